This is an optimization exercise on Yosys and OpenROAD, whose aim is a short achievable clock period and few clock cycles, not a production implementation.
In this exercise RTL edits were held to simulation tests only and were not proved equivalent to the original.
Order is by start time. A run may have started before the one above it ended, and the first run may already hold edits.
Some runs may be left out. An edit can pass the tests and still lose a function that they never use.
In runs 5 to 7 the design's own scripts or RTL, not TritonCTS, make the clock network.
The flow treats the clock pin as an ideal source. Dropping or thinning the clock tree relies on that and would not hold on a real chip.
No activity file was given, so power comes from the tool's default toggle rates.

===== flow/run.sh =====
#!/bin/bash
# synth_recipe.tcl (not shown) runs the flow's synth.tcl, then flattens the netlist and writes it again
# the make line also repeats each setting of config.mk as NAME=value (left out here)
make -C /OpenROAD-flow-scripts/flow DESIGN_CONFIG=/design/flow/config.mk WORK_HOME=/design/flow/orfs CLKGATE_MAP_FILE= SYNTH_SCRIPT=/design/flow/synth_recipe.tcl finish

===== flow/config.mk =====
export PLATFORM = sky130hd
export DESIGN_NAME = CPU
export DESIGN_NICKNAME = CPU
export VERILOG_FILES = /design/flow/design.v
export SDC_FILE = /design/flow/constraint.sdc
export NUM_CORES = 4
export LEC_CHECK = 0
export CAP_MARGIN = 20
export CORE_MARGIN = 2
export CORE_UTILIZATION = 40
export SETUP_SLACK_MARGIN = 0.8
export SLEW_MARGIN = 20

===== flow/constraint.sdc =====
create_clock -name core_clock -period 14.0 [get_ports {clk}]
set_input_delay 2.8000 -clock core_clock [delete_from_list [all_inputs] [get_ports {clk}]]
set_output_delay 2.8000 -clock core_clock [all_outputs]
set_load 0.01 [all_outputs]

===== flow/design.v =====
`timescale 1ns / 1ps
module PC(
	input [31:0] next_inst_in,
	input clk,
	input reset,
	output reg [31:0] next_inst_out
);
always @ (posedge clk or posedge reset) 
	begin
		if(reset == 1)
			next_inst_out <= 0;
		else
			next_inst_out <= next_inst_in;
	end
endmodule
`timescale 1ns / 1ps
module RF(
	 input reg_write,
	 input clk,
    input [4:0] read_register1,
    input [4:0] read_register2,
    input [4:0] write_register,
    input [31:0] write_data,
    output reg[31:0] read_data1,
    output reg[31:0] read_data2
    );
reg [31:0] register_space [0:31];
always @ (posedge clk)
begin
	if(reg_write == 1)
	begin
		register_space[write_register] <= write_data;
	end
end
always @ (*)
begin
	read_data1 = register_space[read_register1];
	read_data2 = register_space[read_register2];
end
endmodule
`timescale 1ns / 1ps
module adder(
	input [31:0] A,B,
  output reg [31:0] result
);
	always @ (*) begin
		result <= A+B;
	end
endmodule
`timescale 1ns / 1ps
module alu (in1,in2,shamt,alucontrol,aluresult,zero);
input      [31:0]   in1,in2;
input      [3:0] alucontrol;
input      [4:0] shamt;
output reg [31:0] aluresult;
output zero;
assign zero = (aluresult == 0);
always@(in1,in2,alucontrol,shamt)
case(alucontrol)
4'b0000: aluresult <= in1&in2;
4'b0001: aluresult <= in1|in2;
4'b0010: aluresult <= in1+in2;
4'b0110: aluresult <= in1-in2;
4'b1110: aluresult <= in2<<shamt;
4'b0111: if (in1 < in2) 
              aluresult <= 1; 
         else aluresult <= 0;
default: aluresult <=0;
endcase
endmodule
`timescale 1ns / 1ps
module alu_control (alu_op,func,alu_alu_output);
input[1:0] alu_op;
input[5:0] func;
output reg[3:0] alu_alu_output;
always @(alu_op or func)
begin
if (alu_op==2'b00)
 alu_alu_output<=4'b0010;
else if (alu_op==2'b01)
alu_alu_output<=4'b0110;
else if (alu_op==2'b11)
 alu_alu_output<=4'b0001;
else if(alu_op==2'b10&& func==6'b100000)
 alu_alu_output<=4'b0010;
else if (alu_op==2'b10&& func==6'b100010)
 alu_alu_output<=4'b0110;
else if (alu_op==2'b10&& func==6'b100100)
 alu_alu_output<=4'b0000;
else if (alu_op==2'b10&& func==6'b100101)
 alu_alu_output<=4'b0001;
else if (alu_op==2'b10&& func==6'b101010)
 alu_alu_output<=4'b0111;
else if (alu_op==2'b10&& func==6'b000000)
 alu_alu_output<=4'b1110;
else  alu_alu_output<=4'bxxxx;
end 
endmodule
`timescale 1ns / 1ps
module and_gate(
    input A,
    input B,
    output out
    );
assign out = A&B;
endmodule
`timescale 1ns / 1ps
module control_unit(
    input [5:0] opcode,
    output reg reg_dst, alu_src, mem_to_reg, reg_write, mem_read, mem_write, branch, jump,
    output reg [1:0] alu_op
);
always @(opcode) begin
    case (opcode)
        6'b000000:{reg_dst, alu_src, mem_to_reg, reg_write, mem_read, mem_write, branch, jump, alu_op}<=10'b100100_0_0_10;  
        6'b100011:{reg_dst, alu_src, mem_to_reg, reg_write, mem_read, mem_write, branch, jump, alu_op}<=10'b011110_0_0_00;  
        6'b101011:{reg_dst, alu_src, mem_to_reg, reg_write, mem_read, mem_write, branch, jump, alu_op}<=10'bx1x001_0_0_00;  
        6'b000100:{reg_dst, alu_src, mem_to_reg, reg_write, mem_read, mem_write, branch, jump, alu_op}<=10'bx0x000_1_0_01;  
        6'b000010:{reg_dst, alu_src, mem_to_reg, reg_write, mem_read, mem_write, branch, jump, alu_op}<=10'b000000_0_1_00;  
		  6'b001000:{reg_dst, alu_src, mem_to_reg, reg_write, mem_read, mem_write, branch, jump, alu_op}<=10'b010100_0_0_00;  
        default:{reg_dst, alu_src, mem_to_reg, reg_write, mem_read, mem_write, branch, jump, alu_op}<=9'bxxx_xxx_x_xx;
    endcase
end
endmodule
`timescale 1ns / 1ps
module data_memory(
    input clk,
    input mem_write,
    input [5:0] address,
    input [31:0] write_data,
    output reg [31:0] read_data
    );
reg [31:0] address_space [0:63];
always @ (posedge clk)
begin
	if(mem_write == 1)
	begin
		address_space[address] <= write_data;
	end
end
always @ (*)
begin
	read_data = address_space[address];
end
endmodule
`timescale 1ns / 1ps
module mux2(
    input [31:0] a,
    input [31:0] b,
    input s,
    output reg [31:0] out
);
always @ (*)
begin
    if(s == 0)
        out <= a;
    else 
        out <= b;
end
endmodule
`timescale 1ns / 1ps
module mux5(
    input [4:0] a,
    input [4:0] b,
    input s,
    output reg [4:0] out
);
always @ (*)
begin
    if(s == 0)
        out <= a;
    else 
        out <= b;
end
endmodule
module shift_left26(
    input [25:0] a,
    output [27:0] out
);
assign out = {a, 2'b00}; 
endmodule
module shift_left32(
    input [31:0] a,
    output [31:0] out
);
assign out = {a[29:0], 2'b00}; 
endmodule
`timescale 1ns / 1ps
module sign_ext(
    input [15:0] in_imm,
    output reg[31:0] out_imm
    );
always @ (*)
begin
out_imm <= {{16{in_imm[15]}},in_imm[15:0]};
end
endmodule
`timescale 1ns / 1ps
module CPU(
clk,
reset,
imem_addr,
imem_data,
wb_en, wb_reg, wb_data,
st_en, st_addr, st_data
);
input clk,reset;
output wire [31:0] imem_addr;
input wire [31:0] imem_data;
output wire wb_en;
output wire [4:0] wb_reg;
output wire [31:0] wb_data;
output wire st_en;
output wire [5:0] st_addr;
output wire [31:0] st_data;
wire [31:0] PCout,PCin;
PC pc_instance(
	.clk(clk),
	.reset(reset),
	.next_inst_in(PCin),
	.next_inst_out(PCout)
);
wire [31:0] inst;
assign imem_addr = PCout;
assign inst = imem_data;
wire reg_dst, alu_src, mem_to_reg, reg_write, mem_read, mem_write, branch, jump;
wire [1:0] alu_op;
control_unit cont_unit_instance(
.opcode(inst[31:26]),
.reg_dst(reg_dst),
.alu_src(alu_src),
.mem_to_reg(mem_to_reg),
.reg_write(reg_write),
.mem_read(mem_read),
.mem_write(mem_write),
.branch(branch),
.jump(jump),
.alu_op(alu_op)
);
wire [4:0] write_reg;
mux5 mux5_instance(
.a(inst[20:16]),
.b(inst[15:11]),
.s(reg_dst),
.out(write_reg)
);
wire [31:0] read_data1,read_data2;
wire [31:0] write_data_reg;
RF rf_instance(
.reg_write(reg_write),
.clk(clk),
.read_register1(inst[25:21]),
.read_register2(inst[20:16]),
.write_register(write_reg),
.write_data(write_data_reg),
.read_data1(read_data1),
.read_data2(read_data2)
);
wire [31:0] sign_imm;
sign_ext sign_extn_instance(
.in_imm(inst[15:0]),
.out_imm(sign_imm)
);
wire [31:0] src_b;
mux2 mux2_instance1(
.a(read_data2),
.b(sign_imm),
.s(alu_src),
.out(src_b)
);
wire [31:0] shift_signed;
shift_left32 shift_instance1(
.a(sign_imm),
.out(shift_signed)
);
wire [3:0] alu_control_wire;
alu_control alu_control_instance(
.func(inst[5:0]),
.alu_op(alu_op),
.alu_alu_output(alu_control_wire)
);
wire [31:0] alu_result;
wire zero_flag;
alu alu_instance(
.in1(read_data1),
.in2(src_b),
.alucontrol(alu_control_wire),
.shamt(inst[10:6]),
.aluresult(alu_result),
.zero(zero_flag)
);
wire [31:0] data_mem_out;
data_memory data_mem_instance(
.clk(clk),
.mem_write(mem_write),
.address(alu_result[5:0]),
.write_data(read_data2),
.read_data(data_mem_out)
);
mux2 mux2_instance2(
.a(alu_result),
.b(data_mem_out),
.s(mem_to_reg),
.out(write_data_reg)
);
wire [31:0] pc_plus_4;
adder adder_instance1(
.A(PCout),
.B(32'd4),
.result(pc_plus_4)
);
wire [31:0] pc_branch;
adder adder_instance2(
.A(shift_signed),
.B(pc_plus_4),
.result(pc_branch)
);
wire [27:0] jump_address;
shift_left26 shift_left26_instance(
.a(inst[25:0]),
.out(jump_address)
);
wire pc_src;
and_gate and_gate_instance(
.A(branch),
.B(zero_flag),
.out(pc_src)
);
wire [31:0] mux_branch;
mux2 mux2_instance3(
.a(pc_plus_4),
.b(pc_branch),
.s(pc_src),
.out(mux_branch)
);
mux2 mux_instance4(
.a(mux_branch),
.b({pc_plus_4[31:28],jump_address}),
.s(jump),
.out(PCin)
);
assign wb_en = reg_write;
assign wb_reg = write_reg;
assign wb_data = write_data_reg;
assign st_en = mem_write;
assign st_addr = alu_result[5:0];
assign st_data = read_data2;
endmodule

==> summary.md, run 1 <==
| Metric | Value |
|---|---|
| Status | `complete, no violations` |
| Min Tclk post-route | `13270 ps` |
| Nets@finish | `10200` |
| Clk Latency, worst-skew pair | `just under 1000 ps` |
| Fin crit share | `a little over nine tenths` |
| I/O Buffers | `between 100 and 150` |
| Layout cells sized above 1 | `20.8%` |
| CTS Buffer Depth | `4` |
| Setup Viol. Count Final | `0` |
| Post-synthesis mux area share | `a little under an eighth` |
| Crit path launch type | `input pin` |
| Post-synthesis simple-gate area fraction | `a little under 7%` |
| Max-cap violation count | `0` |
| Top cell type's share of synthesized area | `between 60% and 70%` |
| Main synth FF type | `edfxtp_1` |
| DRC Markers | `0` |
| Gr usage total | `a little under a third` |
| Slowest CP cell | `nor4_4` |
| Detailed placement HPWL | `361000 µm` |
| H-tree depth | `5` |
| Slew Limit Fails | `0` |
| Commonest non-fill, non-tap cell in the layout | `edfxtp_1` |
| Fillers | `between 20000 and 30000` |
| Worst-path clk slew | `60 ps` |
| Biggest register | `data_mem_instance.address_space` |
| Crit-path leading delay family | `buffers and inverters` |
| Compound-Gate Fraction of Synth Area | `approximately a tenth` |
| Number of flip-flops in the largest register | `slightly above 2000` |
| Max Used Layer | `met5` |
| Routed met2 length | `around 250000 µm` |
| Vias in the first global route | `between 90000 and 100k` |
| CTS tree | `built` |
| Pin count of the biggest net entering global routing | `just under 100` |
| Vert. Die Dim | `591 µm` |
| Crit path arrival time | `about 10000 ps` |
| XOR/XNOR share of the synthesized area | `less than 1%` |
| Core Box Area | `343000 µm²` |
| Synth-to-Final Area Change | `18.1%` |
| WP buf/inv | `9` |
| Biggest area consumer among synthesized cells | `edfxtp_1` |
| EDFF count, synth | `about 3000` |
| Fin cells | `~15000` |
| Iter 0 DRT Violations | `approximately 16000` |
| Vias | `roughly 97000` |
| Largest family of logic cells by synthesized area | `multiplexers` |
| Post-route cell area | `about 160000 µm²` |
| Worst slew margin | `14.4%` |
| VDD IR-drop max | `about 0.14 mV` |
| Setup crit end kind | `output pin` |
| Total CTS buffers | `roughly 340` |
| Biggest regs | `data_mem_instance.address_space (2048), rf_instance.register_space (1024), pc_instance.next_inst_out (30)` |
| Top post-synthesis cells by area | `edfxtp_1 67%, mux4_2 7.6%, mux2i_1 3.7%` |
| Wirelength per Cell | `about 38 µm` |
| Pre-antenna DRT Iters | `7` |
| RSZ-0062 raised after global routing | `false` |
| Fin util | `between 40% and 50%` |
| Die Width | `about 590 µm` |
| Data required, critical path | `11200 ps` |
| First-pass GRT wire length | `between 700000 and 800000 µm` |
| Synth unique cells | `96` |
| Ys Warns | `10` |
| Placer Congestion | `a little under 1` |
| DIE AREA | `349000 µm²` |
| Sequential share of the synthesized area | `approximately two thirds` |
| Worst Hold Class | `register to register` |
| FMAX | `75.4 MHz` |
| M1 WL | `~210000 µm` |
| Syn_area_per_cell | `14.7 µm²` |
| Vias per cell | `approximately 6.5` |
| CTS sink cnt | `around 3100` |
| CP max FO | `26` |
| IO Pins | `around 140` |
| Peak per-stage delay on the critical path | `approximately 700 ps` |
| Met3 wire len | `between 70000 and 80000 µm` |
| Most frequent cells in the layout | `3072 x edfxtp_1, 1265 x nand2_1, 717 x buf_4` |
| Placed instance area | `between 150000 and 200000 µm²` |
| Hold Violations, Final | `0` |
| Mapped Cells | `9349` |
| Power Dens Cells | `~170 nW/µm²` |
| # rows | `roughly 220` |
| FFs w/ async S/R, synth | `less than 1%` |
| GRT overflow | `0` |
| Post-CTS Hold Fix Bufs | `0` |
| Final Skew | `roughly 110 ps` |
| Worst slew pin tran | `around 1300 ps` |
| Initial antenna violation count | `47` |
| Worst path most repeated cell | `buf_4` |
| Adder-Cell Fraction of Synth Area | `about 1.2%` |
| Flops & latches, synth | `3102` |
| Drt total wl | `570000 µm` |
| Clock Tree Root | `clkbuf_16` |
| Sum Neg Setup Slack | `0 ps` |
| Pleak | `between 0.05 and 0.06 µW` |
| Critical Setup Path Class | `input pin to output pin` |
| Detail Route Antenna Nets | `0` |
| Placed cells | `~14000` |
| Synthesized cell area | `138000 µm²` |
| Initial Util | `40.2%` |
## Yosys cell counts, drive strengths merged, types with 117 or more instances
master     n
nand2   1271
o22ai    127
edfxtp  3072
mux4     468
a22oi    219
clkbuf   401
a221oi   170
mux2i    509
inv      149
nor2     361
nand3    117
o21ai    249
ha       130
a21oi    652
buf      238
## worst min-delay path: stages (launching register included)
cell     delay [ps]
dfrtp_1         420
xor2_1          110
xnor2_1         120
## report_power, final
part           total (µW)  switching (µW)  internal (µW)
Clock                8540            3770           4760
Combinational        8680            6100           2580
Sequential          10800            14.7          10800
## final timing paths
check | from | endpoint | slack [ps] | depth (start not counted)
min reg2reg | pc_instance.next_inst_out[31] | pc_instance.next_inst_out[31] | 690 | 2
max reg2reg | rf_instance.register_space[11][0] | pc_instance.next_inst_out[21] | 4840 | 22
max | imem_data[17] | wb_data[15] | 730 | 29
max in group asynchronous | reset | pc_instance.next_inst_out[14] | 11440 | 3
min in group asynchronous | reset | pc_instance.next_inst_out[2] | 2220 | 3
min | pc_instance.next_inst_out[31] | pc_instance.next_inst_out[31] | 690 | 2
## metal layers
metal  GRT usage (%)  vias up
met5           0.162        -
met4            18.0       22
met3            8.99     1462
met2            47.6     7358
met1            41.8    50000
li1                -    38500
## layout make-up
class	count	area [µm²]	share of cell area [%]
well taps	4557	5700	3.50
flip-flops and latches	3102	93000	57.2
clock buffers	407	8800	5.41
multi-input cells	5456	43500	26.7
diodes	34	85.1	0.0523
inverters	153	604	0.371
repair buffers	990	9540	5.87
clock inverters	185	1510	0.926
## repair_timing
action	CTS	global route
buffers inserted	13	8
pin swaps	7	8
resized for setup	65	57
cloned	6	5
endpoints found under the setup margin	32	30
## cell families (layout without fill, tap and decap cells)
| group | after synthesis | after routing |
|---|---|---|
| buffers and inverters | 792 | 1735 |
| adder cells (fa/ha/maj) | 133 | 133 |
| flip-flops | 3102 | 3102 |
| XOR/XNOR | 60 | 60 |
| multiplexers | 1034 | 1034 |
| AO/OA/AOI/OAI | 2046 | 2046 |
| AND/OR/NAND/NOR | 2181 | 2181 |
| other | 1 | 36 |
## stage by stage
stage | hold slack (ps) | total power (µW) | setup slack (ps)
5_1_grt | 749 | 28500 | 771
2_1_floorplan | 631 | 14500 | 824
4_1_cts | 709 | 27700 | 752
6_report | 691 | 28000 | 733
3_3_place_gp | 677 | 19100 | -642
3_5_place_dp | 694 | 19200 | -467
Testbench counts, summed over its fixed seeds: cycles 32,515.
==> inputs of run 2 (changes only) <==
==> flow/design.v (replaced) <==
`timescale 1ns / 1ps
module CPU(
clk,
reset,
imem_addr,
imem_data,
wb_en, wb_reg, wb_data,
st_en, st_addr, st_data
);
input clk,reset;
output wire [31:0] imem_addr;
input wire [31:0] imem_data;
output reg wb_en;
output reg [4:0] wb_reg;
output reg [31:0] wb_data;
output reg st_en;
output reg [5:0] st_addr;
output reg [31:0] st_data;
localparam [5:0] OP_R = 6'b000000, OP_LW = 6'b100011, OP_SW = 6'b101011,
                 OP_BEQ = 6'b000100, OP_J = 6'b000010, OP_ADDI = 6'b001000;
reg [31:0] rf [0:31];
reg [31:0] dmem [0:63];
reg  [9:0] pc;
assign imem_addr = {20'd0, pc, 2'b00};
wire [31:0] inst = imem_data;
wire [9:0]  pcp1 = pc + 10'd1;
wire        f_j  = (inst[31:26] == OP_J);
wire        f_pt = (inst[31:26] == OP_BEQ) & ((inst[25:21] == inst[20:16]) | inst[15]);
wire [9:0]  f_bt = pcp1 + inst[9:0];
wire       redirect;
wire [9:0] redirect_pc;
always @(posedge clk or posedge reset)
	if (reset)
		pc <= 10'd0;
	else if (redirect)
		pc <= redirect_pc;
	else if (f_j)
		pc <= inst[9:0];
	else if (f_pt)
		pc <= f_bt;
	else
		pc <= pcp1;
reg        d_valid;
reg [31:0] d_inst;
reg [9:0]  d_pcp1;
reg        d_pt;
always @(posedge clk or posedge reset)
	if (reset)
		d_valid <= 1'b0;
	else
		d_valid <= ~redirect;
always @(posedge clk) begin
	d_inst <= inst;
	d_pcp1 <= pcp1;
	d_pt   <= f_pt;
end
wire [5:0]  d_op = d_inst[31:26];
wire [4:0]  d_rs = d_inst[25:21];
wire [4:0]  d_rt = d_inst[20:16];
wire [4:0]  d_rd = d_inst[15:11];
wire [5:0]  d_fn = d_inst[5:0];
wire [31:0] d_imm = {{16{d_inst[15]}}, d_inst[15:0]};
wire d_is_r    = (d_op == OP_R);
wire d_is_addi = (d_op == OP_ADDI);
wire d_is_lw   = (d_op == OP_LW);
wire d_is_sw   = (d_op == OP_SW);
wire d_is_beq  = (d_op == OP_BEQ);
wire d_writes  = d_is_r | d_is_addi | d_is_lw;
wire [4:0] d_wreg = d_is_r ? d_rd : d_rt;
wire d_useimm  = d_is_addi | d_is_lw | d_is_sw;
reg        e_valid;
reg        e_writes;
reg [4:0]  e_wreg;
wire [31:0] d_a = (wb_en && wb_reg == d_rs) ? wb_data : rf[d_rs];
wire [31:0] d_b = (wb_en && wb_reg == d_rt) ? wb_data : rf[d_rt];
wire d_fwd_a = e_valid & e_writes & (e_wreg == d_rs);
wire d_fwd_b = e_valid & e_writes & (e_wreg == d_rt);
reg        e_is_sw, e_is_beq, e_is_lw, e_pt;
reg        e_fwd_a, e_fwd_b, e_fwd_bi;
reg [31:0] e_a, e_b, e_bi, e_imm;
reg [5:0]  e_addr_nf;
reg [4:0]  e_sh;
reg        e_sub, e_sel_arith, e_sel_and, e_sel_or, e_sel_slt, e_sel_sll;
reg [9:0]  e_alt;
always @(posedge clk or posedge reset)
	if (reset)
		e_valid <= 1'b0;
	else
		e_valid <= d_valid & ~redirect;
always @(posedge clk) begin
	e_writes    <= d_writes;
	e_wreg      <= d_wreg;
	e_is_sw     <= d_is_sw;
	e_is_lw     <= d_is_lw;
	e_is_beq    <= d_is_beq;
	e_pt        <= d_pt;
	e_fwd_a     <= d_fwd_a;
	e_fwd_b     <= d_fwd_b;
	e_fwd_bi    <= d_fwd_b & ~d_useimm;
	e_a         <= d_a;
	e_b         <= d_b;
	e_bi        <= d_useimm ? d_imm : d_b;
	e_imm       <= d_imm;
	e_addr_nf   <= d_a[5:0] + d_imm[5:0];
	e_sh        <= d_inst[10:6];
	e_sub       <= d_is_r & (d_fn == 6'b100010);
	e_sel_arith <= ~d_is_r | (d_fn == 6'b100000) | (d_fn == 6'b100010);
	e_sel_and   <= d_is_r & (d_fn == 6'b100100);
	e_sel_or    <= d_is_r & (d_fn == 6'b100101);
	e_sel_slt   <= d_is_r & (d_fn == 6'b101010);
	e_sel_sll   <= d_is_r & (d_fn == 6'b000000);
	e_alt       <= d_pt ? d_pcp1 : d_pcp1 + d_inst[9:0];
end
wire [31:0] x_a  = e_fwd_a  ? wb_data : e_a;
wire [31:0] x_b  = e_fwd_b  ? wb_data : e_b;
wire [31:0] x_bi = e_fwd_bi ? wb_data : e_bi;
wire [31:0] x_sum = e_sub ? x_a - x_bi : x_a + x_bi;
wire        x_lt  = x_a < x_bi;
wire [31:0] x_sll = x_bi << e_sh;
wire        x_eq  = (x_a == x_bi);
wire [5:0]  x_addr = e_fwd_a ? wb_data[5:0] + e_imm[5:0] : e_addr_nf;
wire [31:0] x_ld   = (st_en && st_addr == x_addr) ? st_data : dmem[x_addr];
wire [31:0] x_res = e_is_lw ? x_ld :
	({32{e_sel_arith}} & x_sum) |
	({32{e_sel_and}} & (x_a & x_bi)) |
	({32{e_sel_or}} & (x_a | x_bi)) |
	({32{e_sel_slt}} & {31'd0, x_lt}) |
	({32{e_sel_sll}} & x_sll);
assign redirect    = e_valid & e_is_beq & (x_eq != e_pt);
assign redirect_pc = e_alt;
always @(posedge clk or posedge reset)
	if (reset) begin
		wb_en <= 1'b0;
		st_en <= 1'b0;
	end else begin
		wb_en <= e_valid & e_writes;
		st_en <= e_valid & e_is_sw;
	end
always @(posedge clk) begin
	wb_reg  <= e_wreg;
	wb_data <= x_res;
	st_addr <= x_addr;
	st_data <= x_b;
end
always @(posedge clk) begin
	if (wb_en)
		rf[wb_reg] <= wb_data;
	if (st_en)
		dmem[st_addr] <= st_data;
end
endmodule
==> run 2 against run 1 <==
Utilization fell by 2.1 points. Via count fell by 3.6%. Largest cell class unchanged. Combinational power fell by about 30%. Setup slack improved by 6600 ps. Global-route usage fell by 6.1 points. Synthesized area rose by 5.3%. Critical path depth fell by 13. Sequential power rose by 11%. First-iteration DRC count fell by 19%. Critical path type is now register to register.
==> summary.md, run 2 <==
| Metric | Value |
|---|---|
| Status | `complete, no violations` |
| Detail Route Antenna Nets | `0 (unchanged)` |
| Number of flip-flops in the largest register | `2048 (unchanged)` |
| Commonest non-fill, non-tap cell in the layout | `edfxtp_1` |
| Total CTS buffers | `353 (+5.4%)` |
| Setup crit end kind | `register` |
| CTS Buffer Depth | `4 (unchanged)` |
| Gr usage total | `25.7% (-6.1 points)` |
| Setup Buffers After CTS | `0 (-13)` |
| Layout cells sized above 1 | `16.4% (-4.4 points)` |
| Biggest register | `dmem` |
| Reg2reg path depth | `16 (-27%)` |
| I/O Buffers | `120 (-14%)` |
| Min Tclk post-route | `6690 ps (-6570 ps)` |
| Vias in the first global route | `91000 (-1.5%)` |
| FFs w/ async S/R, synth | `0.418% (-0.55 points)` |
| Hold path depth | `0 (-2)` |
| Drt total wl | `482000 µm (-15%)` |
| VDD IR-drop max | `0.132 mV (-3.2%)` |
| Power Dens Cells | `167 nW/µm² (-3.0%)` |
| Reg2Reg Setup Slack | `7310 ps (+2470 ps)` |
| Post-CTS Hold Fix Bufs | `0 (unchanged)` |
| Clock Tree Root | `clkbuf_16` |
| Worst r2r src | `wb_data[0]` |
| Iter 0 DRT Violations | `13000 (-19%)` |
| Placed cells | `14700 (+3.4%)` |
| Hold slack | `353 ps (-338 ps)` |
| Biggest area consumer among synthesized cells | `edfxtp_1` |
| Worst slew margin | `5.42% (-9.0 points)` |
| Fin crit share | `47.8% (-47 points)` |
| Main synth FF type | `edfxtp_1` |
| Crit path arrival time | `7540 ps (-2930 ps)` |
| Initial antenna violation count | `26 (-45%)` |
| Top cell type's share of synthesized area | `63.5% (-3.4 points)` |
| Placer Congestion | `0.917 (-7.0%)` |
| First-pass GRT wire length | `678000 µm (-12%)` |
| Flops & latches, synth | `3346 (+7.9%)` |
| Top post-synthesis cells by count | `3072 x edfxtp_1, 2265 x nand2_1, 751 x nand3_1` |
| Hold Startpoint | `d_inst[10]` |
| Data required, critical path | `14840 ps (+3640 ps)` |
| FMAX | `149 MHz (+98%)` |
| H-tree depth | `5 (unchanged)` |
| Critical Setup Path Class | `register to register` |
| Sequential share of the synthesized area | `67.4% (-0.12 points)` |
| # rows | `221 (+2.8%)` |
| Placed instance area | `153000 µm² (+1.1%)` |
| Pin count of the biggest net entering global routing | `154 (+57%)` |
| DRC Markers | `0 (unchanged)` |
| Synth-to-Final Area Change | `13.1%` |
| Initial Util | `40.1% (-0.070 points)` |
| IO Pins | `143 (unchanged)` |
| Hold Path End | `e_sh[4]` |
| Final Skew | `105 ps (-3.56 ps)` |
| Wirelength per Cell | `31.4 µm (-18%)` |
| CP max FO | `153 (+490%)` |
| Crit path launch type | `register` |
| Fillers | `31500 (+7.7%)` |
| CTS sink cnt | `3346 (+7.9%)` |
| Compound-Gate Fraction of Synth Area | `5.29% (-4.6 points)` |
| Mapped Cells | `10200 (+9.3%)` |
| Synthesized cell area | `145000 µm² (+5.3%)` |
| XOR/XNOR share of the synthesized area | `0.518% (+0.14 points)` |
| Worst slew pin tran | `1420 ps (+141 ps)` |
| Vias per cell | `6.11 (-6.7%)` |
| Fin cells | `15400 (+3.3%)` |
| Area of the multi-input gates | `44600 µm² (+2.7%)` |
| Total power | `27400 µW (-2.1%)` |
| Top-count cell post-synth | `edfxtp_1` |
| Post-CTS sizing | `0 (-100%)` |
| Biggest regs | `dmem (2048), rf (1024)` |
| Hold Violations, Final | `0 (unchanged)` |
| EDFF count, synth | `3072 (unchanged)` |
| DIE AREA | `368000 µm² (+5.3%)` |
| Die Width | `606 µm (+2.6%)` |
| Syn_area_per_cell | `14.2 µm² (-3.6%)` |
| Register area | `97900 µm² (+5.3%)` |
| Pre-antenna DRT Iters | `8 (+1)` |
| Ys Warns | `1 (-9)` |
| Setup Viol. Count Final | `0 (unchanged)` |
| GRT overflow | `0 (unchanged)` |
| Post-synthesis simple-gate area fraction | `11.1% (+4.2 points)` |
| Post-route cell area | `164000 µm² (+0.94%)` |
| Nets@finish | `10400 (+2.4%)` |
| Pleak | `0.0546 µW (-0.61%)` |
| Slew Limit Fails | `0 (unchanged)` |
| Worst R2R End | `wb_data[9]` |
| Largest family of logic cells by synthesized area | `multiplexers` |
| Core Box Area | `362000 µm² (+5.5%)` |
| Clk Latency, worst-skew pair | `950 ps (-30 ps)` |
| Most frequent cells in the layout | `3072 x edfxtp_1, 2265 x nand2_1, 751 x nand3_1` |
| Adder-Cell Fraction of Synth Area | `1.24% (+0.014 points)` |
| Max-cap violation count | `0 (unchanged)` |
| Vias | `93900 (-3.6%)` |
| Worst-path clk slew | `70 ps (about the same)` |
| Post-synthesis mux area share | `12.0% (+0.17 points)` |
| Sum Neg Setup Slack | `0 ps (unchanged)` |
| Vert. Die Dim | `606 µm (+2.6%)` |
| Worst Hold Class | `register to register` |
| RSZ-0062 raised after global routing | `false` |
| CTS tree | `built` |
| Top post-synthesis cells by area | `edfxtp_1 64%, mux4_2 10%, nand2_1 5.9%` |
| Synth unique cells | `78 (-19%)` |
| Detailed placement HPWL | `277000 µm (-23%)` |
[run 2: how the worst max path moves through the flow]
stage / from / endpoint / slack (ps)
detailed placement: wb_data[0] / wb_data[9] / 7670
global route: wb_data[1] / wb_data[2] / 7310
floorplan: imem_data[1] / pc[9] / 9210
CTS: wb_data[1] / wb_data[2] / 7600
finish: wb_data[0] / wb_data[9] / 7310
global placement: wb_data[0] / wb_data[9] / 7740
[run 2: report_power, final]
group	total [µW]	switching [µW]	leakage (µW)	internal, µW
clock	9340	3960	0.00555	5380
combinational	6110	4430	0.0191	1680
sequential	12000	298	0.0300	11700
total	27400	8690	0.0546	18800
[run 2: kinds of logic after synthesis]
group	after synthesis
simple gates	3746
fa+ha+maj	140
flops	3346
buf+inv	884
compound gates	1118
other cells	1
mux	899
xor+xnor	85
[run 2: routing by layer]
| metal | vias up | global-route usage, % | wire [µm] |
|---|---|---|---|
| met3 | 1037 | 5.92 | 50700 |
| met1 | 48500 | 34.8 | 188000 |
| met5 | - | 0 | 62 |
| met2 | 5250 | 40.1 | 221000 |
| li1 | 39100 | - | - |
| met4 | 10 | 10.6 | 22300 |
[run 2: metrics by stage]
stage	utilization (%)	setup WS, ps
final	45.4	7310
after global routing	45.4	7310
after CTS	45.3	7600
after detailed placement	42.2	7670
after global placement	42.2	7740
after floorplan	-	9210
[run 2: area by class of cell]
class / count / share of cell area (%)
antenna: 20 / 0.0305
clock buffer: 459 / 5.83
clock inverter: 185 / 1.09
inverter: 149 / 0.353
multi-input combinational: 6010 / 27.2
sequential: 3346 / 59.6
tap: 4794 / 3.65
timing repair buffer: 415 / 2.25
[run 2: worst max-delay path: stages, from the launching register on]
cell       delay [ps]
dfxtp_1           300
buf_4             160
ha_1              240
fa_1              540
mux2i_4            80
buf_4             280
inv_8             530
buf_12            550
buf_4             680
nand2_1           100
and3_1            200
a311oi_1          260
a31oi_1            90
a21oi_1           950
a2111oi_0         270
o21ai_0           610
o311a_1           290
Testbench counts for the RTL of run 2, summed over its fixed seeds: cycles 33,771.
==> inputs of run 3 (changes only) <==
==> flow/design.v (replaced) <==
`timescale 1ns / 1ps
module CPU(
clk,
reset,
imem_addr,
imem_data,
wb_en, wb_reg, wb_data,
st_en, st_addr, st_data
);
input clk,reset;
output wire [31:0] imem_addr;
input wire [31:0] imem_data;
output reg wb_en;
output reg [4:0] wb_reg;
output reg [31:0] wb_data;
output reg st_en;
output reg [5:0] st_addr;
output reg [31:0] st_data;
localparam [5:0] OP_R = 6'b000000, OP_LW = 6'b100011, OP_SW = 6'b101011,
                 OP_BEQ = 6'b000100, OP_J = 6'b000010, OP_ADDI = 6'b001000;
integer i;
reg [31:0] rf [0:31];
reg [31:0] dmem [0:63];
wire       redirect;
wire       stall;
reg  [9:0] pc;
reg  [9:0] pc_n;
reg  [9:0] e_alt;          
assign imem_addr = {20'd0, pc, 2'b00};
reg  [9:0] pcp1;
reg        inc_c;
always @(*) begin
	inc_c = 1'b1;
	for (i = 0; i < 10; i = i + 1) begin
		pcp1[i] = ~pc_n[i] ^ inc_c;
		inc_c   = inc_c & ~pc_n[i];
	end
end
wire [31:0] inst = imem_data;
wire        f_is_j = (inst[31:26] == OP_J);
wire        f_pt = (inst[31:26] == OP_BEQ) & ((inst[25:21] == inst[20:16]) | inst[15]);
wire [9:0]  f_bt = pcp1 + inst[9:0];
wire [9:0]  f_next = redirect ? e_alt : stall ? ~pc_n : f_is_j ? inst[9:0] : f_pt ? f_bt : pcp1;
always @(posedge clk or posedge reset)
	if (reset) begin
		pc   <= 10'd0;
		pc_n <= 10'h3ff;
	end else begin
		pc   <= f_next;
		pc_n <= ~f_next;
	end
reg        d_valid;
reg [31:0] d_inst;
reg [9:0]  d_pcp1;
reg        d_pt;
reg [31:0] d_rs_oh, d_rt_oh;
always @(posedge clk or posedge reset)
	if (reset)
		d_valid <= 1'b0;
	else if (redirect)
		d_valid <= 1'b0;
	else if (!stall)
		d_valid <= 1'b1;
always @(posedge clk)
	if (!stall) begin
		d_inst <= inst;
		d_pcp1 <= pcp1;
		d_pt   <= f_pt;
		for (i = 0; i < 32; i = i + 1) begin
			d_rs_oh[i] <= (inst[25:21] == i);
			d_rt_oh[i] <= (inst[20:16] == i);
		end
	end
wire [5:0]  d_op = d_inst[31:26];
wire [4:0]  d_rs = d_inst[25:21];
wire [4:0]  d_rt = d_inst[20:16];
wire [4:0]  d_rd = d_inst[15:11];
wire [5:0]  d_fn = d_inst[5:0];
wire [31:0] d_imm = {{16{d_inst[15]}}, d_inst[15:0]};
wire d_is_r    = (d_op == OP_R);
wire d_is_addi = (d_op == OP_ADDI);
wire d_is_lw   = (d_op == OP_LW);
wire d_is_sw   = (d_op == OP_SW);
wire d_is_beq  = (d_op == OP_BEQ);
wire d_writes  = d_is_r | d_is_addi | d_is_lw;
wire d_useimm  = d_is_addi | d_is_lw | d_is_sw;
wire d_uses_rt = d_is_r | d_is_sw | d_is_beq;
wire [4:0] d_wreg = d_is_r ? d_rd : d_rt;
reg        wbi_en;
reg [31:0] wbi_sel;       
reg [31:0] wbi_data_n;    
reg        sti_en;
reg [63:0] sti_sel;       
reg [31:0] sti_data_n;    
wire [31:0] wbi_data = ~wbi_data_n;
wire [31:0] sti_data = ~sti_data_n;
reg        e_valid;
reg        e_writes;
reg [4:0]  e_wreg;
reg        e_is_sw, e_is_beq, e_is_lw, e_pt;
reg        e_fm_a, e_fm_b, e_fm_bi;     
reg        e_fw_a, e_fw_b, e_fw_bi;     
reg [31:0] e_a, e_b, e_bi;
reg [5:0]  e_imm6;
reg [4:0]  e_sh;
reg        e_sub, e_sel_arith, e_sel_and, e_sel_or, e_sel_slt, e_sel_sll;
reg        m_valid;
reg        m_writes;
reg [4:0]  m_wreg;
reg        m_is_lw, m_is_sw;
reg [31:0] m_res;
reg [63:0] m_sel;
reg [5:0]  m_addr;
reg [31:0] m_sdata;
reg [31:0] d_rf_a, d_rf_b;
always @(*) begin
	d_rf_a = 32'd0;
	d_rf_b = 32'd0;
	for (i = 0; i < 32; i = i + 1) begin
		d_rf_a = d_rf_a | ({32{d_rs_oh[i]}} & rf[i]);
		d_rf_b = d_rf_b | ({32{d_rt_oh[i]}} & rf[i]);
	end
end
wire d_byp_a = wbi_en & |(wbi_sel & d_rs_oh);
wire d_byp_b = wbi_en & |(wbi_sel & d_rt_oh);
wire [31:0] d_a = d_byp_a ? wbi_data : d_rf_a;
wire [31:0] d_b = d_byp_b ? wbi_data : d_rf_b;
wire d_fm_a = e_valid & e_writes & (e_wreg == d_rs);
wire d_fm_b = e_valid & e_writes & (e_wreg == d_rt);
wire d_fw_a = m_valid & m_writes & (m_wreg == d_rs);
wire d_fw_b = m_valid & m_writes & (m_wreg == d_rt);
assign stall = d_valid & e_is_lw & (d_fm_a | (d_fm_b & d_uses_rt));
always @(posedge clk or posedge reset)
	if (reset)
		e_valid <= 1'b0;
	else
		e_valid <= d_valid & ~redirect & ~stall;
always @(posedge clk) begin
	e_writes    <= d_writes;
	e_wreg      <= d_wreg;
	e_is_sw     <= d_is_sw;
	e_is_lw     <= d_is_lw;
	e_is_beq    <= d_is_beq;
	e_pt        <= d_pt;
	e_fm_a      <= d_fm_a;
	e_fm_b      <= d_fm_b;
	e_fm_bi     <= d_fm_b & ~d_useimm;
	e_fw_a      <= d_fw_a & ~d_fm_a;
	e_fw_b      <= d_fw_b & ~d_fm_b;
	e_fw_bi     <= d_fw_b & ~d_fm_b & ~d_useimm;
	e_a         <= d_a;
	e_b         <= d_b;
	e_bi        <= d_useimm ? d_imm : d_b;
	e_imm6      <= d_inst[5:0];
	e_sh        <= d_inst[10:6];
	e_sub       <= d_is_r & (d_fn == 6'b100010);
	e_sel_arith <= ~d_is_r | (d_fn == 6'b100000) | (d_fn == 6'b100010);
	e_sel_and   <= d_is_r & (d_fn == 6'b100100);
	e_sel_or    <= d_is_r & (d_fn == 6'b100101);
	e_sel_slt   <= d_is_r & (d_fn == 6'b101010);
	e_sel_sll   <= d_is_r & (d_fn == 6'b000000);
	e_alt       <= d_pt ? d_pcp1 : d_pcp1 + d_inst[9:0];
end
wire [31:0] x_a  = e_fm_a  ? m_res : e_fw_a  ? wbi_data : e_a;
wire [31:0] x_b  = e_fm_b  ? m_res : e_fw_b  ? wbi_data : e_b;
wire [31:0] x_bi = e_fm_bi ? m_res : e_fw_bi ? wbi_data : e_bi;
wire [31:0] x_sum = e_sub ? x_a - x_bi : x_a + x_bi;
wire        x_lt  = x_a < x_bi;
wire [31:0] x_sll = x_bi << e_sh;
wire        x_eq  = (x_a == x_bi);
wire [31:0] x_res =
	({32{e_sel_arith}} & x_sum) |
	({32{e_sel_and}} & (x_a & x_bi)) |
	({32{e_sel_or}} & (x_a | x_bi)) |
	({32{e_sel_slt}} & {31'd0, x_lt}) |
	({32{e_sel_sll}} & x_sll);
wire [5:0] x_addr = x_a[5:0] + e_imm6;
assign redirect = e_valid & e_is_beq & (x_eq != e_pt);
always @(posedge clk or posedge reset)
	if (reset)
		m_valid <= 1'b0;
	else
		m_valid <= e_valid;
always @(posedge clk) begin
	m_writes <= e_writes;
	m_wreg   <= e_wreg;
	m_is_lw  <= e_is_lw;
	m_is_sw  <= e_is_sw;
	m_res    <= x_res;
	m_addr   <= x_addr;
	for (i = 0; i < 64; i = i + 1)
		m_sel[i] <= (x_addr == i);
	m_sdata  <= x_b;
end
reg  [31:0] y_mem;
always @(*) begin
	y_mem = 32'd0;
	for (i = 0; i < 64; i = i + 1)
		y_mem = y_mem | ({32{m_sel[i]}} & dmem[i]);
end
wire        y_ld_byp = sti_en & |(sti_sel & m_sel);
wire [31:0] y_res = !m_is_lw ? m_res : y_ld_byp ? sti_data : y_mem;
always @(posedge clk or posedge reset)
	if (reset) begin
		wb_en <= 1'b0;
		st_en <= 1'b0;
	end else begin
		wb_en <= m_valid & m_writes;
		st_en <= m_valid & m_is_sw;
	end
always @(posedge clk) begin
	wb_reg  <= m_wreg;
	wb_data <= y_res;
	st_addr <= m_addr;
	st_data <= m_sdata;
end
always @(posedge clk) begin
	wbi_en     <= m_valid & m_writes;
	for (i = 0; i < 32; i = i + 1)
		wbi_sel[i] <= (m_wreg == i);
	wbi_data_n <= ~y_res;
	sti_en     <= m_valid & m_is_sw;
	sti_sel    <= m_sel;
	sti_data_n <= ~m_sdata;
end
always @(posedge clk) begin
	for (i = 0; i < 32; i = i + 1)
		if (wbi_en && wbi_sel[i])
			rf[i] <= wbi_data;
	for (i = 0; i < 64; i = i + 1)
		if (sti_en && sti_sel[i])
			dmem[i] <= sti_data;
end
endmodule
==> flow/flow/run.sh (new file) <==
#!/bin/bash
set -euo pipefail
bash standard.sh synth > synth.log 2>&1
sed 's|"\${@:-finish}"|SETUP_SLACK_MARGIN=10 MATCH_CELL_FOOTPRINT=0 "BUFFER_PORTS_ARGS=-buffer_cell sky130_fd_sc_hd__buf_4" "${@:-finish}"|' standard.sh > tuned.sh
grep -q 'SETUP_SLACK_MARGIN=10 MATCH_CELL_FOOTPRINT=0' tuned.sh
bash tuned.sh > layout.log 2>&1
==> flow/standard.sh (new file) <==
#!/bin/bash
# synth_recipe.tcl (not shown) runs the flow's synth.tcl, then flattens the netlist and writes it again
# the make line also repeats each setting of config.mk as NAME=value (left out here)
make -C /OpenROAD-flow-scripts/flow DESIGN_CONFIG=/design/flow/config.mk WORK_HOME=/design/flow/orfs CLKGATE_MAP_FILE= SYNTH_SCRIPT=/design/flow/synth_recipe.tcl "${@:-finish}"
--- a/flow/config.mk
+++ b/flow/config.mk
@@ -7,6 +7,5 @@
 export LEC_CHECK = 0
 export CAP_MARGIN = 20
 export CORE_MARGIN = 2
-export CORE_UTILIZATION = 40
-export SETUP_SLACK_MARGIN = 0.8
+export CORE_UTILIZATION = 55
 export SLEW_MARGIN = 20
removed: flow/run.sh
==> run 3 against run 2 <==
Hold slack got worse by 25 ps. Synthesized cell count down 11%. Setup slack improved by 2300 ps. Cell count down 14%. Non-clock buffer count up 135. Sequential power grew 13%. Critical path depth down 15. Clock power increased by about 10%.
==> summary.md, run 3 <==
| Metric | Value |
|---|---|
| Die Width | `514 µm (-15%)` |
| Detail Route Antenna Nets | `0 (unchanged)` |
| Biggest register | `dmem` |
| Vias per cell | `7.87 (+29%)` |
| Setup crit end kind | `output pin` |
| Drt total wl | `651000 µm (+35%)` |
| FMAX | `228 MHz (+52%)` |
| Crit path arrival time | `1590 ps (-5950 ps)` |
| Total CTS buffers | `385 (+9.1%)` |
| Synth-to-Final Area Change | `14.6%` |
| Hold path depth | `0 (unchanged)` |
| Final Skew | `88.9 ps (-16.3 ps)` |
| Pleak | `0.0545 µW (-0.18%)` |
| CTS tree | `built` |
| Ys Warns | `3 (+2)` |
| Critical Setup Path Class | `register to output pin` |
| Iter 0 DRT Violations | `23900 (+85%)` |
| VDD IR-drop max | `0.140 mV (+6.1%)` |
| Min Tclk post-route | `4390 ps (-2300 ps)` |
| Max-cap violation count | `0 (unchanged)` |
| Core Box Area | `259000 µm² (-28%)` |
| Crit-path leading delay family | `flip-flops` |
| RSZ-0062 raised after global routing | `true` |
| Layout cells sized above 1 | `16.3% (-0.075 points)` |
| Reg2reg path depth | `8 (-8)` |
| Vias | `104000 (+11%)` |
| Worst-path clk slew | `60 ps (about the same)` |
| Number of flip-flops in the largest register | `2048 (unchanged)` |
| Initial Util | `55.1% (+15 points)` |
| Clk Latency, worst-skew pair | `1020 ps (+70 ps)` |
| Top post-synthesis cells by count | `3179 x edfxtp_1, 1059 x a22oi_1, 532 x a221oi_1` |
| Setup Viol. Count Final | `0 (unchanged)` |
| DRC Markers | `0 (unchanged)` |
| Detailed placement HPWL | `351000 µm (+26%)` |
| Wirelength per Cell | `49.1 µm (+57%)` |
| Placer Congestion | `0.974 (+6.2%)` |
| Reg2Reg Setup Slack | `9820 ps (+2510 ps)` |
| Worst r2r src | `d_rt_oh[11]` |
| Main synth FF type | `edfxtp_1` |
| WP buf/inv | `1 (-4)` |
| Data required, critical path | `11200 ps (-3640 ps)` |
| IO Pins | `143 (unchanged)` |
| Gr usage total | `48.3% (+23 points)` |
| Pre-antenna DRT Iters | `7 (-1)` |
| Total power | `28800 µW (+4.9%)` |
| Flops & latches, synth | `3722 (+11%)` |
| Worst Hold Class | `register to register` |
| Vias in the first global route | `96200 (+5.7%)` |
| Hold Startpoint | `m_addr[5]` |
| Sum Neg Setup Slack | `0 ps (unchanged)` |
| Slew Limit Fails | `0 (unchanged)` |
| Initial antenna violation count | `47 (+81%)` |
| CP Depth | `1 (-15)` |
| Top post-synthesis cells by area | `edfxtp_1 67%, dfxtp_1 7.3%, a22oi_1 5.6%` |
| Slowest CP cell | `dfxtp_4` |
| Most frequent cells in the layout | `3179 x edfxtp_1, 1059 x a22oi_1, 530 x a221oi_1` |
| Synth unique cells | `84 (+7.7%)` |
| Worst setup path start | `wb_data[22]` |
| Peak per-stage delay on the critical path | `450 ps (-500 ps)` |
| Pin count of the biggest net entering global routing | `88 (-43%)` |
| CTS Buffer Depth | `4 (unchanged)` |
| Worst slew margin | `8.62% (+3.2 points)` |
| Top-count cell post-synth | `edfxtp_1` |
| Top cell type's share of synthesized area | `66.8% (+3.3 points)` |
| Worst slew pin tran | `1360 ps (-58.2 ps)` |
| Commonest non-fill, non-tap cell in the layout | `edfxtp_1` |
| H-tree depth | `5 (unchanged)` |
| I/O Buffers | `120 (unchanged)` |
| Vert. Die Dim | `514 µm (-15%)` |
| Biggest regs | `dmem (2048), rf (1024)` |
| GRT overflow | `0 (unchanged)` |
| Syn_area_per_cell | `15.6 µm² (+9.9%)` |
| FFs w/ async S/R, synth | `0.672% (+0.25 points)` |
| Synthesized cell area | `143000 µm² (-1.6%)` |
| Nets@finish | `9689 (-7.3%)` |
| # rows | `187 (-15%)` |
| CTS sink cnt | `3722 (+11%)` |
| Mapped Cells | `9143 (-11%)` |
| Crit path launch type | `register` |
| Power Dens Cells | `176 nW/µm² (+5.3%)` |
| Clock Tree Root | `clkbuf_16` |
| EDFF count, synth | `3179 (+3.5%)` |
| First-pass GRT wire length | `852000 µm (+26%)` |
| Fin crit share | `31.4% (-16 points)` |
| Hold Violations, Final | `0 (unchanged)` |
| Worst R2R End | `e_bi[18]` |
| CP max FO | `1 (-99%)` |
| Status | `complete, no violations` |
| Sequential share of the synthesized area | `74.5% (+7.2 points)` |
| Worst Setup EP | `wb_data[22]` |
| Biggest area consumer among synthesized cells | `edfxtp_1` |
| CP Cell Sequence | `buf_6` |
| DIE AREA | `264000 µm² (-28%)` |
-- run 3: layout make-up --
cell class	count	area (µm²)
timing repair inverter	3	15.0
sequential	3722	107000
inverter	253	968
antenna	26	65.1
tap	3402	4260
multi-input combinational	4608	34400
clock buffer	512	10600
timing repair buffer	550	4810
clock inverter	174	1870
fill	18800	95300
-- run 3: worst reg2reg max path, delay by kind of cell (launching register included) --
kind	cells	cell delay (ps)
mux	1	330
buf+inv	2	760
simple gates	2	1640
compound gates	3	1010
flops	1	350
-- run 3: stage by stage --
step / cells / util [%] / area (µm²) / worst slack, ps / hold slack [ps]
after detailed placement: 12500 / 57.7 / 149000 / 8910 / 312
after global routing: 13200 / 63.2 / 164000 / 9620 / 333
after global placement: 12500 / 57.5 / 149000 / 8800 / 313
after CTS: 13200 / 62.9 / 163000 / 9610 / 326
after floorplan: 9164 / - / 143000 / 9280 / 310
final: 13300 / 63.2 / 164000 / 9610 / 328
-- run 3: routing by layer --
| metal | vias to the layer above | wire length, µm | global-route usage, % |
|---|---|---|---|
| li1 | 38100 | - | - |
| met1 | 51200 | 206000 | 59.7 |
| met2 | 11600 | 272000 | 69.9 |
| met3 | 3380 | 107000 | 17.5 |
| met4 | 32 | 65100 | 36.0 |
| met5 | - | 203 | 0 |
-- run 3: where the power goes --
| group | leakage [µW] | switching (µW) | internal, µW | total [µW] |
|---|---|---|---|---|
| sequential | 0.0336 | 529 | 13100 | 13600 |
| clock | 0.00609 | 4370 | 5940 | 10300 |
| combinational | 0.0149 | 3480 | 1350 | 4840 |
| total | 0.0545 | 8380 | 20400 | 28800 |
-- run 3: worst min-delay path by stage --
stage | to | slack, ps
floorplan | m_is_sw | 310
global placement | m_is_sw | 310
detailed placement | m_is_sw | 310
CTS | m_is_sw | 330
global route | st_addr[5] | 330
finish | st_addr[5] | 330
-- run 3: cell families (layout without fill, tap and decap cells) --
| kind of cell | after synthesis | after routing | synth area share, % |
|---|---|---|---|
| AO/OA/AOI/OAI | 2730 | 2731 | 14.7 |
| XOR/XNOR | 68 | 68 | 0.417 |
| adder cells (fa/ha/maj) | 132 | 132 | 1.18 |
| buffers and inverters | 835 | 1492 | 2.30 |
| flip-flops | 3722 | 3722 | 74.5 |
| multiplexers | 202 | 202 | 1.61 |
| other | 1 | 48 | 0.00263 |
| AND/OR/NAND/NOR | 1453 | 1453 | 5.26 |
-- run 3: repair_timing --
item	4_1_cts	5_1_grt
gates resized for setup	263	76
setup endpoints to repair	207	156
hold buffers	0	0
buffers inserted	13	20
pin swaps	11	21
cloned	4	4
Testbench counts for the RTL of run 3, summed over its fixed seeds: cycles 34,077.
==> inputs of run 4 (changes only) <==
--- a/flow/design.v
+++ b/flow/design.v
@@ -40,7 +40,11 @@
 wire        f_is_j = (inst[31:26] == OP_J);
 wire        f_pt = (inst[31:26] == OP_BEQ) & ((inst[25:21] == inst[20:16]) | inst[15]);
 wire [9:0]  f_bt = pcp1 + inst[9:0];
-wire [9:0]  f_next = redirect ? e_alt : stall ? ~pc_n : f_is_j ? inst[9:0] : f_pt ? f_bt : pcp1;
+wire        f_hold  = redirect | stall;
+wire [9:0]  f_base  = redirect ? e_alt : stall ? ~pc_n : pcp1;
+wire        f_taken = f_is_j | f_pt;
+wire [9:0]  f_tgt   = f_is_j ? inst[9:0] : f_bt;
+wire [9:0]  f_next  = (f_taken & ~f_hold) ? f_tgt : f_base;
 always @(posedge clk or posedge reset)
 	if (reset) begin
 		pc   <= 10'd0;
@@ -54,6 +58,7 @@
 reg [9:0]  d_pcp1;
 reg        d_pt;
 reg [31:0] d_rs_oh, d_rt_oh;
+reg        d_byp_a, d_byp_b;    
 always @(posedge clk or posedge reset)
 	if (reset)
 		d_valid <= 1'b0;
@@ -112,6 +117,11 @@
 reg [63:0] m_sel;
 reg [5:0]  m_addr;
 reg [31:0] m_sdata;
+reg        m_ld_byp;    
+always @(posedge clk) begin
+	d_byp_a <= m_valid & m_writes & (m_wreg == (stall ? d_inst[25:21] : inst[25:21]));
+	d_byp_b <= m_valid & m_writes & (m_wreg == (stall ? d_inst[20:16] : inst[20:16]));
+end
 reg [31:0] d_rf_a, d_rf_b;
 always @(*) begin
 	d_rf_a = 32'd0;
@@ -121,8 +131,6 @@
 		d_rf_b = d_rf_b | ({32{d_rt_oh[i]}} & rf[i]);
 	end
 end
-wire d_byp_a = wbi_en & |(wbi_sel & d_rs_oh);
-wire d_byp_b = wbi_en & |(wbi_sel & d_rt_oh);
 wire [31:0] d_a = d_byp_a ? wbi_data : d_rf_a;
 wire [31:0] d_b = d_byp_b ? wbi_data : d_rf_b;
 wire d_fm_a = e_valid & e_writes & (e_wreg == d_rs);
@@ -191,6 +199,7 @@
 	for (i = 0; i < 64; i = i + 1)
 		m_sel[i] <= (x_addr == i);
 	m_sdata  <= x_b;
+	m_ld_byp <= m_valid & m_is_sw & (m_addr == x_addr);
 end
 reg  [31:0] y_mem;
 always @(*) begin
@@ -198,8 +207,7 @@
 	for (i = 0; i < 64; i = i + 1)
 		y_mem = y_mem | ({32{m_sel[i]}} & dmem[i]);
 end
-wire        y_ld_byp = sti_en & |(sti_sel & m_sel);
-wire [31:0] y_res = !m_is_lw ? m_res : y_ld_byp ? sti_data : y_mem;
+wire [31:0] y_res = !m_is_lw ? m_res : m_ld_byp ? sti_data : y_mem;
 always @(posedge clk or posedge reset)
 	if (reset) begin
 		wb_en <= 1'b0;
--- a/flow/config.mk
+++ b/flow/config.mk
@@ -8,4 +8,6 @@
 export CAP_MARGIN = 20
 export CORE_MARGIN = 2
 export CORE_UTILIZATION = 55
+export CTS_CLUSTER_DIAMETER = 80
+export CTS_CLUSTER_SIZE = 25
 export SLEW_MARGIN = 20
==> run 4 against run 3 <==
Cell count decreased by 2.2%. Hold slack got worse by 5.5 ps. Largest power group unchanged. Critical path depth unchanged. Critical path type unchanged. Clock power decreased by about 40%. Sequential share of layout area increased by 2.8 points. Largest cell class unchanged.
==> summary.md, run 4 <==
| Metric | Value |
|---|---|
| Status | `complete, no violations` |
| Met1 Use GR | `59.6% (-0.11 points)` |
| Crit path launch type | `register` |
| Setup Viol. Count Final | `0 (unchanged)` |
| DRC Markers | `0 (unchanged)` |
| I/O Buffers | `120 (unchanged)` |
| Top cell type's share of synthesized area | `66.8% (about the same)` |
| Core Box Area | `259000 µm² (unchanged)` |
| CP max FO | `1 (unchanged)` |
| Biggest area consumer among synthesized cells | `edfxtp_1` |
| Min Tclk post-route | `4230 ps (-166 ps)` |
| Worst r2r src | `m_sel[27]` |
| Peak per-stage delay on the critical path | `400 ps (-50 ps)` |
| Busiest grt layer | `met2` |
| Adder-Cell Fraction of Synth Area | `1.18% (about the same)` |
| Worst setup path start | `pc[8]` |
| Setup crit end kind | `output pin` |
| Pre-antenna DRT Iters | `10 (+3)` |
| WP buf/inv | `1 (unchanged)` |
| Largest family of logic cells by synthesized area | `compound AO/OA/AOI/OAI gates` |
| Initial antenna violation count | `42 (-11%)` |
| Met3 Usage GRT | `16.0% (-1.5 points)` |
| Vias per cell | `7.93 (+0.78%)` |
| Detailed placement HPWL | `353000 µm (+0.74%)` |
| Data required, critical path | `11200 ps (about the same)` |
| Fillers | `19600 (+4.5%)` |
| Compound-Gate Fraction of Synth Area | `14.6% (-0.052 points)` |
| Post-synthesis mux area share | `1.28% (-0.32 points)` |
| Fin crit share | `30.2% (-1.2 points)` |
| GRT overflow | `0 (unchanged)` |
| H-tree depth | `4 (-1)` |
| VDD IR-drop max | `0.153 mV (+9.7%)` |
| Synth unique cells | `95 (+13%)` |
| Clock Tree Root | `clkbuf_16` |
| CTS sink cnt | `3725 (+0.081%)` |
| IO Pins | `143 (unchanged)` |
| Crit-path leading delay family | `flip-flops` |
| Fin cells | `13000 (-2.2%)` |
| Slew Limit Fails | `0 (unchanged)` |
| Hold path depth | `0 (unchanged)` |
| Vert. Die Dim | `514 µm (about the same)` |
| Mapped Cells | `9140 (-0.033%)` |
| # rows | `187 (unchanged)` |
| Iter 0 DRT Violations | `24300 (+1.4%)` |
| Worst Setup EP | `imem_addr[10]` |
| Nets@finish | `9536 (-1.6%)` |
| XOR/XNOR share of the synthesized area | `0.497% (+0.080 points)` |
| FMAX | `236 MHz (+3.9%)` |
| Ys Warns | `3 (unchanged)` |
| Total CTS buffers | `179 (-54%)` |
| Top post-synthesis cells by count | `3179 x edfxtp_1, 643 x a22oi_1, 618 x a221oi_1` |
| Number of flip-flops in the largest register | `2048 (unchanged)` |
| Initial Util | `55.2% (about the same)` |
| CP Cell Sequence | `buf_6` |
| Pleak | `0.0517 µW (-5.2%)` |
| Slowest CP cell | `dfrtp_1` |
| Die Width | `514 µm (about the same)` |
| Gr usage total | `47.7% (-0.59 points)` |
| CTS Buffer Depth | `3 (-1)` |
| Top post-synthesis cells by area | `edfxtp_1 67%, dfxtp_1 7.3%, a221oi_1 3.8%` |
| Wirelength per Cell | `49.7 µm (+1.1%)` |
| Worst Hold Class | `register to register` |
| Main synth FF type | `edfxtp_1` |
| Power Dens Cells | `156 nW/µm² (-11%)` |
| Reg2Reg Setup Slack | `9790 ps (-30 ps)` |
| Worst R2R End | `wb_data[4]` |
| DIE AREA | `264000 µm² (about the same)` |
| Hold Violations, Final | `0 (unchanged)` |
| Detail Route Antenna Nets | `0 (unchanged)` |
| Pin count of the biggest net entering global routing | `88 (unchanged)` |
| First-pass GRT wire length | `841000 µm (-1.4%)` |
| Worst-path clk slew | `100 ps (+40 ps)` |
| Flops & latches, synth | `3725 (+0.081%)` |
| Placer Congestion | `0.966 (-0.76%)` |
| Commonest non-fill, non-tap cell in the layout | `edfxtp_1` |
| Worst slew margin | `14.2% (+5.5 points)` |
| Biggest register | `dmem` |
| Top-count cell post-synth | `edfxtp_1` |
| Register area | `107000 µm² (about the same)` |
| CP Depth | `1 (unchanged)` |
| Synth-to-Final Area Change | `9.91%` |
| Drt total wl | `643000 µm (-1.2%)` |
| Sequential share of the synthesized area | `74.6% (about the same)` |
| Placed cells | `12500 (+0.088%)` |
| Reg2reg path depth | `8 (unchanged)` |
| Area of the multi-input gates | `34000 µm² (-1.0%)` |
| Worst slew pin tran | `1290 ps (-74.3 ps)` |
| Clk Latency, worst-skew pair | `930 ps (-90 ps)` |
| Layout cells sized above 1 | `13.9% (-2.4 points)` |
| FFs w/ async S/R, synth | `0.671% (about the same)` |
| Vias | `103000 (-1.5%)` |
| Crit path arrival time | `1430 ps (-160 ps)` |
| Post-synthesis simple-gate area fraction | `5.42% (+0.17 points)` |
| Most frequent cells in the layout | `3179 x edfxtp_1, 643 x a22oi_1, 617 x a221oi_1` |
| Max-cap violation count | `0 (unchanged)` |
| Critical Setup Path Class | `register to output pin` |
| EDFF count, synth | `3179 (unchanged)` |
| Biggest regs | `dmem (2048), rf (1024)` |
| Syn_area_per_cell | `15.6 µm² (about the same)` |
| Final Skew | `68.0 ps (-20.8 ps)` |
| Routing usage on met2 | `69.5% (-0.40 points)` |
| Vias in the first global route | `94100 (-2.1%)` |
| Synthesized cell area | `143000 µm² (about the same)` |
| RSZ-0062 raised after global routing | `true` |
| CTS tree | `built` |
| Sum Neg Setup Slack | `0 ps (unchanged)` |
run 4: cell count changes after synthesis, moves of 38 or more:
cell      delta
a21oi_1     +95
nand4_1     -38
a222oi_1    +96
a22oi_1    -416
nand2_1     +99
a221oi_1    +86
a22o_1      +81
run 4: per-stage QoR:
step / total power (µW) / worst slack, ps / instance area (µm²) / hold WS (ps) / util [%]
after detailed placement: 17900 / 8710 / 149000 / 324 / 57.6
after global routing: 24900 / 9730 / 157000 / 324 / 60.6
final: 24500 / 9770 / 157000 / 322 / 60.6
after floorplan: 15500 / 9500 / 143000 / 310 / -
after CTS: 24000 / 9710 / 156000 / 325 / 60.1
after global placement: 17900 / 8720 / 149000 / 313 / 57.6
run 4: worst min path at each step:
stage / startpoint / slack, ps / to
3_3_place_gp: e_is_sw / 310 / m_is_sw
5_1_grt: m_sdata[26] / 320 / st_data[26]
6_report: m_sdata[26] / 320 / st_data[26]
2_1_floorplan: e_is_sw / 310 / m_is_sw
4_1_cts: m_sdata[26] / 320 / st_data[26]
3_5_place_dp: e_is_sw / 320 / m_is_sw
run 4: cell type report:
cell class	instances	share of cell area (%)
antenna	39	0.0622
clock buffer	282	3.19
clock inverter	41	0.357
inverter	272	0.656
multi-input combinational	4577	21.7
sequential	3725	68.0
tap	3402	2.71
timing repair buffer	615	3.37
run 4: cell families (layout without fill, tap and decap cells):
group                    count (synthesis)  after routing
other                                    1             61
AND/OR/NAND/NOR                       1523           1524
AO/OA/AOI/OAI                         2662           2662
buffers and inverters                  860           1210
flip-flops                            3725           3725
adder cells (fa/ha/maj)                132            132
multiplexers                           156            156
XOR/XNOR                                81             81
run 4: report_power, final:
group / total, µW / internal (µW) / leakage [µW] / switching [µW]
logic: 4770 / 1290 / 0.0154 / 3480
clock network: 6210 / 2580 / 0.00266 / 3640
registers: 13500 / 13100 / 0.0336 / 432
run 4: routing by layer:
layer / routed length (µm) / part of all wire [%]
met3: 103000 / 16
met2: 273000 / 42
met4: 62000 / 9.6
met1: 206000 / 32
met5: 175 / 0.027
run 4: timing repair:
item	4_1_cts	5_1_grt
pin swaps	20	52
setup endpoints to repair	209	141
hold buffers	0	0
setup buffers	18	64
resized for setup	231	110
gates cloned	3	3
Testbench counts for the RTL of run 4, summed over its fixed seeds: cycles 34,077.
==> inputs of run 5 (changes only) <==
--- a/flow/design.v
+++ b/flow/design.v
@@ -46,13 +46,12 @@
 wire [9:0]  f_tgt   = f_is_j ? inst[9:0] : f_bt;
 wire [9:0]  f_next  = (f_taken & ~f_hold) ? f_tgt : f_base;
 always @(posedge clk or posedge reset)
-	if (reset) begin
-		pc   <= 10'd0;
+	if (reset)
 		pc_n <= 10'h3ff;
-	end else begin
-		pc   <= f_next;
+	else
 		pc_n <= ~f_next;
-	end
+always @(posedge clk)
+	pc <= reset ? 10'd0 : f_next;
 reg        d_valid;
 reg [31:0] d_inst;
 reg [9:0]  d_pcp1;
@@ -90,11 +89,10 @@
 wire d_writes  = d_is_r | d_is_addi | d_is_lw;
 wire d_useimm  = d_is_addi | d_is_lw | d_is_sw;
 wire d_uses_rt = d_is_r | d_is_sw | d_is_beq;
+wire d_is_sub  = d_is_r & (d_fn == 6'b100010);
 wire [4:0] d_wreg = d_is_r ? d_rd : d_rt;
-reg        wbi_en;
 reg [31:0] wbi_sel;       
 reg [31:0] wbi_data_n;    
-reg        sti_en;
 reg [63:0] sti_sel;       
 reg [31:0] sti_data_n;    
 wire [31:0] wbi_data = ~wbi_data_n;
@@ -105,7 +103,7 @@
 reg        e_is_sw, e_is_beq, e_is_lw, e_pt;
 reg        e_fm_a, e_fm_b, e_fm_bi;     
 reg        e_fw_a, e_fw_b, e_fw_bi;     
-reg [31:0] e_a, e_b, e_bi;
+reg [31:0] e_a, e_b, e_bs;    
 reg [5:0]  e_imm6;
 reg [4:0]  e_sh;
 reg        e_sub, e_sel_arith, e_sel_and, e_sel_or, e_sel_slt, e_sel_sll;
@@ -158,10 +156,10 @@
 	e_fw_bi     <= d_fw_b & ~d_fm_b & ~d_useimm;
 	e_a         <= d_a;
 	e_b         <= d_b;
-	e_bi        <= d_useimm ? d_imm : d_b;
+	e_bs        <= d_useimm ? d_imm : d_is_sub ? ~d_b : d_b;
 	e_imm6      <= d_inst[5:0];
 	e_sh        <= d_inst[10:6];
-	e_sub       <= d_is_r & (d_fn == 6'b100010);
+	e_sub       <= d_is_sub;
 	e_sel_arith <= ~d_is_r | (d_fn == 6'b100000) | (d_fn == 6'b100010);
 	e_sel_and   <= d_is_r & (d_fn == 6'b100100);
 	e_sel_or    <= d_is_r & (d_fn == 6'b100101);
@@ -171,15 +169,15 @@
 end
 wire [31:0] x_a  = e_fm_a  ? m_res : e_fw_a  ? wbi_data : e_a;
 wire [31:0] x_b  = e_fm_b  ? m_res : e_fw_b  ? wbi_data : e_b;
-wire [31:0] x_bi = e_fm_bi ? m_res : e_fw_bi ? wbi_data : e_bi;
-wire [31:0] x_sum = e_sub ? x_a - x_bi : x_a + x_bi;
-wire        x_lt  = x_a < x_bi;
-wire [31:0] x_sll = x_bi << e_sh;
-wire        x_eq  = (x_a == x_bi);
+wire [31:0] x_bs = e_fm_bi ? m_res ^ {32{e_sub}} : e_fw_bi ? wbi_data ^ {32{e_sub}} : e_bs;
+wire [31:0] x_sum = x_a + x_bs + {31'd0, e_sub};
+wire        x_lt  = x_a < x_b;
+wire [31:0] x_sll = x_b << e_sh;
+wire        x_eq  = (x_a == x_b);
 wire [31:0] x_res =
 	({32{e_sel_arith}} & x_sum) |
-	({32{e_sel_and}} & (x_a & x_bi)) |
-	({32{e_sel_or}} & (x_a | x_bi)) |
+	({32{e_sel_and}} & (x_a & x_b)) |
+	({32{e_sel_or}} & (x_a | x_b)) |
 	({32{e_sel_slt}} & {31'd0, x_lt}) |
 	({32{e_sel_sll}} & x_sll);
 wire [5:0] x_addr = x_a[5:0] + e_imm6;
@@ -208,35 +206,28 @@
 		y_mem = y_mem | ({32{m_sel[i]}} & dmem[i]);
 end
 wire [31:0] y_res = !m_is_lw ? m_res : m_ld_byp ? sti_data : y_mem;
-always @(posedge clk or posedge reset)
-	if (reset) begin
-		wb_en <= 1'b0;
-		st_en <= 1'b0;
-	end else begin
-		wb_en <= m_valid & m_writes;
-		st_en <= m_valid & m_is_sw;
-	end
-always @(posedge clk) begin
+always @(posedge clk) begin
+	wb_en   <= m_valid & m_writes;
+	st_en   <= m_valid & m_is_sw;
 	wb_reg  <= m_wreg;
 	wb_data <= y_res;
 	st_addr <= m_addr;
 	st_data <= m_sdata;
 end
 always @(posedge clk) begin
-	wbi_en     <= m_valid & m_writes;
 	for (i = 0; i < 32; i = i + 1)
-		wbi_sel[i] <= (m_wreg == i);
+		wbi_sel[i] <= m_valid & m_writes & (m_wreg == i);
 	wbi_data_n <= ~y_res;
-	sti_en     <= m_valid & m_is_sw;
-	sti_sel    <= m_sel;
+	for (i = 0; i < 64; i = i + 1)
+		sti_sel[i] <= m_valid & m_is_sw & m_sel[i];
 	sti_data_n <= ~m_sdata;
 end
 always @(posedge clk) begin
 	for (i = 0; i < 32; i = i + 1)
-		if (wbi_en && wbi_sel[i])
+		if (wbi_sel[i])
 			rf[i] <= wbi_data;
 	for (i = 0; i < 64; i = i + 1)
-		if (sti_en && sti_sel[i])
+		if (sti_sel[i])
 			dmem[i] <= sti_data;
 end
 endmodule
==> flow/flow/run.sh (replaced) <==
#!/bin/bash
set -euo pipefail
bash standard.sh synth > synth.log 2>&1
sed "s|\"\\\${@:-finish}\"|SETUP_SLACK_MARGIN=10 MATCH_CELL_FOOTPRINT=0 \"BUFFER_PORTS_ARGS=-buffer_cell sky130_fd_sc_hd__buf_4\" PRE_DETAIL_PLACE_TCL=$PWD/flow/outflops.tcl PRE_CTS_TCL=$PWD/flow/mycts.tcl \"\${@:-finish}\"|" standard.sh > tuned.sh
grep -q 'PRE_CTS_TCL=' tuned.sh
bash tuned.sh > layout.log 2>&1
==> flow/flow/mycts.tcl (new file) <==

rename clock_tree_synthesis orfs_tritoncts_unused

proc mycts_spread {pts idx} {
  set lo 1e18; set hi -1e18
  foreach p $pts { set v [lindex $p $idx]; if {$v < $lo} {set lo $v}; if {$v > $hi} {set hi $v} }
  return [expr {$hi - $lo}]
}

# split a list of {obj x y} in two halves across its longer side
proc mycts_halves {pts} {
  set idx [expr {[mycts_spread $pts 1] >= [mycts_spread $pts 2] ? 1 : 2}]
  set s [lsort -real -index $idx $pts]
  set h [expr {[llength $s] / 2}]
  return [list [lrange $s 0 [expr {$h - 1}]] [lrange $s $h end]]
}

proc mycts_clusters {pts maxn {maxspan 1e18}} {
  if {[llength $pts] <= $maxn && [mycts_spread $pts 1] + [mycts_spread $pts 2] <= $maxspan} { return [list $pts] }
  set out {}
  foreach half [mycts_halves $pts] { lappend out {*}[mycts_clusters $half $maxn $maxspan] }
  return $out
}

proc mycts_centroid {pts} {
  set sx 0.0; set sy 0.0
  foreach p $pts { set sx [expr {$sx + [lindex $p 1]}]; set sy [expr {$sy + [lindex $p 2]}] }
  set n [llength $pts]
  return [list [expr {int($sx / $n)}] [expr {int($sy / $n)}]]
}

proc mycts_buffer {block master name x y innet outnet} {
  set inst [odb::dbInst_create $block $master $name]
  set w [[$inst getMaster] getWidth]
  set h [[$inst getMaster] getHeight]
  $inst setLocation [expr {$x - $w / 2}] [expr {$y - $h / 2}]
  $inst setPlacementStatus PLACED
  [$inst findITerm A] connect $innet
  [$inst findITerm X] connect $outnet
  return $inst
}

proc clock_tree_synthesis {args} {
  # MYCTS_LEVELS bisection levels below the 4 top buffers: the first
  # MYCTS_MID_LEVELS of them make mid buffer groups, the rest leaf clusters.
  set db [ord::get_db]
  set block [ord::get_db_block]
  set env_or {apply {{n d} { expr {[info exists ::env($n)] ? $::env($n) : $d} }}}
  set leaf_size [{*}$env_or MYCTS_LEAF_SIZE 24]
  # largest width + height of a leaf cluster, in database units
  set leaf_span [expr {[{*}$env_or MYCTS_LEAF_SPAN 90] * [$block getDbUnitsPerMicron]}]
  set mid_levels [{*}$env_or MYCTS_MID_LEVELS 3]
  set leaf_cell [{*}$env_or MYCTS_LEAF_CELL sky130_fd_sc_hd__clkbuf_16]
  set mid_cell [{*}$env_or MYCTS_MID_CELL sky130_fd_sc_hd__clkbuf_16]
  set top_cell [{*}$env_or MYCTS_TOP_CELL sky130_fd_sc_hd__clkbuf_16]
  set db [ord::get_db]
  set block [ord::get_db_block]
  set clk_net [$block findNet clk]
  set sinks {}
  foreach it [$clk_net getITerms] {
    set bb [[$it getInst] getBBox]
    lappend sinks [list $it [expr {([$bb xMin] + [$bb xMax]) / 2}] [expr {([$bb yMin] + [$bb yMax]) / 2}]]
  }
  puts "mycts: [llength $sinks] sinks; leaf size $leaf_size, mid levels $mid_levels, cells $top_cell $mid_cell $leaf_cell"
  set quarters {}
  foreach half [mycts_halves $sinks] { lappend quarters {*}[mycts_halves $half] }
  set nleaf 0
  set nmid 0
  set q 0
  foreach quarter $quarters {
    set topnet [odb::dbNet_create $block "clknet_top_$q"]
    $topnet setSigType CLOCK
    set groups [list $quarter]
    for {set l 0} {$l < $mid_levels} {incr l} {
      set ng {}
      foreach g $groups { lappend ng {*}[mycts_halves $g] }
      set groups $ng
    }
    set midpos {}
    foreach g $groups {
      if {$mid_levels > 0} {
        set midnet [odb::dbNet_create $block "clknet_mid_$nmid"]
        $midnet setSigType CLOCK
      } else {
        set midnet $topnet
      }
      set leafpos {}
      foreach cl [mycts_clusters $g $leaf_size $leaf_span] {
        set net [odb::dbNet_create $block "clknet_leaf_$nleaf"]
        $net setSigType CLOCK
        foreach p $cl {
          set it [lindex $p 0]
          $it disconnect
          $it connect $net
        }
        lassign [mycts_centroid $cl] x y
        mycts_buffer $block [$db findMaster $leaf_cell] "clkbuf_leaf_$nleaf" $x $y $midnet $net
        lappend leafpos [list {} $x $y]
        incr nleaf
      }
      if {$mid_levels > 0} {
        lassign [mycts_centroid $leafpos] x y
        mycts_buffer $block [$db findMaster $mid_cell] "clkbuf_mid_$nmid" $x $y $topnet $midnet
        lappend midpos [list {} $x $y]
        incr nmid
      } else {
        lappend midpos {*}$leafpos
      }
    }
    lassign [mycts_centroid $midpos] x y
    mycts_buffer $block [$db findMaster $top_cell] "clkbuf_top_$q" $x $y $clk_net $topnet
    incr q
  }
  puts "mycts: 4 top, $nmid mid, $nleaf leaf buffers"
  global_connect
  set_propagated_clock [all_clocks]
}
==> flow/flow/outflops.tcl (new file) <==
# Sourced by ORFS's detail_place.tcl (PRE_DETAIL_PLACE_TCL): put each flip-flop
# that drives an output port's buffer (and nothing else) right beside that
# buffer, so the clock-to-output path has no long wire. Detailed placement
# then legalizes the moved cells.
set block [ord::get_db_block]
set moved 0
foreach bterm [$block getBTerms] {
  if {[$bterm getIoType] != "OUTPUT"} { continue }
  set net [$bterm getNet]
  if {$net == "NULL"} { continue }
  set buf ""
  foreach it [$net getITerms] { if {[$it isOutputSignal]} { set buf [$it getInst] } }
  if {$buf == ""} { continue }
  set drv ""
  set others 0
  foreach it [$buf getITerms] {
    if {![$it isInputSignal]} { continue }
    set n2 [$it getNet]
    if {$n2 == "NULL"} { continue }
    foreach it2 [$n2 getITerms] {
      if {[$it2 isOutputSignal]} { set drv [$it2 getInst] } elseif {[$it2 getInst] != $buf} { incr others }
    }
  }
  if {$drv == "" || $others != 0} { continue }
  if {![string match "*__df*" [[$drv getMaster] getName]]} { continue }
  lassign [$buf getLocation] bx by
  set w [[$drv getMaster] getWidth]
  $drv setLocation [expr {$bx - $w}] $by
  incr moved
}
puts "outflops: moved $moved output flip-flops beside their port buffers"
--- a/flow/config.mk
+++ b/flow/config.mk
@@ -8,6 +8,4 @@
 export CAP_MARGIN = 20
 export CORE_MARGIN = 2
 export CORE_UTILIZATION = 55
-export CTS_CLUSTER_DIAMETER = 80
-export CTS_CLUSTER_SIZE = 25
 export SLEW_MARGIN = 20
==> run 5 against run 4 <==
Maximum frequency hardly changed. Routed wire length grew 0.56%. Power up 5.7%. Hold slack lost 4.6 ps. Register-to-register slack got worse by 20 ps. Utilization up 0.83 points. Largest power group unchanged.
==> summary.md, run 5 <==
| Metric | Value |
|---|---|
| Worst setup path start | `m_sel[54]` |
| Pleak | `0.0523 µW (+1.1%)` |
| Detail Route Antenna Nets | `0 (unchanged)` |
| Wirelength per Cell | `50.5 µm (+1.8%)` |
| Biggest regs | `dmem (2048), rf (1024)` |
| Max-cap violation count | `0 (unchanged)` |
| Hold path depth | `0 (unchanged)` |
| FFs w/ async S/R, synth | `0.349% (-0.32 points)` |
| Number of flip-flops in the largest register | `2048 (unchanged)` |
| DIE AREA | `263000 µm² (-0.25%)` |
| Critical Setup Path Class | `register to register` |
| Flops & latches, synth | `3723 (-0.054%)` |
| Hold Startpoint | `e_is_sw` |
| Placed cells | `12400 (-1.0%)` |
| Worst-path clk slew | `70 ps (-30 ps)` |
| Vias per cell | `8.02 (+1.1%)` |
| Vias in the first global route | `94700 (+0.56%)` |
| First-pass GRT wire length | `846000 µm (+0.59%)` |
| Crit path launch type | `register` |
| Peak per-stage delay on the critical path | `870 ps (+470 ps)` |
| Sequential share of the synthesized area | `74.7% (+0.12 points)` |
| Synthesized cell area | `142000 µm² (-0.25%)` |
| Iter 0 DRT Violations | `23100 (-4.8%)` |
| Most frequent cells in the layout | `3179 x edfxtp_1, 642 x a22oi_1, 608 x a22o_1, 608 x a221oi_1, 536 x buf_4` |
| Synth-to-Final Area Change | `10.9%` |
| Crit path arrival time | `4840 ps (+3410 ps)` |
| DRC Markers | `0 (unchanged)` |
| CP max FO | `24 (+23)` |
| Initial Util | `55.4% (+0.26 points)` |
| Nets@finish | `9581 (+0.47%)` |
| Synth unique cells | `84 (-12%)` |
| Fin cells | `12800 (-1.2%)` |
| Fillers | `19000 (-3.2%)` |
| Clk Latency, worst-skew pair | `770 ps (-160 ps)` |
| Ys Warns | `3 (unchanged)` |
| Placer Congestion | `0.949 (-1.8%)` |
| Reg2reg path depth | `9 (+1)` |
| Pre-antenna DRT Iters | `10 (unchanged)` |
| Mapped Cells | `9061 (-0.86%)` |
| Vias | `103000 (-0.12%)` |
| I/O Buffers | `120 (unchanged)` |
| Detailed placement HPWL | `343000 µm (-2.9%)` |
| Fin crit share | `30.2% (about the same)` |
| Biggest area consumer among synthesized cells | `edfxtp_1` |
| VDD IR-drop max | `0.125 mV (-18%)` |
| # rows | `186 (-0.53%)` |
| Biggest register | `dmem` |
| Layout cells sized above 1 | `14.1% (+0.22 points)` |
| Syn_area_per_cell | `15.7 µm² (+0.62%)` |
| RSZ-0062 raised after global routing | `true` |
| Pin count of the biggest net entering global routing | `81 (-8.0%)` |
| Top cell type's share of synthesized area | `67.0% (+0.17 points)` |
| Final WS setup | `9770 ps (+3.88 ps)` |
| Min Tclk post-route | `4230 ps (-3.88 ps)` |
| Initial antenna violation count | `36 (-14%)` |
| Final Skew | `97.4 ps (+29.3 ps)` |
| CP Cell Sequence | `buf_4 -> buf_4 -> a22o_1 -> a221oi_1 -> nand4_1 -> nor4_1 -> nand4_1 -> a31oi_4 -> inv_1` |
| Status | `complete, no violations` |
| Worst r2r src | `m_sel[54]` |
| Worst slew pin tran | `1380 ps (+93.3 ps)` |
| Worst slew margin | `7.32% (-6.8 points)` |
| Sum Neg Setup Slack | `0 ps (unchanged)` |
| Drt total wl | `647000 µm (+0.56%)` |
| Setup Viol. Count Final | `0 (unchanged)` |
| Gr usage total | `47.9% (+0.20 points)` |
| GRT overflow | `0 (unchanged)` |
| Core Box Area | `257000 µm² (-0.71%)` |
| Die Width | `513 µm (-0.13%)` |
| Top post-synthesis cells by count | `3179 x edfxtp_1, 642 x a22oi_1, 614 x a221oi_1` |
| Total power | `25900 µW (+5.7%)` |
| Top post-synthesis cells by area | `edfxtp_1 67%, dfxtp_1 7.5%, a221oi_1 3.8%` |
| Worst Hold Class | `register to register` |
| Power Dens Cells | `164 nW/µm² (+5.0%)` |
| Setup crit end kind | `register` |
| Vert. Die Dim | `513 µm (-0.13%)` |
| Slew Limit Fails | `0 (unchanged)` |
| Main synth FF type | `edfxtp_1` |
| Commonest non-fill, non-tap cell in the layout | `edfxtp_1` |
| Slowest CP cell | `nand4_1` |
| Data required, critical path | `14610 ps (+3410 ps)` |
| FMAX | `237 MHz (about the same)` |
| Hold Violations, Final | `0 (unchanged)` |
| EDFF count, synth | `3179 (unchanged)` |
| Pre-CTS setup slack | `8120 ps (-591 ps)` |
| IO Pins | `143 (unchanged)` |
| Top-count cell post-synth | `edfxtp_1` |
==> run 5: what timing repair did <==
| action | in CTS | in global routing |
|---|---|---|
| hold buffers | 0 | 0 |
| gates cloned | 27 | 2 |
| pin swaps | 25 | 44 |
| setup buffers | 48 | 19 |
| gates resized for setup | 134 | 79 |
| endpoints found under the setup margin | 134 | 82 |
==> run 5: critical path: cells and delay by family, from the launching register on <==
kind / cells / cell delay [ps]
AND/OR/NAND/NOR: 3 / 1640
buffers and inverters: 3 / 970
flip-flops: 1 / 310
AO/OA/AOI/OAI: 3 / 1100
==> run 5: where the power goes <==
group          switching, µW  internal (µW)
logic                   3510           1270
clock network           3700           3750
registers                522          13200
total                   7740          18200
==> run 5: worst paths after layout <==
path	slack, ps	endpoint
min in group asynchronous	2180	e_valid
max	9770	wb_data[14]
min	320	m_is_sw
max in group asynchronous	11400	m_valid
min reg2reg	320	m_is_sw
max reg2reg	9770	wb_data[14]
==> run 5: layout make-up <==
cell class / count / area [µm²] / share of cell area, %
Sequential cell: 3723 / 107000 / 67.5
Timing Repair inverter: 21 / 105 / 0.0665
Buffer: 298 / 7460 / 4.72
Multi-Input combinational cell: 4521 / 33800 / 21.4
Inverter: 251 / 1020 / 0.648
Timing Repair Buffer: 569 / 4650 / 2.95
Antenna cell: 28 / 70.1 / 0.0443
Tap cell: 3384 / 4230 / 2.68
==> run 5: metal layers <==
layer | GRT usage, % | up-vias | routed length, µm
met4 | 38.1 | 22 | 66900
li1 | - | 37400 | -
met1 | 58.8 | 51200 | 204000
met3 | 16.5 | 3050 | 104000
met2 | 69.3 | 11000 | 271000
met5 | 0.384 | - | 400
==> run 5: stage by stage <==
step	hold slack [ps]	instance area (µm²)	util [%]
6_report	318	158000	61.5
5_1_grt	318	158000	61.4
4_1_cts	321	157000	61.2
3_5_place_dp	327	149000	57.8
3_3_place_gp	327	149000	57.8
2_1_floorplan	310	143000	-
==> run 5: logic make-up after synthesis <==
kind of cell	Yosys count	synth area share, %
compound gates	2697	14.8
flops	3723	74.7
fa+ha+maj	162	1.45
mux	137	1.07
xor+xnor	113	0.695
buf+inv	841	2.35
simple gates	1387	4.98
other cells	1	0.00263
Testbench counts for the RTL of run 5, summed over its fixed seeds: cycles 34,077.
==> inputs of run 6 (changes only) <==
==> flow/flow/run.sh (replaced) <==
#!/bin/bash
set -euo pipefail
bash standard.sh synth > synth.log 2>&1
sed "s|\"\\\${@:-finish}\"|SETUP_SLACK_MARGIN=10.5 MATCH_CELL_FOOTPRINT=0 \"BUFFER_PORTS_ARGS=-buffer_cell sky130_fd_sc_hd__buf_4\" PRE_DETAIL_PLACE_TCL=$PWD/flow/outflops.tcl PRE_CTS_TCL=$PWD/flow/mycts.tcl \"\${@:-finish}\"|" standard.sh > tuned.sh
grep -q 'PRE_CTS_TCL=' tuned.sh
bash tuned.sh > layout.log 2>&1
==> run 6 against run 5 <==
Clock power about the same. Setup slack improved by 110 ps. Design area increased by 2.2%. Combinational power increased by 12%. Utilization increased by 1.3 points. Synthesized area unchanged. Largest power group unchanged.
==> summary.md, run 6 <==
| Metric | Value |
|---|---|
| Fin crit share | `29.4% (-0.77 points)` |
| Worst Hold Class | `register to register` |
| Post-synthesis simple-gate area fraction | `4.98% (unchanged)` |
| Nets@finish | `9738 (+1.6%)` |
| Sequential share of the synthesized area | `74.7% (unchanged)` |
| VDD IR-drop max | `0.158 mV (+26%)` |
| Mapped Cells | `9061 (unchanged)` |
| Die Width | `513 µm (unchanged)` |
| Flops & latches, synth | `3723 (unchanged)` |
| Main synth FF type | `edfxtp_1` |
| Wirelength per Cell | `50.9 µm (+0.69%)` |
| Worst slew pin tran | `1360 ps (-20.5 ps)` |
| Commonest non-fill, non-tap cell in the layout | `edfxtp_1` |
| Synth-to-Final Area Change | `13.3%` |
| Biggest regs | `dmem (2048), rf (1024)` |
| Sum Neg Setup Slack | `0 ps (unchanged)` |
| Min Tclk post-route | `4120 ps (-108 ps)` |
| FFs w/ async S/R, synth | `0.349% (unchanged)` |
| Hold Startpoint | `e_is_sw` |
| EDFF count, synth | `3179 (unchanged)` |
| Crit path arrival time | `4710 ps (-130 ps)` |
| Pre-antenna DRT Iters | `13 (+3)` |
| Initial antenna violation count | `34 (-5.6%)` |
| GRT overflow | `0 (unchanged)` |
| Post-synthesis mux area share | `1.07% (unchanged)` |
| Crit path launch type | `input pin` |
| Data required, critical path | `14600 ps (about the same)` |
| Placed cells | `12400 (+0.057%)` |
| Layout cells sized above 1 | `17.8% (+3.7 points)` |
| Top cell type's share of synthesized area | `67.0% (unchanged)` |
| Status | `complete, no violations` |
| Largest family of logic cells by synthesized area | `compound AO/OA/AOI/OAI gates` |
| Vias in the first global route | `95900 (+1.3%)` |
| Pleak | `0.0536 µW (+2.5%)` |
| Max-cap violation count | `0 (unchanged)` |
| Worst r2r src | `e_fw_b` |
| CP Cell Sequence | `buf_8 -> ha_4 -> a21o_1 -> a21oi_2 -> o21bai_2 -> a2111oi_4 -> o41ai_2 -> xor2_1 -> nand2_1 -> xnor2_2 -> o211a_1` |
| Core Box Area | `257000 µm² (unchanged)` |
| Number of flip-flops in the largest register | `2048 (unchanged)` |
| Fin cells | `12900 (+1.2%)` |
| Syn_area_per_cell | `15.7 µm² (unchanged)` |
| Worst slew margin | `8.70% (+1.4 points)` |
| Final Skew | `85.4 ps (-12.0 ps)` |
| Biggest register | `dmem` |
| Gr usage total | `48.6% (+0.67 points)` |
| Ys Warns | `3 (unchanged)` |
| Setup crit end kind | `register` |
| Post-CTS Hold Fix Bufs | `0 (unchanged)` |
| Vert. Die Dim | `513 µm (unchanged)` |
| Detail Route Antenna Nets | `0 (unchanged)` |
| Pre-CTS setup slack | `8260 ps (+143 ps)` |
| Fin util | `62.8% (+1.3 points)` |
| Synth unique cells | `84 (unchanged)` |
| Pin count of the biggest net entering global routing | `86 (+6.2%)` |
| Biggest area consumer among synthesized cells | `edfxtp_1` |
| Drt total wl | `659000 µm (+1.9%)` |
| Clk Latency, worst-skew pair | `740 ps (-30 ps)` |
| Power Dens Cells | `164 nW/µm² (+0.22%)` |
| Worst setup path start | `imem_data[1]` |
| Compound-Gate Fraction of Synth Area | `14.8% (unchanged)` |
| CP max FO | `2 (-92%)` |
| I/O Buffers | `120 (unchanged)` |
| First-pass GRT wire length | `857000 µm (+1.4%)` |
| DIE AREA | `263000 µm² (unchanged)` |
| Detailed placement HPWL | `349000 µm (+1.7%)` |
| Top post-synthesis cells by area | `edfxtp_1 67%, dfxtp_1 7.5%, a221oi_1 3.8%` |
| Most frequent cells in the layout | `3179 x edfxtp_1, 642 x a22oi_1, 608 x a22o_1` |
| Synthesized cell area | `142000 µm² (unchanged)` |
| Slew Limit Fails | `0 (unchanged)` |
| IO Pins | `143 (unchanged)` |
| # rows | `186 (unchanged)` |
| Top-count cell post-synth | `edfxtp_1` |
| DRC Markers | `0 (unchanged)` |
| Setup Viol. Count Final | `0 (unchanged)` |
| Peak per-stage delay on the critical path | `410 ps (-460 ps)` |
| Worst-path clk slew | `70 ps (about the same)` |
| Vias | `105000 (+1.9%)` |
| Hold Violations, Final | `0 (unchanged)` |
| XOR/XNOR share of the synthesized area | `0.695% (unchanged)` |
| FMAX | `243 MHz (+2.6%)` |
| Vias per cell | `8.07 (+0.68%)` |
| RSZ-0062 raised after global routing | `true` |
| Placer Congestion | `0.970 (+2.2%)` |
| Adder-Cell Fraction of Synth Area | `1.45% (unchanged)` |
| Slowest CP cell | `o41ai_2` |
| Iter 0 DRT Violations | `24100 (+4.2%)` |
| Initial Util | `55.4% (unchanged)` |
| Final WS setup | `9880 ps (+108 ps)` |
| Top post-synthesis cells by count | `3179 x edfxtp_1, 642 x a22oi_1, 614 x a221oi_1` |
| Critical Setup Path Class | `input pin to register` |
run 6: report_power, final:
group	internal, µW	switching (µW)
combinational	1600	3760
clock	3730	3720
sequential	13200	551
run 6: cell families after synthesis:
family | after synthesis
DFF | 3723
buffers and inverters | 841
muxes | 137
AOI/OAI and AO/OA | 2697
and+or+nand+nor | 1387
other | 1
xor gates and xnor gates | 113
adders and majority gates | 162
run 6: layout make-up:
cell class	instances	area, µm²
inverters	251	1040
fillers	18700	95700
well taps	3384	4230
plain buffers	296	7410
multi-input cells	4522	34900
flip-flops and latches	3723	107000
repair buffers	724	6800
repair inverters	24	120
diodes	24	60.1
run 6: routing by layer:
metal	vias to the layer above	global-route usage, %	wire, µm
met5	-	0.0913	153
met4	24	38.0	69800
met3	3322	16.3	108000
met2	11400	70.5	275000
met1	52100	59.9	206000
li1	37700	-	-
run 6: path summary, 6_finish.rpt:
path,endpoint,slack (ps),depth (start not counted)
max,pc[9],9880,11
min,m_is_sw,330,0
max reg2reg,pc[3],10050,17
min reg2reg,m_is_sw,330,0
max in group asynchronous,m_valid,11330,2
min in group asynchronous,d_valid,2250,2
run 6: timing repair:
action                     CTS  global route
pin swaps                  121           133
gates cloned                38             6
setup endpoints to repair  254           216
resized for setup          534           197
setup buffers              129            74
run 6: per-stage QoR:
step / hold WS, ps / total power [µW] / instance area [µm²]
global route: 338 / 26900 / 161000
detailed placement: 319 / 18100 / 149000
floorplan: 310 / 15700 / 143000
global placement: 317 / 18000 / 149000
CTS: 331 / 25900 / 160000
finish: 329 / 26500 / 161000
run 6: critical path, delay by kind of cell:
| family | cells | cell delay, ps |
|---|---|---|
| AOI/OAI and AO/OA | 6 | 1150 |
| xor gates and xnor gates | 2 | 330 |
| adders and majority gates | 1 | 250 |
| buffers and inverters | 1 | 100 |
| and+or+nand+nor | 1 | 100 |
==> inputs of run 7 (changes only) <==
--- a/flow/design.v
+++ b/flow/design.v
@@ -46,12 +46,13 @@
 wire [9:0]  f_tgt   = f_is_j ? inst[9:0] : f_bt;
 wire [9:0]  f_next  = (f_taken & ~f_hold) ? f_tgt : f_base;
 always @(posedge clk or posedge reset)
-	if (reset)
+	if (reset) begin
+		pc   <= 10'd0;
 		pc_n <= 10'h3ff;
-	else
+	end else begin
+		pc   <= f_next;
 		pc_n <= ~f_next;
-always @(posedge clk)
-	pc <= reset ? 10'd0 : f_next;
+	end
 reg        d_valid;
 reg [31:0] d_inst;
 reg [9:0]  d_pcp1;
==> run 7 against run 6 <==
Hold slack improved by 17 ps. Sequential cell count is the same. Setup slack improved by 32 ps. Clock power about the same. Synthesized cell count rose by 0.56%. Still clean. Maximum frequency is 0.79% higher. Register-to-register slack is essentially flat. Design area grew 0.52%.
==> summary.md, run 7 <==
| Metric | Value |
|---|---|
| Status | `complete, no violations` |
| Most frequent cells in the layout | `3179 x edfxtp_1, 640 x a22oi_1, 609 x a22o_1` |
| Post-route cell area | `162000 µm² (+0.52%)` |
| P_sw | `7960 µW (-0.90%)` |
| Clk Latency, worst-skew pair | `770 ps (+30 ps)` |
| First-pass GRT wire length | `867000 µm (+1.2%)` |
| Hold Startpoint | `m_sdata[3]` |
| Placed instance area | `149000 µm² (+0.43%)` |
| Clock power frac | `28.2% (about the same)` |
| GRT overflow | `0 (unchanged)` |
| Vert. Die Dim | `514 µm (+0.11%)` |
| Drt total wl | `664000 µm (+0.72%)` |
| Synth unique cells | `82 (-2.4%)` |
| Placer Congestion | `0.945 (-2.7%)` |
| Compound-Gate Fraction of Synth Area | `14.8% (+0.058 points)` |
| Reg2Reg Setup Slack | `10050 ps (about the same)` |
| Pin count of the biggest net entering global routing | `77 (-10%)` |
| WP buf/inv | `1 (unchanged)` |
| Core Box Area | `259000 µm² (+0.72%)` |
| Worst slew margin | `7.94% (-0.75 points)` |
| XOR/XNOR share of the synthesized area | `0.619% (-0.075 points)` |
| FFs w/ async S/R, synth | `0.618% (+0.27 points)` |
| Post-synthesis simple-gate area fraction | `5.14% (+0.16 points)` |
| Biggest register | `dmem` |
| Sum Neg Setup Slack | `0 ps (unchanged)` |
| Pre-CTS setup slack | `8780 ps (+516 ps)` |
| Crit path launch type | `register` |
| Vias in the first global route | `97200 (+1.4%)` |
| Ys Warns | `3 (unchanged)` |
| Top post-synthesis cells by area | `edfxtp_1 67%, dfxtp_1 7.3%, a221oi_1 3.8%` |
| Crit path arrival time | `1290 ps (-3420 ps)` |
| Biggest regs | `dmem (2048), rf (1024)` |
| Slew Limit Fails | `0 (unchanged)` |
| # rows | `187 (+0.54%)` |
| Detail Route Antenna Nets | `0 (unchanged)` |
| Reg2reg path depth | `16 (-1)` |
| Worst r2r src | `e_fw_b` |
| Post-synthesis mux area share | `1.09% (+0.019 points)` |
| Worst R2R End | `pc[9]` |
| Crit-path leading delay family | `flip-flops` |
| EDFF count, synth | `3179 (unchanged)` |
| Number of flip-flops in the largest register | `2048 (unchanged)` |
| Initial Util | `55.1% (-0.27 points)` |
| Min Tclk post-route | `4090 ps (-32.5 ps)` |
| Pleak | `0.0538 µW (+0.40%)` |
| Max-cap violation count | `0 (unchanged)` |
| Nets@finish | `9815 (+0.79%)` |
| Synth-to-Final Area Change | `13.6%` |
| Worst slew pin tran | `1380 ps (+21.8 ps)` |
| Vias per cell | `8.06 (-0.17%)` |
| Final WS setup | `9910 ps (+32.5 ps)` |
| Setup Viol. Count Final | `0 (unchanged)` |
| Peak per-stage delay on the critical path | `390 ps (-20 ps)` |
| Sequential share of power | `52.1% (+0.4 points)` |
| Commonest non-fill, non-tap cell in the layout | `edfxtp_1` |
| Power Dens Cells | `162 nW/µm² (-1.2%)` |
| Critical Setup Path Class | `register to output pin` |
| Main synth FF type | `edfxtp_1` |
| Hold Path End | `st_data[3]` |
| Wirelength per Cell | `50.9 µm (about the same)` |
| Total power | `26300 µW (-0.71%)` |
| Synthesized cell area | `143000 µm² (+0.23%)` |
| Mapped Cells | `9112 (+0.56%)` |
| Sequential share of the synthesized area | `74.6% (-0.14 points)` |
| Setup crit end kind | `output pin` |
| VDD IR-drop max | `0.123 mV (-22%)` |
| Vias | `105000 (+0.58%)` |
| Top-count cell post-synth | `edfxtp_1` |
| Flops & latches, synth | `3723 (unchanged)` |
| Die Width | `514 µm (+0.11%)` |
| DIE AREA | `264000 µm² (+0.23%)` |
| Hold path depth | `0 (unchanged)` |
| Fin crit share | `29.2% (-0.23 points)` |
| FMAX | `245 MHz (+0.79%)` |
| Largest family of logic cells by synthesized area | `compound AO/OA/AOI/OAI gates` |
| Iter 0 DRT Violations | `23800 (-0.95%)` |
| RSZ-0062 raised after global routing | `true` |
| Gr usage total | `49.1% (+0.50 points)` |
| Initial antenna violation count | `51 (+50%)` |
| CP max FO | `1 (-1)` |
| Top post-synthesis cells by count | `3179 x edfxtp_1, 643 x a22oi_1, 612 x a221oi_1` |
| Layout cells sized above 1 | `18.4% (+0.59 points)` |
| Slowest CP cell | `dfrtp_1` |
| DRC Markers | `0 (unchanged)` |
| I/O Buffers | `120 (unchanged)` |
| Data required, critical path | `11200 ps (-3400 ps)` |
| Detailed placement HPWL | `361000 µm (+3.4%)` |
| Adder-Cell Fraction of Synth Area | `1.45% (-0.0033 points)` |
| CP Cell Sequence | `buf_6` |
| IO Pins | `143 (unchanged)` |
| Syn_area_per_cell | `15.7 µm² (-0.33%)` |
| Sw frac | `30.2% (-0.057 points)` |
| CP Depth | `1 (-10)` |
| Top cell type's share of synthesized area | `66.8% (-0.15 points)` |
| Worst Hold Class | `register to register` |
| Hold Violations, Final | `0 (unchanged)` |
| Biggest area consumer among synthesized cells | `edfxtp_1` |
| Final Skew | `122 ps (+36.6 ps)` |
| Pre-antenna DRT Iters | `11 (-2)` |
| Cell-internal power | `18400 µW (-0.63%)` |
| Worst-path clk slew | `70 ps (about the same)` |
| Gate power share | `19.7% (-0.5 points)` |
==> run 7: cell count changes after synthesis, sizes merged, moves of 10 or more <==
cell   delta
nor2b    +30
o31ai    +14
mux2i    -13
nand2    -11
dfrtp    +10
dfxtp    -10
==> run 7: per-stage QoR <==
| stage | utilization [%] | cells | hold slack [ps] |
|---|---|---|---|
| 2_1_floorplan | - | 9133 | 310 |
| 3_3_place_gp | 57.6 | 12500 | 339 |
| 3_5_place_dp | 57.7 | 12500 | 340 |
| 4_1_cts | 62.0 | 12900 | 346 |
| 5_1_grt | 62.6 | 13000 | 358 |
| 6_report | 62.7 | 13000 | 346 |
==> run 7: timing repair <==
item,in CTS,in global routing
setup buffers,129,64
pin swaps,114,120
gates cloned,44,5
endpoints found under the setup margin,333,231
gates resized for setup,515,235
hold buffers,0,0
==> run 7: per-layer routing <==
layer | global-route usage (%) | routed length (µm) | vias up
met4 | 39.4 | 71900 | 30
li1 | - | - | 38000
met5 | 0 | 215 | -
met3 | 16.6 | 107000 | 3485
met2 | 71.4 | 278000 | 11500
met1 | 60.0 | 207000 | 52200
==> run 7: logic make-up after synthesis <==
group	after synthesis
muxes	132
buffers and inverters	842
and+or+nand+nor	1430
other	1
adders and majority gates	162
DFF	3723
AOI/OAI and AO/OA	2721
xor gates and xnor gates	101
==> run 7: worst max-delay path by stage <==
stage | endpoint | start
2_1_floorplan | pc_n[9] | imem_data[1]
3_3_place_gp | pc[6] | imem_data[21]
3_5_place_dp | pc[3] | imem_data[21]
4_1_cts | imem_addr[6] | pc[4]
5_1_grt | imem_addr[2] | pc[0]
6_report | imem_addr[6] | pc[4]
==> run 7: layout make-up <==
class / count / area, µm²
Timing Repair inverter: 28 / 140
Tap cell: 3402 / 4260
Sequential cell: 3723 / 107000
Multi-Input combinational cell: 4572 / 35500
Inverter: 249 / 1050
Fill cell: 18900 / 96700
Buffer: 297 / 7430
Timing Repair Buffer: 748 / 6980
Antenna cell: 26 / 65.1
==> run 7: power by group through the flow <==
stage / Combinational [µW] / Clock, µW / Sequential, µW
floorplan: 1960 / 0 / 13500
global placement: 4060 / 0 / 13700
detailed placement: 4140 / 0 / 13700
CTS: 4660 / 7370 / 13600
global route: 5230 / 7750 / 13700
finish: 5190 / 7440 / 13700
Testbench counts for the RTL of run 7, summed over its fixed seeds: cycles 34,077.

[what the ideal ports hide]
How much do the figures lean on ideal ports? The routed layouts below were timed once more, with nothing changed but the port constraints. Step 1, drivers: a clkbuf_16 drives clk and a buf_2 each remaining input, both assumed. Step 2 adds t to the input delays and takes it off the output delays; t is the mean of the earliest and latest rising clock arrival at the registers after step 1. Input paths then give back, and output paths get back, about the clock's delay inside the block. Slacks: ideal / step 1 / step 2; pairs: ideal / step 1.
run | shift t [ns] | setup slack, ns | worst hold slack (ns)
run 1 | 1.034 | 0.733 / 0.554 / 0.554 | 0.691 / 0.691 / 0.691
run 2 | 1.001 | 7.306 / 7.306 / 7.306 | 0.353 / 0.353 / 0.353
run 3 | 1.082 | 9.605 / 9.500 / 9.021 | 0.328 / 0.328 / 0.328
run 4 | 1.008 | 9.771 / 9.660 / 9.171 | 0.322 / 0.322 / 0.322
run 5 | 0.925 | 9.775 / 9.762 / 9.227 | 0.318 / 0.318 / 0.318
run 6 | 0.948 | 9.882 / 9.771 / 9.141 | 0.329 / 0.329 / 0.329
run 7 | 0.956 | 9.915 / 9.673 / 9.327 | 0.346 / 0.346 / 0.346
After both steps every run listed still meets setup and hold. The setup slack of run 6, which loses most, moves by -0.111 ns with the drivers and by -0.741 ns with both steps.
